What follows belongs to an exercise in optimizing a design on an open flow for small area; a production flow would make more cautious choices. At most, simulation tests tie the RTL to the original design; equivalence was not proved. The runs stand in the order in which they began. Some may have run side by side, so a run need not build on the results above it, and the first need not be the original design. Some runs may be left out. An edit can pass the tests and still lose a function that they never use. For runs 2 to 7, only the layout was checked, not whether the RTL still works. In runs 13 to 18 the design's own scripts or RTL, not TritonCTS, make the clock network. The flow treats the clock pin as an ideal source. Dropping or thinning the clock tree relies on that and would not hold on a real chip.

## flow/design.v

```verilog
`timescale 1ns / 1ps
module sev_seg(
    input clk,
    input rst,
    input [3:0] binary_input_0,
    input [3:0] binary_input_1,
    input [3:0] binary_input_2,
    input [3:0] binary_input_3,
    output wire [3:0] IO_SSEG_SEL,  
    output wire [6:0] IO_SSEG  
);
    reg [1:0] current_LED;  
    reg [6:0] LED_out [0:3];   
    reg [18:0] counter;  
    parameter max_counter = 5;  
    wire [3:0] four_bit_data [0:3];   
    assign four_bit_data[0] = binary_input_0;
    assign four_bit_data[1] = binary_input_1;
    assign four_bit_data[2] = binary_input_2;
    assign four_bit_data[3] = binary_input_3;
    always @(posedge clk) begin
      if (rst) begin
        counter <= 0;
        current_LED <= 0;
        LED_out[0] <= 7'b0; LED_out[1] <= 7'b0; LED_out[2] <= 7'b0; LED_out[3] <= 7'b0;
      end else begin
        if (counter < max_counter) begin
            counter <= counter + 1;
        end else begin
            counter <= 0;
            current_LED <= current_LED + 1;
        end
        case (four_bit_data[current_LED])
            4'b0000: LED_out[current_LED] <= 7'b1000000;  
            4'b0001: LED_out[current_LED] <= 7'b1111001;  
            4'b0010: LED_out[current_LED] <= 7'b0100100;  
            4'b0011: LED_out[current_LED] <= 7'b0110000;  
            4'b0100: LED_out[current_LED] <= 7'b0011001;  
            4'b0101: LED_out[current_LED] <= 7'b0010010;  
            4'b0110: LED_out[current_LED] <= 7'b0000010;  
            4'b0111: LED_out[current_LED] <= 7'b1111000;  
            4'b1000: LED_out[current_LED] <= 7'b0000000;  
            4'b1001: LED_out[current_LED] <= 7'b0011000;  
        endcase
      end
    end
    assign IO_SSEG_SEL = (current_LED == 2'b00) ? 4'b1110 :
                         (current_LED == 2'b01) ? 4'b1101 :
                         (current_LED == 2'b10) ? 4'b1011 :
                         4'b0111;   
    assign IO_SSEG = LED_out[current_LED];
endmodule
`timescale 1ns / 1ps
module timer(
    input clk,                     
    input rst,                     
    input IO_BTN_C, IO_BTN_L, IO_BTN_R,  
    input [2:0] IO_SWITCH,         
    output wire [6:0] IO_SSEG,      
    output wire [3:0] IO_SSEG_SEL,  
    output reg [15:0] IO_LED       
);
    reg [31:0] counter;
    reg [31:0] blink_counter;  
    parameter max_counter = 1000;  
    parameter blink_rate = 250;    
    reg [5:0] Minutes, Seconds;
    reg [3:0] Digit_0, Digit_1, Digit_2, Digit_3;
    reg [1:0] timer_state;  
    reg blink_enable;       
    sev_seg U00(
        .clk(clk),
        .rst(rst),
        .binary_input_0(Digit_0),
        .binary_input_1(Digit_1),
        .binary_input_2(Digit_2),
        .binary_input_3(Digit_3),
        .IO_SSEG_SEL(IO_SSEG_SEL),  
        .IO_SSEG(IO_SSEG)           
    );
    always @(posedge clk) begin
      if (rst) begin
        counter <= 0;
        blink_counter <= 0;
        Minutes <= 0; Seconds <= 0;
        Digit_0 <= 0; Digit_1 <= 0; Digit_2 <= 0; Digit_3 <= 0;
        timer_state <= 0;
        blink_enable <= 0;
        IO_LED <= 16'b0;
      end else begin
        case (timer_state)
            2'b00: begin
                if (IO_BTN_L) begin
                    timer_state <= 2'b00;  
                end else if (IO_BTN_C) begin
                    timer_state <= 2'b01;  
                end
                if (IO_SWITCH[0]) begin
                    Minutes <= 1; Seconds <= 0;
                end else if (IO_SWITCH[1]) begin
                    Minutes <= 3; Seconds <= 0;
                end else if (IO_SWITCH[2]) begin
                    Minutes <= 5; Seconds <= 0;
                end else begin
                    Minutes <= 0; Seconds <= 0;
                end
                IO_LED <= 16'b0;  
                blink_enable <= 0;  
            end
            2'b01: begin
                if (IO_BTN_R) begin
                    timer_state <= 2'b10;  
                end else if (IO_BTN_L) begin
                    timer_state <= 2'b00;  
                end else if (counter < max_counter) begin
                    counter <= counter + 1;
                end else begin
                    counter <= 0;
                    if (Seconds > 0) begin
                        Seconds <= Seconds - 1;
                    end else if (Minutes > 0) begin
                        Minutes <= Minutes - 1;
                        Seconds <= 59;
                    end else begin
                        timer_state <= 2'b11;  
                    end
                end
            end
            2'b10: begin
                if (IO_BTN_C) begin
                    timer_state <= 2'b01;  
                end else if (IO_BTN_L) begin
                    timer_state <= 2'b00;  
                end
            end
            2'b11: begin
                if (IO_BTN_L) begin
                    timer_state <= 2'b00;  
                    IO_LED <= 16'b0;  
                end else begin
                    if (blink_counter < blink_rate) begin
                        blink_counter <= blink_counter + 1;
                    end else begin
                        blink_counter <= 0;
                        IO_LED <= ~IO_LED;  
                    end
                end
            end
        endcase
        Digit_0 <= Seconds % 10;
        Digit_1 <= Seconds / 10;
        Digit_2 <= Minutes % 10;
        Digit_3 <= Minutes / 10;
      end
    end
endmodule
```

## flow/run.sh

```bash
#!/bin/bash
# synth_recipe.tcl (not shown) runs the flow's synth.tcl, then flattens the netlist and writes it again
# the make line also repeats each setting of config.mk as NAME=value (left out here)
make -C /OpenROAD-flow-scripts/flow DESIGN_CONFIG=/design/flow/config.mk WORK_HOME=/design/flow/orfs CLKGATE_MAP_FILE= SYNTH_SCRIPT=/design/flow/synth_recipe.tcl finish
```

## flow/config.mk

```make
export PLATFORM = sky130hd
export DESIGN_NAME = timer
export DESIGN_NICKNAME = timer
export VERILOG_FILES = /design/flow/design.v
export SDC_FILE = /design/flow/constraint.sdc
export NUM_CORES = 4
export LEC_CHECK = 0
export CAP_MARGIN = 20
export CORE_MARGIN = 2
export CORE_UTILIZATION = 40
export PLACE_DENSITY = 0.6
export SLEW_MARGIN = 20
```

## flow/constraint.sdc

```tcl
create_clock -name core_clock -period 10.0 [get_ports {clk}]
set_input_delay 2.0000 -clock core_clock [delete_from_list [all_inputs] [get_ports {clk}]]
set_output_delay 2.0000 -clock core_clock [all_outputs]
set_load 0.01 [all_outputs]
```

==> results of run 1 <==
sequential cells by signal, indices dropped and copies added (netlist names), named ones only:
| name | cells |
|---|---|
| U00.current_LED | 2 |
| Seconds | 6 |
| Digit_2 | 4 |
| counter | 32 |
| Digit_3 | 3 |
| Digit_0 | 4 |
| U00.LED_out | 28 |
| IO_LED | 16 |
| blink_counter | 32 |
| timer_state | 2 |
| Digit_1 | 3 |
| U00.counter | 19 |
| Minutes | 6 |
metrics by stage:
stage	area (sq um)	setup slack, ns	hold WS [ns]	utilization	std cells
6_report	8090	5.80	0.452	0.471	1021
5_1_grt	8090	5.56	0.478	0.471	1021
4_1_cts	8090	5.47	0.457	0.471	1021
3_5_place_dp	7530	5.00	0.446	0.438	989
3_3_place_gp	7520	5.17	0.421	0.438	989
2_1_floorplan	7040	6.23	0.414	-	762
worst max-delay path: stages:
cell             delay [ns]
clkdlybuf4s50_1        0.54
and3b_2                0.37
nor2b_2                0.61
or2_1                  0.82
nor2_1                 0.12
final cells by class:
cell class              count  area (sq um)  area share
multi-input cells         533          3300       0.408
flip-flops and latches    159          3460       0.428
clock buffers              19           433      0.0535
repair buffers             36           350      0.0433
inverters                  36           135      0.0167
clock inverters            13           130      0.0161
well taps                 225           282      0.0348
logic make-up after synthesis:
group	count (synthesis)	share of synthesized area
compound gates	134	0.125
xor+xnor	32	0.0402
fa+ha+maj	21	0.0376
buf+inv	70	0.0400
flops	159	0.496
mux	18	0.0389
other cells	1	0.000537
simple gates	312	0.222
worst max-delay path by stage:
stage                         to  slack, ns  depth (start not counted)
2_1_floorplan        counter[31]       6.23                          8
3_3_place_gp   blink_counter[24]       5.17                          5
3_5_place_dp    blink_counter[5]       5.00                          5
4_1_cts         blink_counter[5]       5.47                          5
5_1_grt         blink_counter[5]       5.56                          5
6_report       blink_counter[24]       5.80                          5
cells in the final DEF, fill, tap and decap left out, types with 4 or more instances in the layout:
| cell type | n |
|---|---|
| nand3_1 | 19 |
| nand4_1 | 10 |
| edfxtp_1 | 28 |
| ha_1 | 21 |
| o21a_1 | 8 |
| nand2b_1 | 13 |
| dfxtp_1 | 131 |
| a21oi_1 | 36 |
| a31oi_1 | 20 |
| nand2_1 | 24 |
| nor4_1 | 20 |
| inv_6 | 5 |
| clkdlybuf4s50_1 | 33 |
| xnor2_1 | 20 |
| mux4_2 | 7 |
| and2_1 | 6 |
| nor2_1 | 155 |
| or3_1 | 4 |
| clkbuf_16 | 17 |
| nor3_1 | 16 |
| mux2i_1 | 8 |
| and3_1 | 15 |
| o21ai_0 | 17 |
| a211oi_1 | 24 |
| inv_1 | 36 |
| conb_1 | 16 |
| xor2_1 | 12 |
routing by layer:
metal,wire (microns),GRT usage,share of wire,up-vias
li1,-,-,-,2700
met2,6910,0.266,0.48,89
met5,0,0,0,-
met1,6750,0.210,0.47,2579
met3,487,0.0328,0.034,27
met4,292,0.0700,0.020,0
==> results.py, run 1 <==
metrics = {
    "run": {
        "max-cap-violations": 0,
    },
    "detailed_routing": {
        "routedWlPerCell_microns": 14.1,
        "vias": 5395,
        "wirelength_microns": 14400,
        "drc_errors": 0,
        "via_per_inst": 5.28,
        "drt_iter0_markers": 368,
        "drt_pre_antenna_iters": 5,
        "ant_nets": 0,
    },
    "clock_network": {
        "clkTransAtPathRegs_ns": 0.06,
        "cts_buffers": 17,
        "cts_buffer_depth": 2,
        "clk_latency_ns": 0.42,
        "cts_root_buf": "clkbuf_16",
        "hold_buffers": 0,
        "cts_resized": 0,
        "postCtsSetupBuffers": 0,
        "htree_levels": 4,
        "cts_tree": "done",
        "cts.sinks": 159,
    },
    "sta": {
        "final_hold_viol_count": 0,
        "rsz0062_at_grt": "false",
        "post-route-period-util": 0.420,
        "fmax_ghz": 0.238,
        "worst_pin_slew_ns": 0.944,
        "slew_violations": 0,
        "skew_ns": 0.00605,
        "finalSetupViolations": 0,
        "min_period_ns": 4.20,
        "tns_ns": 0,
        "maxSlewHeadroom": 0.370,
    },
    "global_routing": {
        "first_global_vias": 5139,
        "grt_max_degree": 51,
        "gr-total-overflow": 0,
        "grt_pass1_wl_microns": 24300,
        "track_usage": 0.163,
        "antenna_found_initial": 0,
    },
    "finish": {
        "fill_cells": 1655,
        "diodes": 0,
        "drive_gt1_frac": 0.0754,
        "nets": 812,
        "area_delta_synth_final_pct": 16.0,
    },
    "floorplanning": {
        "chipWidth_microns": 136,
        "io_pins": 35,
        "core-area_sq_um": 17200,
        "start_util": 0.406,
        "std_cell_rows": 48,
        "dieHeight_microns": 136,
        "die_area_sq_um": 18500,
    },
    "placed_design": {
        "hpwl_microns": 10200,
        "gp_congestion": 0.765,
        "port_buffers": 34,
    },
    "yosys": {
        "synth_top_area_share": 0.376,
        "ys.flop_type": "dfxtp_1",
        "synth.cell_area_sq_um": 6980,
        "ys_top_cells_by_area": "dfxtp_1, edfxtp_1, nor2_1, ha_1, a21oi_1",
        "yosysMostFrequentCell": "nor2_1",
        "synthCells": 747,
        "ys_warn_count": 2,
        "yosys.area.top_type": "dfxtp_1",
        "ys_ff_latch": 159,
        "synth_common_cells": "nor2_1, dfxtp_1, a21oi_1, inv_1, edfxtp_1",
        "async_reset_ff_frac": 0,
        "yosysUniqueCellTypes": 67,
        "synth.avg_cell_area_sq_um": 9.34,
        "seq_area_frac_synth": 0.496,
        "synth_edf_count": 28,
    },
    "hold_path": {
        "hold_depth": 1,
        "min_from": "U00.counter[0]",
        "worst_hold_path.endpoint": "U00.counter[0]",
        "hold_class": "register to register",
    },
    "setup_path": {
        "r2r-end": "U00.LED_out[1][4]",
        "cp.required_ns": 10.27,
        "crit_type": "input port to register",
        "critPathLaunch": "IO_BTN_L",
        "reg2regPathDepth": 8,
        "timing.rr.start": "U00.current_LED[0]",
        "worstPathArrival_ns": 4.47,
        "r2r_slack_ns": 6.84,
        "end_kind": "register",
        "crit_fanout": 28,
        "setup.worst_path.start_class": "input port",
    },
    "outcome": {
        "outcome": "complete, no violations",
    },
}
Power of run 1 is not shown: the default activity estimate is doubtful for this run.
==> run 2, diff against run 1 <==
==> flow/design.v (replaced) <==
module sev_seg(
    input clk,
    input rst,
    input [2:0] min,
    input [2:0] sec_t,
    input [3:0] sec_u,
    output wire [3:0] IO_SSEG_SEL,
    output reg [6:0] IO_SSEG
);
    reg [1:0] current_LED;
    reg [2:0] counter;        
    reg [3:0] sel;
    reg [3:0] shown;
    reg [3:0] old_0;
    reg [2:0] old_1, old_2;
    reg seen;
    wire step = counter[2] & ~counter[1];   
    wire [1:0] next_LED = current_LED + step;
    always @(posedge clk) begin
      if (rst) begin
        counter <= 0;
        current_LED <= 0;
        sel <= 0;
        shown <= 4'd8;
        seen <= 0;
      end else begin
        counter <= {counter[1:0], ~counter[2]};
        current_LED <= next_LED;
        case (next_LED)
            2'd0: sel <= sec_u;
            2'd1: sel <= {1'b0, sec_t};
            2'd2: sel <= {1'b0, min};
            2'd3: sel <= 4'd0;
        endcase
        if (step) begin
            if (current_LED == 2'd3) seen <= 1'b1;
            case (current_LED)
                2'd3: shown <= old_0;
                2'd0: shown <= seen ? {1'b0, old_1} : 4'd8;
                2'd1: shown <= seen ? {1'b0, old_2} : 4'd8;
                2'd2: shown <= seen ? 4'd0 : 4'd8;
            endcase
        end else begin
            shown <= sel;
        end
      end
    end
    always @(posedge clk) begin
        if (step) begin
            case (current_LED)
                2'd0: old_0 <= sel;
                2'd1: old_1 <= sel[2:0];
                2'd2: old_2 <= sel[2:0];
                default: ;
            endcase
        end
    end
    assign IO_SSEG_SEL = (current_LED == 2'b00) ? 4'b1110 :
                         (current_LED == 2'b01) ? 4'b1101 :
                         (current_LED == 2'b10) ? 4'b1011 :
                         4'b0111;
    wire A = shown[3], B = shown[2], C = shown[1], D = shown[0];
    always @(*) begin
        IO_SSEG[0] = ~(A | C | (B & D) | (~B & ~D));
        IO_SSEG[1] = ~(~B | (~C & ~D) | (C & D));
        IO_SSEG[2] = ~(B | ~C | D);
        IO_SSEG[3] = ~((~B & ~D) | (C & ~D) | (B & ~C & D) | (~B & C));
        IO_SSEG[4] = ~((~B & ~D) | (C & ~D));
        IO_SSEG[5] = ~(A | (~C & ~D) | (B & ~C) | (B & ~D));
        IO_SSEG[6] = ~(A | (B & ~C) | (~B & C) | (C & ~D));
    end
endmodule
module timer(
    input clk,
    input rst,
    input IO_BTN_C, IO_BTN_L, IO_BTN_R,
    input [2:0] IO_SWITCH,
    output wire [6:0] IO_SSEG,
    output wire [3:0] IO_SSEG_SEL,
    output wire [15:0] IO_LED
);
    reg [9:0] counter;        
    reg [7:0] blink_counter;  
    reg [2:0] min;            
    reg [2:0] sec_t;          
    reg [3:0] sec_u;          
    reg [1:0] timer_state;    
    reg led;
    assign IO_LED = {16{led}};
    wire tick  = counter[9] & counter[8] & counter[7] & counter[6] & counter[5] & counter[3];
    wire blink = blink_counter[7] & blink_counter[6] & blink_counter[5] & blink_counter[4] &
                 blink_counter[3] & blink_counter[1];
    wire sec_zero = (sec_u == 4'd0) & (sec_t == 3'd0);
    wire min_zero = (min == 3'd0);
    sev_seg U00(
        .clk(clk),
        .rst(rst),
        .min(min),
        .sec_t(sec_t),
        .sec_u(sec_u),
        .IO_SSEG_SEL(IO_SSEG_SEL),
        .IO_SSEG(IO_SSEG)
    );
    always @(posedge clk) begin
      if (rst) begin
        counter <= 0;
        blink_counter <= 0;
        min <= 0; sec_t <= 0; sec_u <= 0;
        timer_state <= 0;
        led <= 1'b0;
      end else begin
        case (timer_state)
            2'b00: begin
                if (!IO_BTN_L && IO_BTN_C)
                    timer_state <= 2'b01;
                min <= IO_SWITCH[0] ? 3'd1 : IO_SWITCH[1] ? 3'd3 : IO_SWITCH[2] ? 3'd5 : 3'd0;
                sec_t <= 0; sec_u <= 0;
                led <= 1'b0;
            end
            2'b01: begin
                if (IO_BTN_R) begin
                    timer_state <= 2'b10;
                end else if (IO_BTN_L) begin
                    timer_state <= 2'b00;
                end else if (!tick) begin
                    counter <= counter + 1'b1;
                end else begin
                    counter <= 0;
                    if (!sec_zero) begin
                        if (sec_u == 4'd0) begin
                            sec_u <= 4'd9;
                            sec_t <= sec_t - 1'b1;
                        end else begin
                            sec_u <= sec_u - 1'b1;
                        end
                    end else if (!min_zero) begin
                        min <= min - 1'b1;
                        sec_t <= 3'd5; sec_u <= 4'd9;
                    end else begin
                        timer_state <= 2'b11;
                    end
                end
            end
            2'b10: begin
                if (IO_BTN_C)
                    timer_state <= 2'b01;
                else if (IO_BTN_L)
                    timer_state <= 2'b00;
            end
            2'b11: begin
                if (IO_BTN_L) begin
                    timer_state <= 2'b00;
                    led <= 1'b0;
                end else if (!blink) begin
                    blink_counter <= blink_counter + 1'b1;
                end else begin
                    blink_counter <= 0;
                    led <= ~led;
                end
            end
        endcase
      end
    end
endmodule
==> run 2 against run 1 <==
Against the previous run:
- still clean on timing, DRC and antenna
- sequential share of layout area is 6.1 points lower
- critical path depth is 2 lower
- non-clock buffer count stayed put
- first-iteration DRC count is 74% lower
- synthesized cell count is 55% lower
- critical path type is now register to output port
==> results.py, run 2 <==
metrics = {
    "floorplanning": {
        "dieHeight_microns": 89.0,
        "start_util": 0.418,
        "die_area_sq_um": 7910,
        "core-area_sq_um": 6910,
        "io_pins": 35,
        "chipWidth_microns": 89.0,
        "std_cell_rows": 30,
    },
    "finish": {
        "seq_area_sq_um": 1200,
        "top_regs": "counter: 10 flops, blink_counter: 8 flops",
        "area_delta_synth_final_pct": 13.6,
        "diodes": 0,
        "fill_cells": 685,
        "final_util": 0.475,
        "largest_reg_flops": 10,
        "drive_gt1_frac": 0.0688,
        "layout_common_cells": "dfxtp_1, nor2_1, clkdlybuf4s50_1",
        "largest-register": "counter",
        "multi_input_area_sq_um": 1460,
        "layout_commonest_cell": "dfxtp_1",
        "nets": 369,
    },
    "sta": {
        "worst_pin_slew_ns": 0.524,
        "rsz0062_at_grt": "false",
        "skew_ns": 0.00736,
        "tns_ns": 0,
        "finalSetupViolations": 0,
        "whs_ns": 0.435,
        "slew_violations": 0,
        "min_period_ns": 3.70,
        "final_hold_viol_count": 0,
        "maxSlewHeadroom": 0.648,
        "post-route-period-util": 0.370,
        "fmax_ghz": 0.270,
    },
    "setup_path": {
        "reg2regPathDepth": 7,
        "crit_fanout": 8,
        "r2r_slack_ns": 7.66,
        "cpPeakStageDelay_ns": 0.54,
        "cp_top_family": "buffers and inverters",
        "cp.depth": 3,
        "end_kind": "output port",
        "setup.worst_path.start_class": "register",
        "worstPathArrival_ns": 1.70,
        "path_cells": "or2_2 -> a21oi_1 -> clkdlybuf4s50_1",
        "cp.buffers_inverters": 1,
        "cpMaxStageDelayCell": "clkdlybuf4s50_1",
        "cp.required_ns": 8.00,
        "crit_type": "register to output port",
    },
    "yosys": {
        "synth.avg_cell_area_sq_um": 8.64,
        "synthCells": 334,
        "seq_area_frac_synth": 0.416,
        "yosysUniqueCellTypes": 53,
        "synth.cell_area_sq_um": 2890,
        "synth_top_area_share": 0.312,
        "yosysMostFrequentCell": "dfxtp_1",
        "async_reset_ff_frac": 0,
        "ys_ff_latch": 55,
        "synth_common_cells": "dfxtp_1, nor2_1, nand2_1, a21oi_1, o21ai_0",
        "ys_warn_count": 2,
        "yosys.area.top_type": "dfxtp_1",
        "ys.flop_type": "dfxtp_1",
        "ys_top_cells_by_area": "dfxtp_1, edfxtp_1, nor2_1, ha_1, a21oi_1",
        "synth_edf_count": 10,
    },
    "hold_path": {
        "hold_class": "register to register",
        "hold_depth": 1,
    },
    "detailed_routing": {
        "drt_pre_antenna_iters": 4,
        "wirelength_microns": 5470,
        "routedWlPerCell_microns": 12.3,
        "drc_errors": 0,
        "drt_iter0_markers": 94,
        "via_per_inst": 5.13,
        "ant_nets": 0,
        "vias": 2281,
    },
    "clock_network": {
        "cts_resized": 0,
        "cts_root_buf": "clkbuf_8",
        "cts.sinks": 55,
        "clkTransAtPathRegs_ns": 0.10,
        "clk_latency_ns": 0.31,
        "cts_buffers": 5,
        "postCtsSetupBuffers": 0,
        "cts_buffer_depth": 2,
        "cts_tree": "done",
        "htree_levels": 2,
        "hold_buffers": 0,
    },
    "global_routing": {
        "gr-total-overflow": 0,
        "track_usage": 0.147,
        "antenna_found_initial": 0,
        "grt_max_degree": 36,
        "grt_pass1_wl_microns": 9310,
        "first_global_vias": 2069,
    },
    "placed_design": {
        "gp_congestion": 0.791,
        "port_buffers": 34,
        "hpwl_microns": 4020,
    },
    "outcome": {
        "outcome": "complete, no violations",
    },
    "run": {
        "max-cap-violations": 0,
    },
}
[run 2: final cells by class]
| type | instances | share of cell area |
|---|---|---|
| sequential | 55 | 0.366 |
| multi-input combinational | 236 | 0.446 |
| clock buffer | 5 | 0.0210 |
| clock inverter | 3 | 0.00534 |
| timing repair buffer | 36 | 0.108 |
| tap | 96 | 0.0366 |
| inverter | 14 | 0.0160 |
[run 2: path summary, 6_finish.rpt]
path | startpoint | endpoint
hold / removal | U00.counter[2] | U00.counter[0]
setup / recovery | U00.shown[1] | IO_SSEG[6]
setup reg to reg | timer_state[1] | sec_u[2]
hold reg to reg | U00.counter[2] | U00.counter[0]
[run 2: kinds of logic (layout without fill, tap and decap cells)]
logic type	count (synthesis)	after routing	share of synthesized area
adders and majority gates	13	13	0.0564
and+or+nand+nor	142	142	0.257
muxes	6	6	0.0212
xor gates and xnor gates	13	13	0.0394
AOI/OAI and AO/OA	62	62	0.133
buffers and inverters	43	58	0.0772
DFF	55	55	0.416
[run 2: per-layer routing]
| metal | part of all wire | vias to the layer above | track usage |
|---|---|---|---|
| met1 | 0.49 | 1071 | 0.195 |
| met4 | 0.0099 | 0 | 0.0366 |
| met3 | 0.037 | 4 | 0.0305 |
| met5 | 0 | - | 0 |
| li1 | - | 1165 | - |
| met2 | 0.47 | 41 | 0.246 |
[run 2: metrics by stage]
stage          worst slack [ns]  std cells  cell area, sq um
2_1_floorplan              6.71        334              2890
3_3_place_gp               6.12        437              3190
3_5_place_dp               6.08        437              3190
4_1_cts                    6.29        445              3280
5_1_grt                    6.17        445              3280
6_report                   6.30        445              3280
Power of run 2 is not shown: the default activity estimate is doubtful for this run.
==> run 3, diff against run 2 <==
--- a/flow/config.mk
+++ b/flow/config.mk
@@ -6,4 +6,5 @@
 export NUM_CORES = 4
 export LEC_CHECK = 0
+export ABC_AREA = 1
 export CAP_MARGIN = 20
 export CORE_MARGIN = 2
==> run 3 against run 2 <==
Against the previous run:
- sequential share of layout area fell by 1.8 points
- cell area rose by 5.3%
- clock skew rose by 0.0011 ns
- die area rose by 5.0%
- non-clock buffer count fell by 2
- core utilization fell by 0.14 points
- cell count rose by 19%
- count of clock-buffer cells in the layout did not move
==> results.py, run 3 <==
metrics = {
    "clock_network": {
        "clk_latency_ns": 0.31,
        "hold_buffers": 0,
        "htree_levels": 2,
        "cts_buffers": 5,
        "clkTransAtPathRegs_ns": 0.10,
        "cts_root_buf": "clkbuf_8",
        "cts.sinks": 55,
        "cts_buffer_depth": 2,
        "postCtsSetupBuffers": 0,
        "cts_resized": 0,
        "cts_tree": "done",
    },
    "floorplanning": {
        "dieHeight_microns": 91.2,
        "chipWidth_microns": 91.2,
        "std_cell_rows": 31,
        "io_pins": 35,
        "die_area_sq_um": 8310,
        "core-area_sq_um": 7290,
        "start_util": 0.417,
    },
    "detailed_routing": {
        "ant_nets": 0,
        "routedWlPerCell_microns": 10.7,
        "vias": 2489,
        "via_per_inst": 4.71,
        "drt_pre_antenna_iters": 4,
        "drc_errors": 0,
        "wirelength_microns": 5630,
        "drt_iter0_markers": 87,
    },
    "finish": {
        "area_delta_synth_final_pct": 13.6,
        "fill_cells": 761,
        "largest_reg_flops": 10,
        "final_util": 0.473,
        "layout_common_cells": "nand2_1, nor2_1, inv_1",
        "layout_commonest_cell": "nand2_1",
        "fin_cells": 529,
        "nets": 450,
        "drive_gt1_frac": 0.0814,
        "largest-register": "counter",
        "diodes": 0,
        "top_regs": "counter: 10 flops, blink_counter: 8 flops",
    },
    "global_routing": {
        "antenna_found_initial": 0,
        "grt_pass1_wl_microns": 10000,
        "track_usage": 0.145,
        "gr-total-overflow": 0,
        "grt_max_degree": 20,
        "first_global_vias": 2362,
    },
    "setup_path": {
        "worstPathArrival_ns": 3.98,
        "timing.rr.start": "timer_state[1]",
        "cpMaxStageDelayCell": "clkdlybuf4s50_1",
        "crit_type": "input port to register",
        "critPathLaunch": "rst",
        "cpPeakStageDelay_ns": 0.81,
        "reg2regPathDepth": 9,
        "path_cells": "clkdlybuf4s50_1 -> clkinv_1 -> nand2_1 -> nor3_1",
        "cp.required_ns": 10.19,
        "setup.worst_path.start_class": "input port",
        "r2r_slack_ns": 8.08,
        "r2r-end": "sec_u[3]",
        "crit_fanout": 19,
        "end_kind": "register",
        "cp_top_family": "buffers and inverters",
        "worstSetupEndpoint": "counter[8]",
        "cp.depth": 4,
        "cp.buffers_inverters": 2,
    },
    "yosys": {
        "ys.flop_type": "dfxtp_1",
        "synth.cell_area_sq_um": 3040,
        "yosysUniqueCellTypes": 38,
        "synth_edf_count": 10,
        "ys_ff_latch": 55,
        "yosys.area.top_type": "dfxtp_1",
        "seq_area_frac_synth": 0.395,
        "synthCells": 410,
        "yosysMostFrequentCell": "nand2_1",
        "ys_warn_count": 2,
        "ys_top_cells_by_area": "dfxtp_1, nand2_1, edfxtp_1, nor2_1, inv_1",
        "async_reset_ff_frac": 0,
        "synth_top_area_share": 0.297,
        "synth.avg_cell_area_sq_um": 7.41,
        "synth_common_cells": "nand2_1, nor2_1, inv_1, dfxtp_1, nand3_1",
    },
    "sta": {
        "min_period_ns": 3.79,
        "skew_ns": 0.00849,
        "setup_ws_ns": 6.21,
        "fmax_ghz": 0.264,
        "finalSetupViolations": 0,
        "maxSlewHeadroom": 0.629,
        "tns_ns": 0,
        "slew_violations": 0,
        "rsz0062_at_grt": "false",
        "worst_pin_slew_ns": 0.553,
        "post-route-period-util": 0.379,
        "final_hold_viol_count": 0,
    },
    "placed_design": {
        "port_buffers": 34,
        "gp_congestion": 0.797,
        "place_ws_ns": 5.80,
        "hpwl_microns": 4230,
        "dp_cells": 521,
    },
    "run": {
        "max-cap-violations": 0,
    },
    "hold_path": {
        "min_from": "U00.counter[0]",
        "hold_class": "register to register",
    },
    "outcome": {
        "outcome": "complete, no violations",
    },
}
-- run 3: cell types whose count changed after synthesis, sizes merged, moves of 6 or more --
cell and change:
nor2 +25, nand2 +64, nand2b -9, clkbuf -7, inv +36, nand3 +22
nor2b -6, o21ai -12
-- run 3: tightest hold or removal path: stages, from the launching register on --
cell and delay, ns:
dfxtp_1 0.31, inv_1 0.04, nor2_1 0.03
-- run 3: kinds of logic after synthesis --
kind of cell	count (synthesis)	share of synthesized area
xor+xnor	8	0.0255
flops	55	0.395
buf+inv	75	0.121
simple gates	221	0.335
fa+ha+maj	13	0.0535
compound gates	38	0.0700
-- run 3: worst min path at each step --
stage / end / slack [ns] / cells after the start
after floorplan: U00.counter[1] / 0.39 / 2
after detailed placement: U00.counter[1] / 0.40 / 2
after CTS: U00.counter[1] / 0.42 / 2
final: U00.counter[1] / 0.42 / 2
after global placement: U00.counter[1] / 0.40 / 2
after global routing: U00.counter[1] / 0.46 / 2
-- run 3: cell type report --
| class | instances | area (sq um) | share of cell area |
|---|---|---|---|
| Multi-Input combinational cell | 280 | 1470 | 0.426 |
| Clock buffer | 5 | 68.8 | 0.0199 |
| Clock inverter | 3 | 42.5 | 0.0123 |
| Tap cell | 99 | 124 | 0.0359 |
| Sequential cell | 55 | 1200 | 0.348 |
| Inverter | 53 | 204 | 0.0591 |
| Timing Repair Buffer | 34 | 340 | 0.0986 |
-- run 3: through the flow --
stage / hold slack, ns / instance area (sq um)
CTS: 0.418 / 3450
global placement: 0.400 / 3340
global route: 0.456 / 3450
finish: 0.416 / 3450
detailed placement: 0.402 / 3340
floorplan: 0.388 / 3040
-- run 3: per-layer routing --
layer	wire, microns	up-vias	GRT usage
li1	-	1329	-
met1	2730	1120	0.177
met2	2660	38	0.252
met3	199	2	0.0315
met4	42	0	0.0492
met5	0	-	0
Power of run 3 is not shown: the default activity estimate is doubtful for this run.
==> run 4, diff against run 3 <==
==> flow/flow/run.sh (new file) <==
#!/bin/bash
# The standard layout, with two changes to how it is made:
#  - ports are buffered with the smallest buffer (buf_1) instead of the
#    resizer's default choice
#  - clock tree synthesis clusters more sinks per buffer and inserts no
#    dummy loads
# Each tool's output stays in orfs/logs; the make output goes to flow.log.
set -euo pipefail
export BUFFER_PORTS_ARGS="-buffer_cell sky130_fd_sc_hd__buf_1"
export CTS_ARGS="-sink_clustering_enable -repair_clock_nets -dont_use_dummy_load -sink_clustering_size 30 -sink_clustering_max_diameter 100"
bash standard.sh > flow.log 2>&1
==> flow/standard.sh (new file) <==
#!/bin/bash
# synth_recipe.tcl (not shown) runs the flow's synth.tcl, then flattens the netlist and writes it again
# the make line also repeats each setting of config.mk as NAME=value (left out here)
make -C /OpenROAD-flow-scripts/flow DESIGN_CONFIG=/design/flow/config.mk WORK_HOME=/design/flow/orfs CLKGATE_MAP_FILE= SYNTH_SCRIPT=/design/flow/synth_recipe.tcl "${@:-finish}"
removed: flow/run.sh
==> run 4 against run 3 <==
Against the previous run:
- worst setup slack improved by 0.15 ns
- fmax increased by 4.2%
- sequential cell count is the same
- synthesized cell count stayed put
- area after synthesis did not move
- clock skew about the same
- critical endpoint unchanged
==> results.py, run 4 <==
metrics = {
    "outcome": {
        "outcome": "complete, no violations",
    },
    "detailed_routing": {
        "drt_pre_antenna_iters": 4,
        "vias": 2471,
        "via_per_inst": 4.70,
        "ant_nets": 0,
        "drt_iter0_markers": 90,
        "routedWlPerCell_microns": 10.4,
        "wirelength_microns": 5460,
        "drc_errors": 0,
    },
    "sta": {
        "fmax_ghz": 0.275,
        "final_hold_viol_count": 0,
        "rsz0062_at_grt": "false",
        "slew_violations": 0,
        "worst_pin_slew_ns": 0.701,
        "tns_ns": 0,
        "maxSlewHeadroom": 0.533,
        "skew_ns": 0.00887,
        "post-route-period-util": 0.364,
        "min_period_ns": 3.64,
        "finalSetupViolations": 0,
    },
    "setup_path": {
        "cpMaxStageDelayCell": "clkinv_1",
        "r2r-end": "counter[8]",
        "worstPathArrival_ns": 3.82,
        "crit_type": "input port to register",
        "cp.required_ns": 10.18,
        "timing.rr.start": "timer_state[1]",
        "cp_top_family": "buffers and inverters",
        "r2r_slack_ns": 8.09,
        "setup.worst_path.start_class": "input port",
        "crit_fanout": 19,
        "cp.buffers_inverters": 2,
        "cpPeakStageDelay_ns": 0.71,
        "path_cells": "buf_1 -> clkinv_1 -> nand2_1 -> nor3_1",
        "worstSetupEndpoint": "counter[8]",
        "end_kind": "register",
        "cp.depth": 4,
        "critPathLaunch": "rst",
        "reg2regPathDepth": 7,
    },
    "hold_path": {
        "hold_class": "register to register",
    },
    "global_routing": {
        "grt_pass1_wl_microns": 9440,
        "gr-total-overflow": 0,
        "first_global_vias": 2151,
        "track_usage": 0.137,
        "grt_max_degree": 20,
        "antenna_found_initial": 0,
    },
    "finish": {
        "area_delta_synth_final_pct": 5.19,
        "diodes": 0,
        "final_util": 0.438,
        "nets": 450,
        "largest_reg_flops": 10,
        "layout_commonest_cell": "nand2_1",
        "layout_common_cells": "nand2_1, nor2_1, inv_1",
        "largest-register": "counter",
        "top_regs": "counter: 10 flops, blink_counter: 8 flops",
        "drive_gt1_frac": 0.0773,
    },
    "floorplanning": {
        "chipWidth_microns": 91.2,
        "start_util": 0.417,
        "io_pins": 35,
        "dieHeight_microns": 91.2,
        "std_cell_rows": 31,
        "core-area_sq_um": 7290,
        "die_area_sq_um": 8310,
    },
    "placed_design": {
        "hpwl_microns": 4150,
        "port_buffers": 34,
        "gp_congestion": 0.797,
    },
    "yosys": {
        "yosys.area.top_type": "dfxtp_1",
        "async_reset_ff_frac": 0,
        "ys_top_cells_by_area": "dfxtp_1, nand2_1, edfxtp_1, nor2_1, inv_1",
        "synth.avg_cell_area_sq_um": 7.41,
        "synth_common_cells": "nand2_1, nor2_1, inv_1, dfxtp_1, nand3_1",
        "ys.flop_type": "dfxtp_1",
        "ys_ff_latch": 55,
        "synth_top_area_share": 0.297,
        "synth.cell_area_sq_um": 3040,
        "seq_area_frac_synth": 0.395,
        "ys_warn_count": 2,
        "yosysMostFrequentCell": "nand2_1",
        "synth_edf_count": 10,
        "yosysUniqueCellTypes": 38,
        "synthCells": 410,
    },
    "run": {
        "max-cap-violations": 0,
    },
    "clock_network": {
        "cts_buffer_depth": 2,
        "cts_buffers": 5,
        "cts_resized": 0,
        "cts_tree": "done",
        "hold_buffers": 0,
        "clkTransAtPathRegs_ns": 0.08,
        "htree_levels": 2,
        "postCtsSetupBuffers": 0,
        "cts.sinks": 55,
        "clk_latency_ns": 0.30,
        "cts_root_buf": "clkbuf_8",
    },
}
run 4: metrics by stage:
step | cells | setup slack [ns] | hold WS (ns) | instance area (sq um)
final | 526 | 6.36 | 0.412 | 3200
after global routing | 526 | 6.17 | 0.449 | 3200
after CTS | 526 | 6.35 | 0.416 | 3200
after detailed placement | 521 | 6.02 | 0.399 | 3130
after global placement | 521 | 6.04 | 0.397 | 3130
after floorplan | 410 | 7.11 | 0.388 | 3040
run 4: area by class of cell:
cell class / instances / area [sq um]
clock buffer: 5 / 68.8
fill: 793 / 4100
inverter: 53 / 204
multi-input combinational: 280 / 1470
sequential: 55 / 1200
tap: 99 / 124
timing repair buffer: 34 / 128
run 4: how the worst min path moves through the flow:
stage                         startpoint             end  slack, ns  depth (start not counted)
after floorplan           U00.counter[0]  U00.counter[1]       0.39                          2
after global placement    U00.counter[2]  U00.counter[0]       0.40                          1
after detailed placement  U00.counter[0]  U00.counter[1]       0.40                          2
after CTS                 U00.counter[0]  U00.counter[1]       0.42                          2
after global routing      U00.counter[0]  U00.counter[1]       0.45                          2
final                     U00.counter[0]  U00.counter[1]       0.41                          2
run 4: logic make-up after synthesis:
logic type / count (synthesis) / synth area share
DFF: 55 / 0.395
and+or+nand+nor: 221 / 0.335
xor gates and xnor gates: 8 / 0.0255
buffers and inverters: 75 / 0.121
adders and majority gates: 13 / 0.0535
AOI/OAI and AO/OA: 38 / 0.0700
run 4: routing by layer:
metal,track usage,share of wire
met4,0.0417,0.014
met3,0.0282,0.037
met1,0.186,0.50
met5,0,0
met2,0.220,0.45
run 4: worst register-to-register path, stage by stage, from the launching register on:
cell and delay, ns:
dfxtp_1 0.35, inv_1 0.10, ha_1 0.51, nand2_4 0.21
nor3_1 0.32, nand2_1 0.14, nor2_1 0.12, nor3_1 0.05
Power of run 4 is not shown: the default activity estimate is doubtful for this run.
==> run 5, diff against run 4 <==
--- a/flow/flow/run.sh
+++ b/flow/flow/run.sh
@@ -8,4 +8,4 @@
 set -euo pipefail
 export BUFFER_PORTS_ARGS="-buffer_cell sky130_fd_sc_hd__buf_1"
-export CTS_ARGS="-sink_clustering_enable -repair_clock_nets -dont_use_dummy_load -sink_clustering_size 30 -sink_clustering_max_diameter 100"
+export CTS_ARGS="-sink_clustering_enable -repair_clock_nets -dont_use_dummy_load -buf_list sky130_fd_sc_hd__clkbuf_16 -root_buf sky130_fd_sc_hd__clkbuf_16 -sink_clustering_size 60 -sink_clustering_max_diameter 300"
 bash standard.sh > flow.log 2>&1
--- a/flow/config.mk
+++ b/flow/config.mk
@@ -6,5 +6,4 @@
 export NUM_CORES = 4
 export LEC_CHECK = 0
-export ABC_AREA = 1
 export CAP_MARGIN = 20
 export CORE_MARGIN = 2
==> run 5 against run 4 <==
Against the previous run:
- still clean on timing, DRC and antenna
- critical endpoint is now IO_SSEG_SEL[3]
- first-iteration DRC count rose by 16%
- via count fell by 9.3%
- worst hold slack improved by 0.019 ns
==> results.py, run 5 <==
metrics = {
    "sta": {
        "min_period_ns": 3.29,
        "maxSlewHeadroom": 0.631,
        "worst_pin_slew_ns": 0.550,
        "final_hold_viol_count": 0,
        "skew_ns": 0.0114,
        "post-route-period-util": 0.329,
        "slew_violations": 0,
        "rsz0062_at_grt": "false",
        "tns_ns": 0,
        "finalSetupViolations": 0,
        "fmax_ghz": 0.304,
        "setup_ws_ns": 6.71,
    },
    "floorplanning": {
        "std_cell_rows": 30,
        "die_area_sq_um": 7910,
        "chipWidth_microns": 89.0,
        "start_util": 0.418,
        "io_pins": 35,
        "core-area_sq_um": 6910,
        "dieHeight_microns": 89.0,
    },
    "yosys": {
        "ys.flop_type": "dfxtp_1",
        "muxShareOfSynthArea": 0.0212,
        "ys_warn_count": 2,
        "yosys.area.top_type": "dfxtp_1",
        "synthSimpleGateAreaFrac": 0.257,
        "seq_area_frac_synth": 0.416,
        "synthXorXnorAreaFrac": 0.0394,
        "synth_adder_area_share": 0.0564,
        "synth_edf_count": 10,
        "synth.avg_cell_area_sq_um": 8.64,
        "synth_common_cells": "dfxtp_1, nor2_1, nand2_1, a21oi_1, o21ai_0",
        "ys_ff_latch": 55,
        "synthCells": 334,
        "synth-compound-area-share": 0.133,
        "synth_top_area_share": 0.312,
        "yosysMostFrequentCell": "dfxtp_1",
        "synth.cell_area_sq_um": 2890,
        "yosysUniqueCellTypes": 53,
        "synth_top_family_by_area": "simple AND/OR/NAND/NOR gates",
        "async_reset_ff_frac": 0,
        "ys_top_cells_by_area": "dfxtp_1, edfxtp_1, nor2_1, ha_1, a21oi_1",
    },
    "detailed_routing": {
        "ant_nets": 0,
        "drt_iter0_markers": 104,
        "drt_pre_antenna_iters": 4,
        "vias": 2241,
        "wirelength_microns": 5360,
        "via_per_inst": 5.07,
        "routedWlPerCell_microns": 12.1,
        "drc_errors": 0,
    },
    "clock_network": {
        "hold_buffers": 0,
        "cts_resized": 0,
        "clk_latency_ns": 0.29,
        "cts_buffer_depth": 2,
        "htree_levels": 2,
        "cts.sinks": 55,
        "cts_tree": "done",
        "postCtsSetupBuffers": 0,
        "cts_buffers": 5,
        "clkTransAtPathRegs_ns": 0.07,
        "cts_root_buf": "clkbuf_16",
    },
    "finish": {
        "drive_gt1_frac": 0.0636,
        "largest_reg_flops": 10,
        "multi_input_area_sq_um": 1460,
        "seq_area_sq_um": 1200,
        "diodes": 0,
        "area_delta_synth_final_pct": 7.54,
        "largest-register": "counter",
        "fill_cells": 691,
        "top_regs": "counter: 10 flops, blink_counter: 8 flops",
        "layout_common_cells": "dfxtp_1, nor2_1, buf_1",
        "layout_commonest_cell": "dfxtp_1",
        "nets": 369,
    },
    "hold_path": {
        "hold_depth": 1,
        "hold_class": "register to register",
        "min_from": "U00.counter[2]",
        "worst_hold_path.endpoint": "U00.counter[0]",
    },
    "global_routing": {
        "gr-total-overflow": 0,
        "antenna_found_initial": 0,
        "first_global_vias": 2027,
        "grt_max_degree": 36,
        "track_usage": 0.141,
        "grt_pass1_wl_microns": 8970,
    },
    "setup_path": {
        "cp.buffers_inverters": 1,
        "crit_type": "register to output port",
        "cpPeakStageDelay_ns": 0.65,
        "cp_top_family": "flip-flops",
        "cpMaxStageDelayCell": "dfxtp_1",
        "crit_fanout": 14,
        "path_cells": "nand2_1 -> buf_1",
        "reg2regPathDepth": 7,
        "end_kind": "output port",
        "cp.required_ns": 8.00,
        "setup.worst_path.start_class": "register",
        "r2r-end": "sec_u[2]",
        "timing.rr.start": "timer_state[1]",
        "r2r_slack_ns": 7.64,
        "worstPathArrival_ns": 1.29,
    },
    "run": {
        "max-cap-violations": 0,
    },
    "placed_design": {
        "port_buffers": 34,
        "place_ws_ns": 6.45,
        "hpwl_microns": 3940,
        "gp_congestion": 0.799,
    },
    "outcome": {
        "outcome": "complete, no violations",
    },
}
==> run 5: per-layer routing <==
layer,part of all wire,GRT usage
met1,0.49,0.184
met2,0.46,0.244
met3,0.040,0.0277
met4,0.0099,0.0326
met5,0,0
==> run 5: kinds of logic after synthesis <==
group	count (synthesis)
DFF	55
muxes	6
and+or+nand+nor	142
buffers and inverters	43
xor gates and xnor gates	13
adders and majority gates	13
AOI/OAI and AO/OA	62
==> run 5: cell type report <==
type	count	share of cell area
clock buffer	5	0.0403
inverter	14	0.0169
multi-input combinational	236	0.471
sequential	55	0.387
tap	96	0.0387
timing repair buffer	36	0.0459
==> run 5: through the flow <==
stage / instances / util / area [sq um] / hold slack [ns]
final: 442 / 0.449 / 3100 / 0.431
after global routing: 442 / 0.449 / 3100 / 0.453
after CTS: 442 / 0.449 / 3100 / 0.429
after detailed placement: 437 / 0.431 / 2980 / 0.420
after global placement: 437 / 0.431 / 2980 / 0.411
after floorplan: 334 / - / 2890 / 0.394
==> run 5: worst reg2reg max path: stages, from the launching register on <==
cell	delay, ns
dfxtp_1	0.34
inv_1	0.10
ha_1	0.49
or3b_4	0.49
nor3_4	0.20
and2_4	0.21
nand3b_2	0.10
a2111oi_4	0.33
==> run 5: how the worst max path moves through the flow <==
stage | start | end | slack, ns | cells past startpoint
after floorplan | IO_BTN_L | sec_u[2] | 6.71 | 5
after global placement | IO_BTN_L | sec_u[2] | 6.50 | 6
after detailed placement | IO_BTN_L | sec_u[2] | 6.45 | 6
after CTS | U00.current_LED[0] | IO_SSEG_SEL[3] | 6.66 | 2
after global routing | IO_BTN_L | min[0] | 6.50 | 7
final | U00.current_LED[0] | IO_SSEG_SEL[3] | 6.71 | 2
Power of run 5 is not shown: the default activity estimate is doubtful for this run.
==> run 6, diff against run 5 <==
--- a/flow/flow/run.sh
+++ b/flow/flow/run.sh
@@ -8,4 +8,4 @@
 set -euo pipefail
 export BUFFER_PORTS_ARGS="-buffer_cell sky130_fd_sc_hd__buf_1"
-export CTS_ARGS="-sink_clustering_enable -repair_clock_nets -dont_use_dummy_load -buf_list sky130_fd_sc_hd__clkbuf_16 -root_buf sky130_fd_sc_hd__clkbuf_16 -sink_clustering_size 60 -sink_clustering_max_diameter 300"
+export CTS_ARGS="-sink_clustering_enable -repair_clock_nets -dont_use_dummy_load -buf_list sky130_fd_sc_hd__clkbuf_4 -root_buf sky130_fd_sc_hd__clkbuf_8 -sink_clustering_size 10 -sink_clustering_max_diameter 50"
 bash standard.sh > flow.log 2>&1
==> run 6 against run 5 <==
Against the previous run:
- still clean on timing, DRC and antenna
- register-to-register slack about the same
- core utilization down 0.82 points
- non-clock buffer count unchanged
- die area unchanged
- count of clock-buffer cells in the layout unchanged
==> results.py, run 6 <==
metrics = {
    "outcome": {
        "outcome": "complete, no violations",
    },
    "yosys": {
        "synth.avg_cell_area_sq_um": 8.64,
        "async_reset_ff_frac": 0,
        "synth_top_area_share": 0.312,
        "seq_area_frac_synth": 0.416,
        "ys_top_cells_by_area": "dfxtp_1, edfxtp_1, nor2_1, ha_1, a21oi_1",
        "ys_warn_count": 2,
        "synth_edf_count": 10,
        "yosys.area.top_type": "dfxtp_1",
        "ys_ff_latch": 55,
        "yosysMostFrequentCell": "dfxtp_1",
        "synth.cell_area_sq_um": 2890,
        "synth_common_cells": "dfxtp_1, nor2_1, nand2_1, a21oi_1, o21ai_0",
        "ys.flop_type": "dfxtp_1",
        "yosysUniqueCellTypes": 53,
        "synthCells": 334,
    },
    "clock_network": {
        "cts.sinks": 55,
        "clk_latency_ns": 0.30,
        "clkTransAtPathRegs_ns": 0.10,
        "cts_root_buf": "clkbuf_8",
        "cts_buffers": 5,
        "htree_levels": 2,
        "postCtsSetupBuffers": 0,
        "cts_buffer_depth": 2,
        "cts_tree": "done",
        "hold_buffers": 0,
        "cts_resized": 0,
    },
    "finish": {
        "area_delta_synth_final_pct": 5.59,
        "layout_commonest_cell": "dfxtp_1",
        "nets": 369,
        "diodes": 0,
        "drive_gt1_frac": 0.0636,
        "layout_common_cells": "dfxtp_1, nor2_1, buf_1",
        "top_regs": "counter: 10 flops, blink_counter: 8 flops",
        "largest-register": "counter",
        "largest_reg_flops": 10,
    },
    "sta": {
        "fmax_ghz": 0.302,
        "maxSlewHeadroom": 0.631,
        "worst_pin_slew_ns": 0.549,
        "slew_violations": 0,
        "finalSetupViolations": 0,
        "rsz0062_at_grt": "false",
        "min_period_ns": 3.31,
        "final_hold_viol_count": 0,
        "skew_ns": 0.0216,
        "tns_ns": 0,
        "post-route-period-util": 0.331,
    },
    "detailed_routing": {
        "drc_errors": 0,
        "wirelength_microns": 5330,
        "via_per_inst": 5.02,
        "vias": 2219,
        "drt_pre_antenna_iters": 4,
        "ant_nets": 0,
        "routedWlPerCell_microns": 12.0,
        "drt_iter0_markers": 92,
    },
    "global_routing": {
        "gr-total-overflow": 0,
        "grt_pass1_wl_microns": 8930,
        "first_global_vias": 2012,
        "grt_max_degree": 36,
        "track_usage": 0.139,
        "antenna_found_initial": 0,
    },
    "hold_path": {
        "hold_depth": 1,
        "worst_hold_path.endpoint": "U00.counter[0]",
        "hold_class": "register to register",
        "min_from": "U00.counter[2]",
    },
    "setup_path": {
        "setup.worst_path.start_class": "register",
        "crit_fanout": 14,
        "reg2regPathDepth": 7,
        "worstPathArrival_ns": 1.31,
        "r2r-end": "sec_u[2]",
        "cp.required_ns": 8.00,
        "r2r_slack_ns": 7.65,
        "timing.rr.start": "timer_state[1]",
        "end_kind": "output port",
        "crit_type": "register to output port",
    },
    "floorplanning": {
        "std_cell_rows": 30,
        "die_area_sq_um": 7910,
        "dieHeight_microns": 89.0,
        "core-area_sq_um": 6910,
        "io_pins": 35,
        "chipWidth_microns": 89.0,
        "start_util": 0.418,
    },
    "placed_design": {
        "gp_congestion": 0.799,
        "hpwl_microns": 3940,
        "port_buffers": 34,
    },
    "run": {
        "max-cap-violations": 0,
    },
}
==> run 6: cell families (layout without fill, tap and decap cells) <==
group	Yosys count	count (layout)	share of synthesized area
AND/OR/NAND/NOR	142	142	0.257
AO/OA/AOI/OAI	62	62	0.133
flip-flops	55	55	0.416
buffers and inverters	43	55	0.0772
adder cells (fa/ha/maj)	13	13	0.0564
XOR/XNOR	13	13	0.0394
multiplexers	6	6	0.0212
==> run 6: per-layer routing <==
layer,vias to the layer above,track usage,routed length [microns]
met5,-,0,0
met4,0,0.0204,13
met3,2,0.0277,200
met2,38,0.240,2430
met1,1013,0.186,2680
li1,1166,-,-
==> run 6: worst max-delay path: stages (launching register included) <==
cell,delay (ns)
dfxtp_1,0.66
nand2_1,0.18
buf_1,0.17
==> run 6: worst max-delay path by stage <==
stage	startpoint	to	slack [ns]	depth (start not counted)
final	U00.current_LED[0]	IO_SSEG_SEL[3]	6.69	2
after global routing	IO_BTN_L	min[0]	6.51	7
after CTS	U00.current_LED[0]	IO_SSEG_SEL[3]	6.63	2
after detailed placement	IO_BTN_L	sec_u[2]	6.45	6
after global placement	IO_BTN_L	sec_u[2]	6.50	6
after floorplan	IO_BTN_L	sec_u[2]	6.71	5
==> run 6: area by class of cell <==
class,instances,area [sq um]
Clock buffer,5,68.8
Fill cell,696,3860
Inverter,14,52.6
Multi-Input combinational cell,236,1460
Sequential cell,55,1200
Tap cell,96,120
Timing Repair Buffer,36,143
==> run 6: through the flow <==
step           instances  setup WS (ns)  hold slack, ns  instance area (sq um)  utilization
2_1_floorplan        334           6.71           0.394                   2890            -
3_3_place_gp         437           6.50           0.411                   2980        0.431
3_5_place_dp         437           6.45           0.420                   2980        0.431
4_1_cts              442           6.63           0.432                   3050        0.441
5_1_grt              442           6.51           0.458                   3050        0.441
6_report             442           6.69           0.436                   3050        0.441
Power of run 6 is not shown: the default activity estimate is doubtful for this run.
==> run 7, diff against run 6 <==
--- a/flow/flow/run.sh
+++ b/flow/flow/run.sh
@@ -8,4 +8,4 @@
 set -euo pipefail
 export BUFFER_PORTS_ARGS="-buffer_cell sky130_fd_sc_hd__buf_1"
-export CTS_ARGS="-sink_clustering_enable -repair_clock_nets -dont_use_dummy_load -buf_list sky130_fd_sc_hd__clkbuf_4 -root_buf sky130_fd_sc_hd__clkbuf_8 -sink_clustering_size 10 -sink_clustering_max_diameter 50"
+export CTS_ARGS="-sink_clustering_enable -repair_clock_nets -dont_use_dummy_load -buf_list sky130_fd_sc_hd__clkbuf_4 -root_buf sky130_fd_sc_hd__clkbuf_8 -tree_buf sky130_fd_sc_hd__clkbuf_4"
 bash standard.sh > flow.log 2>&1
==> run 7 against run 6 <==
Against the previous run:
- area after synthesis unchanged
- worst hold slack unchanged
- sequential share of layout area unchanged
- first-iteration DRC count stayed put
- fmax did not move
- global-route usage unchanged
- worst setup slack did not move
- count of clock-buffer cells in the layout unchanged
- sequential cell count unchanged
- largest cell class unchanged
- routed wire length unchanged
- synthesized cell count stayed put
- still clean on timing, DRC and antenna
==> results.py, run 7 <==
metrics = {
    "hold_path": {
        "hold_class": "register to register",
        "worst_hold_path.endpoint": "U00.counter[0]",
        "hold_depth": 1,
        "min_from": "U00.counter[2]",
    },
    "floorplanning": {
        "start_util": 0.418,
        "core-area_sq_um": 6910,
        "std_cell_rows": 30,
        "chipWidth_microns": 89.0,
        "io_pins": 35,
        "die_area_sq_um": 7910,
        "dieHeight_microns": 89.0,
    },
    "sta": {
        "min_period_ns": 3.31,
        "rsz0062_at_grt": "false",
        "post-route-period-util": 0.331,
        "final_hold_viol_count": 0,
        "slew_violations": 0,
        "finalSetupViolations": 0,
        "fmax_ghz": 0.302,
        "worst_pin_slew_ns": 0.549,
        "tns_ns": 0,
        "maxSlewHeadroom": 0.631,
        "skew_ns": 0.0216,
    },
    "setup_path": {
        "critPathLaunch": "U00.current_LED[0]",
        "cp.required_ns": 8.00,
        "worstPathArrival_ns": 1.31,
        "cpMaxStageDelayCell": "dfxtp_1",
        "cp.buffers_inverters": 1,
        "path_cells": "nand2_1 -> buf_1",
        "cpPeakStageDelay_ns": 0.66,
        "r2r-end": "sec_u[2]",
        "timing.rr.start": "timer_state[1]",
        "crit_type": "register to output port",
        "crit_fanout": 14,
        "reg2regPathDepth": 7,
        "cp.depth": 2,
        "r2r_slack_ns": 7.65,
        "end_kind": "output port",
        "setup.worst_path.start_class": "register",
        "cp_top_family": "flip-flops",
    },
    "yosys": {
        "ys_warn_count": 2,
        "seq_area_frac_synth": 0.416,
        "async_reset_ff_frac": 0,
        "synthCells": 334,
        "synth_edf_count": 10,
        "ys_ff_latch": 55,
        "synth.cell_area_sq_um": 2890,
        "synth_top_area_share": 0.312,
        "ys_top_cells_by_area": "dfxtp_1, edfxtp_1, nor2_1, ha_1, a21oi_1",
        "yosysMostFrequentCell": "dfxtp_1",
        "ys.flop_type": "dfxtp_1",
        "yosys.area.top_type": "dfxtp_1",
        "yosysUniqueCellTypes": 53,
        "synth.avg_cell_area_sq_um": 8.64,
        "synth_common_cells": "dfxtp_1, nor2_1, nand2_1, a21oi_1, o21ai_0",
    },
    "finish": {
        "diodes": 0,
        "top_regs": "counter: 10 flops, blink_counter: 8 flops",
        "fill_cells": 696,
        "largest-register": "counter",
        "area_delta_synth_final_pct": 5.59,
        "nets": 369,
        "layout_commonest_cell": "dfxtp_1",
        "largest_reg_flops": 10,
        "drive_gt1_frac": 0.0636,
        "layout_common_cells": "dfxtp_1, nor2_1, buf_1",
    },
    "detailed_routing": {
        "wl_met3_microns": 200,
        "routedWlPerCell_microns": 12.0,
        "wl_met1_microns": 2680,
        "dr_wl_met2_microns": 2430,
        "via_per_inst": 5.02,
        "drt_pre_antenna_iters": 4,
        "drc_errors": 0,
        "wirelength_microns": 5330,
        "ant_nets": 0,
        "drt_iter0_markers": 92,
        "maxUsedRoutingLayer": "met4",
        "vias": 2219,
    },
    "run": {
        "max-cap-violations": 0,
    },
    "global_routing": {
        "grt_max_degree": 36,
        "antenna_found_initial": 0,
        "grt_pass1_wl_microns": 8930,
        "first_global_vias": 2012,
        "track_usage": 0.139,
        "gr-total-overflow": 0,
    },
    "clock_network": {
        "hold_buffers": 0,
        "cts_root_buf": "clkbuf_8",
        "postCtsSetupBuffers": 0,
        "htree_levels": 2,
        "cts_buffers": 5,
        "clk_latency_ns": 0.30,
        "clkTransAtPathRegs_ns": 0.10,
        "cts_resized": 0,
        "cts_buffer_depth": 2,
        "cts.sinks": 55,
        "cts_tree": "done",
    },
    "placed_design": {
        "hpwl_microns": 3940,
        "gp_congestion": 0.799,
        "port_buffers": 34,
    },
    "outcome": {
        "outcome": "complete, no violations",
    },
}
## run 7: cell counts after synthesis
No cell type changed its count.
## run 7: worst max-delay path by stage
stage / slack (ns) / endpoint
floorplan: 6.71 / sec_u[2]
global placement: 6.50 / sec_u[2]
detailed placement: 6.45 / sec_u[2]
CTS: 6.63 / IO_SSEG_SEL[3]
global route: 6.51 / min[0]
finish: 6.69 / IO_SSEG_SEL[3]
## run 7: cell families after synthesis
logic type / Yosys count / synth area share
muxes: 6 / 0.0212
AOI/OAI and AO/OA: 62 / 0.133
DFF: 55 / 0.416
xor gates and xnor gates: 13 / 0.0394
adders and majority gates: 13 / 0.0564
buffers and inverters: 43 / 0.0772
and+or+nand+nor: 142 / 0.257
## run 7: cell type report
cell class | count | area (sq um) | area share
multi-input combinational | 236 | 1460 | 0.480
clock buffer | 5 | 68.8 | 0.0226
sequential | 55 | 1200 | 0.394
inverter | 14 | 52.6 | 0.0172
timing repair buffer | 36 | 143 | 0.0468
tap | 96 | 120 | 0.0394
## run 7: routing by layer
layer | global-route usage | vias up
li1 | - | 1166
met1 | 0.186 | 1013
met2 | 0.240 | 38
met3 | 0.0277 | 2
met4 | 0.0204 | 0
met5 | 0 | -
## run 7: stage by stage
stage / std cells / utilization / hold slack, ns / setup WS (ns) / cell area (sq um)
2_1_floorplan: 334 / - / 0.394 / 6.71 / 2890
3_3_place_gp: 437 / 0.431 / 0.411 / 6.50 / 2980
6_report: 442 / 0.441 / 0.436 / 6.69 / 3050
5_1_grt: 442 / 0.441 / 0.458 / 6.51 / 3050
4_1_cts: 442 / 0.441 / 0.432 / 6.63 / 3050
3_5_place_dp: 437 / 0.431 / 0.420 / 6.45 / 2980
## run 7: worst reg2reg max path, delay by kind of cell, from the launching register on
| family | cells | cell delay, ns |
|---|---|---|
| adder cells (fa/ha/maj) | 1 | 0.49 |
| AND/OR/NAND/NOR | 4 | 1.00 |
| AO/OA/AOI/OAI | 1 | 0.33 |
| buffers and inverters | 1 | 0.10 |
| flip-flops | 1 | 0.34 |
Power of run 7 is not shown: the default activity estimate is doubtful for this run.
==> run 8, diff against run 7 <==
--- a/flow/design.v
+++ b/flow/design.v
@@ -88,9 +88,4 @@
     reg led;
     assign IO_LED = {16{led}};
-    wire tick  = counter[9] & counter[8] & counter[7] & counter[6] & counter[5] & counter[3];
-    wire blink = blink_counter[7] & blink_counter[6] & blink_counter[5] & blink_counter[4] &
-                 blink_counter[3] & blink_counter[1];
-    wire sec_zero = (sec_u == 4'd0) & (sec_t == 3'd0);
-    wire min_zero = (min == 3'd0);
     sev_seg U00(
         .clk(clk),
@@ -102,63 +97,76 @@
         .IO_SSEG(IO_SSEG)
     );
+    wire st_clear = (timer_state == 2'b00);
+    wire st_run   = (timer_state == 2'b01);
+    wire st_pause = (timer_state == 2'b10);
+    wire st_done  = (timer_state == 2'b11);
+    wire tick  = counter[9] & counter[8] & counter[7] & counter[6] & counter[5] & counter[3];
+    wire blink = blink_counter[7] & blink_counter[6] & blink_counter[5] & blink_counter[4] &
+                 blink_counter[3] & blink_counter[1];
+    wire u_zero = ~(sec_u[3] | sec_u[2] | sec_u[1] | sec_u[0]);
+    wire t_zero = ~(sec_t[2] | sec_t[1] | sec_t[0]);
+    wire m_zero = ~(min[2] | min[1] | min[0]);
+    wire counting = st_run & ~IO_BTN_R & ~IO_BTN_L;   
+    wire second   = counting & tick;                  
+    wire finished = second & u_zero & t_zero & m_zero;
+    wire dec_u    = second & ~(u_zero & t_zero & m_zero);
+    wire dec_t    = dec_u & u_zero;
+    wire dec_m    = dec_t & t_zero;
+    wire blinking = st_done & ~IO_BTN_L;              
+    wire [3:0] u_dn = {u_zero | (sec_u[3] & sec_u[0]),
+                       (sec_u[2] & (sec_u[1] | sec_u[0])) | (sec_u[3] & ~sec_u[0]),
+                       sec_u[1] ? sec_u[0] : (~sec_u[0] & (sec_u[2] | sec_u[3])),
+                       ~sec_u[0]};
+    wire [2:0] t_dn = {t_zero | (sec_t[2] & sec_t[0]),
+                       (sec_t[1] & sec_t[0]) | (sec_t[2] & ~sec_t[0]),
+                       ~sec_t[0]};
+    wire [2:0] m_dn = {min[2] & min[0],
+                       (min[1] & min[0]) | (min[2] & ~min[0]),
+                       ~min[0]};
+    wire [2:0] preset = {~IO_SWITCH[0] & ~IO_SWITCH[1] & IO_SWITCH[2],
+                         ~IO_SWITCH[0] & IO_SWITCH[1],
+                         IO_SWITCH[0] | IO_SWITCH[1] | IO_SWITCH[2]};
+    wire [9:0] c_tgl;
+    wire [7:0] b_tgl;
+    assign c_tgl[0] = counting;
+    assign b_tgl[0] = blinking;
+    genvar i;
+    generate
+        for (i = 1; i < 10; i = i + 1) begin : cg
+            assign c_tgl[i] = c_tgl[i-1] & counter[i-1];
+        end
+        for (i = 1; i < 8; i = i + 1) begin : bg
+            assign b_tgl[i] = b_tgl[i-1] & blink_counter[i-1];
+        end
+    endgenerate
+    reg [1:0] next_state;
+    always @(*) begin
+        case (timer_state)
+            2'b00: next_state = (~IO_BTN_L & IO_BTN_C) ? 2'b01 : 2'b00;
+            2'b01: next_state = IO_BTN_R ? 2'b10 : IO_BTN_L ? 2'b00 : finished ? 2'b11 : 2'b01;
+            2'b10: next_state = IO_BTN_C ? 2'b01 : IO_BTN_L ? 2'b00 : 2'b10;
+            default: next_state = IO_BTN_L ? 2'b00 : 2'b11;
+        endcase
+    end
     always @(posedge clk) begin
-      if (rst) begin
-        counter <= 0;
-        blink_counter <= 0;
-        min <= 0; sec_t <= 0; sec_u <= 0;
-        timer_state <= 0;
-        led <= 1'b0;
-      end else begin
-        case (timer_state)
-            2'b00: begin
-                if (!IO_BTN_L && IO_BTN_C)
-                    timer_state <= 2'b01;
-                min <= IO_SWITCH[0] ? 3'd1 : IO_SWITCH[1] ? 3'd3 : IO_SWITCH[2] ? 3'd5 : 3'd0;
-                sec_t <= 0; sec_u <= 0;
-                led <= 1'b0;
+        if (rst) begin
+            timer_state <= 2'b00;
+            counter <= 0;
+            blink_counter <= 0;
+            min <= 0; sec_t <= 0; sec_u <= 0;
+        end else begin
+            timer_state <= next_state;
+            counter <= (counting & tick) ? 10'd0 : counter ^ c_tgl;
+            blink_counter <= (blinking & blink) ? 8'd0 : blink_counter ^ b_tgl;
+            if (st_clear) begin
+                min <= preset; sec_t <= 0; sec_u <= 0;
+            end else begin
+                if (dec_u) sec_u <= u_dn;
+                if (dec_t) sec_t <= t_dn;
+                if (dec_m) min <= m_dn;
             end
-            2'b01: begin
-                if (IO_BTN_R) begin
-                    timer_state <= 2'b10;
-                end else if (IO_BTN_L) begin
-                    timer_state <= 2'b00;
-                end else if (!tick) begin
-                    counter <= counter + 1'b1;
-                end else begin
-                    counter <= 0;
-                    if (!sec_zero) begin
-                        if (sec_u == 4'd0) begin
-                            sec_u <= 4'd9;
-                            sec_t <= sec_t - 1'b1;
-                        end else begin
-                            sec_u <= sec_u - 1'b1;
-                        end
-                    end else if (!min_zero) begin
-                        min <= min - 1'b1;
-                        sec_t <= 3'd5; sec_u <= 4'd9;
-                    end else begin
-                        timer_state <= 2'b11;
-                    end
-                end
-            end
-            2'b10: begin
-                if (IO_BTN_C)
-                    timer_state <= 2'b01;
-                else if (IO_BTN_L)
-                    timer_state <= 2'b00;
-            end
-            2'b11: begin
-                if (IO_BTN_L) begin
-                    timer_state <= 2'b00;
-                    led <= 1'b0;
-                end else if (!blink) begin
-                    blink_counter <= blink_counter + 1'b1;
-                end else begin
-                    blink_counter <= 0;
-                    led <= ~led;
-                end
-            end
-        endcase
-      end
+        end
     end
+    always @(posedge clk)
+        led <= ~rst & blinking & (led ^ blink);
 endmodule
==> flow/run.sh (new file) <==
#!/bin/bash
# synth_recipe.tcl (not shown) runs the flow's synth.tcl, then flattens the netlist and writes it again
# the make line also repeats each setting of config.mk as NAME=value (left out here)
make -C /OpenROAD-flow-scripts/flow DESIGN_CONFIG=/design/flow/config.mk WORK_HOME=/design/flow/orfs CLKGATE_MAP_FILE= SYNTH_SCRIPT=/design/flow/synth_recipe.tcl finish
removed: flow/flow/run.sh
removed: flow/standard.sh
==> run 8 against run 7 <==
Against the previous run:
- die area is 12% lower
- register-to-register slack worse by 0.29 ns
- still clean
- critical path depth is 12 higher
- first-iteration DRC count is 58% lower
- core utilization is 3.8 points higher
- count of clock-buffer cells in the layout is 1 higher
- via count is 21% lower
- sequential cell count stayed put
- worst hold slack worse by 0.017 ns
- largest cell class is now flip-flops and latches
==> results.py, run 8 <==
metrics = {
    "clock_network": {
        "htree_levels": 2,
        "hold_buffers": 0,
        "clk_latency_ns": 0.30,
        "cts_root_buf": "clkbuf_8",
        "cts_tree": "done",
        "cts_resized": 0,
        "postCtsSetupBuffers": 0,
        "cts_buffers": 5,
        "cts.sinks": 55,
        "cts_buffer_depth": 2,
        "clkTransAtPathRegs_ns": 0.09,
    },
    "sta": {
        "maxSlewHeadroom": 0.337,
        "worst_pin_slew_ns": 0.991,
        "slew_violations": 0,
        "min_period_ns": 4.44,
        "rsz0062_at_grt": "false",
        "final_hold_viol_count": 0,
        "fmax_ghz": 0.225,
        "setup_ws_ns": 5.56,
        "post-route-period-util": 0.444,
        "finalSetupViolations": 0,
        "skew_ns": 0.00660,
        "tns_ns": 0,
    },
    "yosys": {
        "synthXorXnorAreaFrac": 0.0208,
        "synth_common_cells": "dfxtp_1, nor2_1, and2_1, ha_1, buf_4",
        "async_reset_ff_frac": 0,
        "synth_adder_area_share": 0.0842,
        "yosysUniqueCellTypes": 47,
        "synth_top_family_by_area": "simple AND/OR/NAND/NOR gates",
        "seq_area_frac_synth": 0.475,
        "ys.flop_type": "dfxtp_1",
        "yosys.area.top_type": "dfxtp_1",
        "synthSimpleGateAreaFrac": 0.216,
        "yosysMostFrequentCell": "dfxtp_1",
        "ys_warn_count": 2,
        "synth.avg_cell_area_sq_um": 10.1,
        "muxShareOfSynthArea": 0.0357,
        "synth_edf_count": 10,
        "synth-compound-area-share": 0.0991,
        "synth.cell_area_sq_um": 2530,
        "synthCells": 250,
        "synth_top_area_share": 0.357,
        "ys_top_cells_by_area": "dfxtp_1, edfxtp_1, ha_1, buf_4, and2_1",
        "ys_ff_latch": 55,
    },
    "finish": {
        "fill_cells": 556,
        "diodes": 0,
        "drive_gt1_frac": 0.0485,
        "layout_commonest_cell": "dfxtp_1",
        "area_delta_synth_final_pct": 14.4,
        "largest-register": "counter",
        "largest_reg_flops": 10,
        "layout_common_cells": "dfxtp_1, clkdlybuf4s50_1, nor2_1",
        "top_regs": "counter: 10 flops, blink_counter: 8 flops",
        "nets": 292,
        "final_util": 0.480,
        "finish.instance_area_sq_um": 2890,
    },
    "outcome": {
        "outcome": "complete, no violations",
    },
    "placed_design": {
        "gp_congestion": 0.761,
        "port_buffers": 34,
        "place_ws_ns": 5.27,
        "dpl-instance-area_sq_um": 2810,
        "hpwl_microns": 3140,
    },
    "floorplanning": {
        "die_area_sq_um": 6970,
        "start_util": 0.419,
        "dieHeight_microns": 83.5,
        "std_cell_rows": 28,
        "chipWidth_microns": 83.5,
        "io_pins": 35,
        "core-area_sq_um": 6030,
    },
    "setup_path": {
        "path_cells": "clkdlybuf4s50_1 -> or4b_4 -> inv_1 -> ha_1 -> ha_1 -> ha_1 -> ha_1 -> ha_1 -> ha_1 -> ha_1 -> ha_1 -> ha_1 -> xnor2_1 -> nor3_1",
        "end_kind": "register",
        "cpPeakStageDelay_ns": 0.59,
        "worstPathArrival_ns": 4.59,
        "setup.worst_path.start_class": "input port",
        "critPathMostFrequentCell": "ha_1",
        "crit_fanout": 5,
        "cp.required_ns": 10.15,
        "crit_type": "input port to register",
        "cpMaxStageDelayCell": "or4b_4",
    },
    "global_routing": {
        "track_usage": 0.132,
        "grt_pass1_wl_microns": 7610,
        "first_global_vias": 1717,
        "gr-total-overflow": 0,
        "grt_max_degree": 28,
        "antenna_found_initial": 0,
    },
    "detailed_routing": {
        "drc_errors": 0,
        "drt_pre_antenna_iters": 4,
        "routedWlPerCell_microns": 12.6,
        "ant_nets": 0,
        "drt_iter0_markers": 39,
        "wirelength_microns": 4310,
        "vias": 1759,
        "via_per_inst": 5.13,
    },
    "run": {
        "max-cap-violations": 0,
    },
    "hold_path": {
        "hold_class": "register to register",
    },
}
==> run 8: kinds of logic after synthesis <==
family | count (synthesis)
mux | 9
xor+xnor | 6
fa+ha+maj | 17
compound gates | 37
buf+inv | 30
flops | 55
simple gates | 96
==> run 8: critical path: cells and delay by family <==
family / cells / cell delay (ns)
fa+ha+maj: 9 / 1.28
simple gates: 2 / 0.65
buf+inv: 2 / 0.55
xor+xnor: 1 / 0.12
==> run 8: path summary, 6_finish.rpt <==
path                  startpoint             end  slack [ns]  depth (start not counted)
setup / recovery        IO_BTN_L      counter[9]        5.56                         14
hold / removal    U00.counter[2]  U00.counter[0]        0.42                          1
setup reg to reg  timer_state[0]      counter[9]        7.36                         13
hold reg to reg   U00.counter[2]  U00.counter[0]        0.42                          1
==> run 8: area by class of cell <==
class / instances / area, sq um / share of cell area
flip-flops and latches: 55 / 1200 / 0.416
multi-input cells: 165 / 1150 / 0.399
clock buffers: 6 / 72.6 / 0.0251
repair buffers: 34 / 340 / 0.118
clock inverters: 2 / 7.51 / 0.00260
inverters: 6 / 22.5 / 0.00779
well taps: 75 / 93.8 / 0.0325
==> run 8: routing by layer <==
metal / wire (microns) / part of all wire / global-route usage
met1: 2090 / 0.49 / 0.164
met2: 1930 / 0.45 / 0.216
met3: 210 / 0.049 / 0.0386
met4: 75 / 0.017 / 0.0484
met5: 0 / 0 / 0
==> run 8: through the flow <==
stage	hold WS (ns)	cells
floorplan	0.394	250
global placement	0.414	335
detailed placement	0.410	335
CTS	0.423	343
global route	0.435	343
finish	0.419	343
Power of run 8 is not shown: the default activity estimate is doubtful for this run.
==> run 9, diff against run 8 <==
==> flow/flow/run.sh (new file) <==
#!/bin/bash
# The standard layout, with two changes to how it is made:
#  - ports are buffered with the smallest buffer (buf_1) instead of the
#    resizer's default choice
#  - clock tree synthesis inserts no dummy loads
# Each tool's output stays in orfs/logs; the make output goes to flow.log.
set -euo pipefail
export BUFFER_PORTS_ARGS="-buffer_cell sky130_fd_sc_hd__buf_1"
export CTS_ARGS="-sink_clustering_enable -repair_clock_nets -dont_use_dummy_load"
bash standard.sh > flow.log 2>&1
==> flow/standard.sh (new file) <==
#!/bin/bash
# synth_recipe.tcl (not shown) runs the flow's synth.tcl, then flattens the netlist and writes it again
# the make line also repeats each setting of config.mk as NAME=value (left out here)
make -C /OpenROAD-flow-scripts/flow DESIGN_CONFIG=/design/flow/config.mk WORK_HOME=/design/flow/orfs CLKGATE_MAP_FILE= SYNTH_SCRIPT=/design/flow/synth_recipe.tcl "${@:-finish}"
removed: flow/run.sh
==> run 9 against run 8 <==
Against the previous run:
- via count decreased by 0.85%
- non-clock buffer count grew 1
- still clean on timing, DRC and antenna
- sequential cell count did not move
- first-iteration DRC count rose by 67%
- fmax rose by 10%
- count of clock-buffer cells in the layout is 1 lower
- register-to-register slack improved by 0.02 ns
- largest cell class unchanged
- die area is the same
- critical path type unchanged
- worst setup slack improved by 0.41 ns
- routed wire length is 3.1% lower
==> results.py, run 9 <==
metrics = {
    "outcome": {
        "outcome": "complete, no violations",
    },
    "sta": {
        "fmax_ghz": 0.248,
        "slew_violations": 0,
        "finalSetupViolations": 0,
        "worst_pin_slew_ns": 0.734,
        "skew_ns": 0.0190,
        "post-route-period-util": 0.403,
        "rsz0062_at_grt": "false",
        "min_period_ns": 4.03,
        "final_hold_viol_count": 0,
        "tns_ns": 0,
        "maxSlewHeadroom": 0.507,
    },
    "finish": {
        "layout_commonest_cell": "dfxtp_1",
        "top_regs": "counter: 10 flops, blink_counter: 8 flops",
        "area_delta_synth_final_pct": 5.84,
        "largest_reg_flops": 10,
        "drive_gt1_frac": 0.0526,
        "nets": 293,
        "final_util": 0.444,
        "diodes": 0,
        "layout_common_cells": "dfxtp_1, buf_1, nor2_1",
        "largest-register": "counter",
    },
    "clock_network": {
        "cts_buffers": 5,
        "hold_buffers": 0,
        "cts_tree": "done",
        "htree_levels": 2,
        "cts.sinks": 55,
        "cts_root_buf": "clkbuf_8",
        "clk_latency_ns": 0.31,
        "cts_buffer_depth": 2,
        "cts_resized": 0,
        "postCtsSetupBuffers": 0,
        "clkTransAtPathRegs_ns": 0.09,
    },
    "setup_path": {
        "critPathMostFrequentCell": "ha_1",
        "crit_fanout": 5,
        "setup.worst_path.start_class": "input port",
        "end_kind": "register",
        "r2r_slack_ns": 7.38,
        "worstPathArrival_ns": 4.24,
        "cpMaxStageDelayCell": "or4b_4",
        "cp.required_ns": 10.21,
        "cpPeakStageDelay_ns": 0.57,
        "crit_type": "input port to register",
        "path_cells": "buf_1 -> or4b_4 -> inv_1 -> ha_1 -> ha_1 -> ha_1 -> ha_1 -> ha_1 -> ha_1 -> ha_1 -> ha_1 -> ha_1 -> and2_1",
    },
    "yosys": {
        "synth_top_area_share": 0.357,
        "yosysUniqueCellTypes": 47,
        "synth.avg_cell_area_sq_um": 10.1,
        "ys_ff_latch": 55,
        "ys_warn_count": 2,
        "seq_area_frac_synth": 0.475,
        "synth.cell_area_sq_um": 2530,
        "async_reset_ff_frac": 0,
        "ys.flop_type": "dfxtp_1",
        "yosysMostFrequentCell": "dfxtp_1",
        "yosys.area.top_type": "dfxtp_1",
        "ys_top_cells_by_area": "dfxtp_1, edfxtp_1, ha_1, buf_4, and2_1",
        "synth_edf_count": 10,
        "synth_common_cells": "dfxtp_1, nor2_1, and2_1, ha_1, buf_4",
        "synthCells": 250,
    },
    "hold_path": {
        "hold_class": "register to register",
    },
    "detailed_routing": {
        "drt_pre_antenna_iters": 4,
        "wirelength_microns": 4180,
        "ant_nets": 0,
        "drc_errors": 0,
        "via_per_inst": 5.11,
        "drt_iter0_markers": 65,
        "routedWlPerCell_microns": 12.2,
        "vias": 1744,
    },
    "global_routing": {
        "first_global_vias": 1650,
        "grt_pass1_wl_microns": 7610,
        "gr-total-overflow": 0,
        "antenna_found_initial": 0,
        "grt_max_degree": 28,
        "track_usage": 0.133,
    },
    "floorplanning": {
        "dieHeight_microns": 83.5,
        "std_cell_rows": 28,
        "start_util": 0.419,
        "die_area_sq_um": 6970,
        "chipWidth_microns": 83.5,
        "io_pins": 35,
        "core-area_sq_um": 6030,
    },
    "placed_design": {
        "gp_congestion": 0.745,
        "port_buffers": 34,
        "hpwl_microns": 3040,
    },
    "run": {
        "max-cap-violations": 0,
    },
}
[run 9: cell counts after synthesis]
No cell type changed its count.
[run 9: worst paths after layout]
kind / from / endpoint / cells past startpoint
setup / recovery: IO_BTN_L / counter[8] / 13
hold / removal: U00.counter[2] / U00.counter[0] / 1
setup reg to reg: timer_state[0] / counter[8] / 12
hold reg to reg: U00.counter[2] / U00.counter[0] / 1
[run 9: cell families after synthesis]
logic type	Yosys count	synth area share
simple gates	96	0.216
buf+inv	30	0.0684
mux	9	0.0357
fa+ha+maj	17	0.0842
flops	55	0.475
compound gates	37	0.0991
xor+xnor	6	0.0208
[run 9: per-layer routing]
layer  vias to the layer above  GRT usage  wire, microns
met5                         -          0              0
met4                         0     0.0484             63
met3                         5     0.0336            160
met2                        36      0.217           1960
met1                       802      0.170           1990
li1                        901          -              -
[run 9: area by class of cell]
| cell class | instances | area (sq um) |
|---|---|---|
| inverters | 6 | 22.5 |
| well taps | 75 | 93.8 |
| fillers | 590 | 3350 |
| repair buffers | 35 | 135 |
| clock buffers | 5 | 68.8 |
| multi-input cells | 165 | 1150 |
| flip-flops and latches | 55 | 1200 |
[run 9: critical path: cells and delay by family]
kind / cells / cell delay, ns
buffers and inverters: 2 / 0.18
adders and majority gates: 9 / 1.37
and+or+nand+nor: 2 / 0.70
[run 9: stage by stage]
step / hold WS, ns / std cells / setup WS [ns] / cell area, sq um
after floorplan: 0.394 / 250 / 5.91 / 2530
after global placement: 0.416 / 336 / 5.68 / 2610
after detailed placement: 0.425 / 336 / 5.64 / 2610
after CTS: 0.436 / 341 / 5.97 / 2670
after global routing: 0.474 / 341 / 5.79 / 2670
final: 0.433 / 341 / 5.97 / 2670
Power of run 9 is not shown: the default activity estimate is doubtful for this run.
==> run 10, diff against run 9 <==
==> flow/flow/run.sh (replaced) <==
#!/bin/bash
# The standard layout, with these changes to how it is made:
#  - ports are buffered with the smallest buffer (buf_1) instead of the
#    resizer's default choice
#  - clock tree synthesis inserts no dummy loads
#  - after global routing, cells off the critical paths are downsized
# Each tool's output stays in orfs/logs; the make output goes to flow.log.
set -euo pipefail
export BUFFER_PORTS_ARGS="-buffer_cell sky130_fd_sc_hd__buf_1"
export CTS_ARGS="-sink_clustering_enable -repair_clock_nets -dont_use_dummy_load"
export RECOVER_POWER=100
bash standard.sh > flow.log 2>&1
==> run 10 against run 9 <==
Against the previous run:
- area after synthesis unchanged
- sequential share of layout area rose by 0.27 points
- sequential cell count unchanged
- critical path depth is 1 higher
- largest cell class unchanged
==> results.py, run 10 <==
metrics = {
    "clock_network": {
        "cts_resized": 0,
        "hold_buffers": 0,
        "clkTransAtPathRegs_ns": 0.09,
        "clk_latency_ns": 0.30,
        "htree_levels": 2,
        "cts_root_buf": "clkbuf_8",
        "cts_buffers": 5,
        "cts_buffer_depth": 2,
        "cts.sinks": 55,
        "postCtsSetupBuffers": 0,
        "cts_tree": "done",
    },
    "yosys": {
        "synth.cell_area_sq_um": 2530,
        "yosys.area.top_type": "dfxtp_1",
        "yosysMostFrequentCell": "dfxtp_1",
        "yosysUniqueCellTypes": 47,
        "synth_top_area_share": 0.357,
        "ys_ff_latch": 55,
        "synthCells": 250,
        "seq_area_frac_synth": 0.475,
        "synth.avg_cell_area_sq_um": 10.1,
        "ys_warn_count": 2,
        "async_reset_ff_frac": 0,
        "ys_top_cells_by_area": "dfxtp_1, edfxtp_1, ha_1, buf_4, and2_1",
        "synth_edf_count": 10,
        "ys.flop_type": "dfxtp_1",
        "synth_common_cells": "dfxtp_1, nor2_1, and2_1, ha_1, buf_4",
    },
    "sta": {
        "worst_pin_slew_ns": 1.17,
        "skew_ns": 0.0191,
        "tns_ns": 0,
        "slew_violations": 0,
        "finalSetupViolations": 0,
        "post-route-period-util": 0.410,
        "setup_ws_ns": 5.90,
        "fmax_ghz": 0.244,
        "rsz0062_at_grt": "false",
        "min_period_ns": 4.10,
        "maxSlewHeadroom": 0.219,
        "final_hold_viol_count": 0,
    },
    "detailed_routing": {
        "drt_iter0_markers": 62,
        "ant_nets": 0,
        "wirelength_microns": 4190,
        "routedWlPerCell_microns": 12.3,
        "via_per_inst": 5.11,
        "drt_pre_antenna_iters": 4,
        "vias": 1744,
        "drc_errors": 0,
    },
    "floorplanning": {
        "die_area_sq_um": 6970,
        "start_util": 0.419,
        "io_pins": 35,
        "chipWidth_microns": 83.5,
        "core-area_sq_um": 6030,
        "dieHeight_microns": 83.5,
        "std_cell_rows": 28,
    },
    "setup_path": {
        "cp.buffers_inverters": 2,
        "worstPathArrival_ns": 4.25,
        "crit_type": "input port to register",
        "timing.rr.start": "timer_state[0]",
        "crit_fanout": 5,
        "cpMaxStageDelayCell": "or4b_1",
        "critPathLaunch": "IO_BTN_L",
        "cpPeakStageDelay_ns": 0.60,
        "end_kind": "register",
        "cp_top_family": "adder cells",
        "r2r_slack_ns": 7.32,
        "path_cells": "buf_1 -> or4b_1 -> inv_1 -> ha_1 -> ha_1 -> ha_1 -> ha_1 -> ha_1 -> ha_1 -> ha_1 -> ha_1 -> ha_1 -> xnor2_1 -> nor3_1",
        "cp.required_ns": 10.15,
        "setup.worst_path.start_class": "input port",
        "critPathMostFrequentCell": "ha_1",
    },
    "global_routing": {
        "track_usage": 0.133,
        "first_global_vias": 1650,
        "antenna_found_initial": 0,
        "busiest_layer": "met2",
        "gr-total-overflow": 0,
        "grt_pass1_wl_microns": 7610,
        "grt.met1_usage": 0.170,
        "met2_usage": 0.217,
        "use_met3": 0.0336,
        "grt_max_degree": 28,
    },
    "finish": {
        "fill_cells": 593,
        "largest_reg_flops": 10,
        "drive_gt1_frac": 0.0376,
        "diodes": 0,
        "top_regs": "counter: 10 flops, blink_counter: 8 flops",
        "largest-register": "counter",
        "finish.instance_area_sq_um": 2660,
        "nets": 293,
        "seq_area_sq_um": 1200,
        "multi_input_area_sq_um": 1140,
        "layout_common_cells": "dfxtp_1, buf_1, nor2_1",
        "layout_commonest_cell": "dfxtp_1",
        "area_delta_synth_final_pct": 5.20,
    },
    "run": {
        "max-cap-violations": 0,
    },
    "placed_design": {
        "gp_congestion": 0.745,
        "dpl-instance-area_sq_um": 2610,
        "place_ws_ns": 5.64,
        "port_buffers": 34,
        "hpwl_microns": 3040,
    },
    "outcome": {
        "outcome": "complete, no violations",
    },
    "hold_path": {
        "hold_class": "register to register",
        "min_from": "U00.counter[2]",
    },
}
[run 10: through the flow]
step / util / hold WS, ns / cells
4_1_cts: 0.444 / 0.436 / 341
2_1_floorplan: - / 0.394 / 250
3_5_place_dp: 0.432 / 0.425 / 336
6_report: 0.441 / 0.433 / 341
5_1_grt: 0.441 / 0.474 / 341
3_3_place_gp: 0.432 / 0.416 / 336
[run 10: cell families (layout without fill, tap and decap cells)]
family                     count (synthesis)  after routing  share of synthesized area
AOI/OAI and AO/OA                         37             37                     0.0991
xor gates and xnor gates                   6              6                     0.0208
adders and majority gates                 17             17                     0.0842
buffers and inverters                     30             46                     0.0684
DFF                                       55             55                      0.475
muxes                                      9              9                     0.0357
and+or+nand+nor                           96             96                      0.216
[run 10: final timing paths]
| path | end | cells past startpoint |
|---|---|---|
| setup / recovery | counter[9] | 14 |
| hold / removal | U00.counter[0] | 1 |
| setup reg to reg | counter[9] | 13 |
| hold reg to reg | U00.counter[0] | 1 |
[run 10: layout make-up]
type	count	share of cell area
Sequential cell	55	0.452
Inverter	6	0.00847
Clock buffer	5	0.0259
Multi-Input combinational cell	165	0.429
Timing Repair Buffer	35	0.0494
Tap cell	75	0.0353
[run 10: layer usage]
| metal | vias to the layer above | routed length (microns) |
|---|---|---|
| li1 | 902 | - |
| met1 | 801 | 2000 |
| met2 | 36 | 1960 |
| met3 | 5 | 163 |
| met4 | 0 | 60 |
| met5 | - | 0 |
Power of run 10 is not shown: the default activity estimate is doubtful for this run.
==> run 11, diff against run 10 <==
==> flow/flow/run.sh (replaced) <==
#!/bin/bash
# The standard layout, with these changes to how it is made:
#  - after the standard synthesis, its combinational logic is mapped again
#    for area (ABC: deepsyn, choices, area-recovering mapping); the
#    registers, their names and cell types stay as the synthesis made them
#  - ports are buffered with the smallest buffer (buf_1)
#  - clock tree synthesis inserts no dummy loads
#  - after global routing, cells off the critical paths are downsized
# Logs: synth.log, reopt.log (Yosys/ABC), flow.log (make); ORFS's own logs
# stay in orfs/logs.
set -euo pipefail
export BUFFER_PORTS_ARGS="-buffer_cell sky130_fd_sc_hd__buf_1"
export CTS_ARGS="-sink_clustering_enable -repair_clock_nets -dont_use_dummy_load"
export RECOVER_POWER=100

PLAT=$FLOW_HOME/platforms/$FLOW_PLATFORM
LIB=$PLAT/lib/sky130_fd_sc_hd__tt_025C_1v80.lib
RES=$PWD/orfs/results/$FLOW_PLATFORM/timer/base
YOSYS=yosys
[[ -x $FLOW_HOME/../tools/install/yosys/bin/yosys ]] && YOSYS=$FLOW_HOME/../tools/install/yosys/bin/yosys

# 1. standard synthesis only
bash standard.sh "$RES/1_2_yosys.v" > synth.log 2>&1
cp "$RES/1_2_yosys.v" standard_synth.v

# 2. map the combinational logic again; registers are kept as instances
python3 flow/mkcells.py "$LIB" > comb_cells.v
DONT_USE=$(make -s -C "$FLOW_HOME" DESIGN_CONFIG="$PWD/config.mk" WORK_HOME="$PWD/orfs" print-DONT_USE_CELLS 2>/dev/null | sed -n 's/^DONT_USE_CELLS: //p')
DU=""
for c in $DONT_USE; do DU="$DU -dont_use $c"; done
$YOSYS -l reopt.log -p "
read_verilog comb_cells.v
read_liberty -lib -ignore_redef $LIB
read_verilog standard_synth.v
hierarchy -top $FLOW_TOP
flatten
hierarchy -top $FLOW_TOP
techmap
opt -purge
abc -liberty $LIB $DU -script $PWD/flow/reopt.abc
opt_clean -purge
insbuf -buf sky130_fd_sc_hd__buf_1 A X
stat -liberty $LIB
write_verilog -noattr -nohex -nodec reopt.v
" > /dev/null
cp reopt.v "$RES/1_2_yosys.v"

# 3. the rest of the standard layout
bash standard.sh > flow.log 2>&1
==> flow/flow/mkcells.py (new file) <==
# Writes a Verilog model of every combinational cell of a liberty file (its
# output functions as assigns), so that Yosys can take mapped logic apart.
import re, sys
lib = open(sys.argv[1]).read()
for c in re.split(r'\n\s*cell\s*\(', lib)[1:]:
    name = c.split(')')[0].strip().strip('"')
    if re.search(r'\bff\s*\(|\blatch\s*\(|statetable', c):
        continue
    ins, outs = [], []
    for pin, body in re.findall(r'pin\s*\(\s*"?(\w+)"?\s*\)\s*\{(.*?)\n\s{8}\}', c, re.S):
        d = re.search(r'direction\s*:\s*"?(\w+)"?', body)
        if not d:
            continue
        if d.group(1) == 'input':
            ins.append(pin)
        elif d.group(1) == 'output':
            f = re.search(r'function\s*:\s*"([^"]*)"', body)
            if f:
                outs.append((pin, f.group(1)))
    if not outs:
        continue
    print(f"module {name}({', '.join(ins + [o for o, _ in outs])});")
    for i in ins:
        print(f"  input {i};")
    for o, f in outs:
        e = re.sub(r'\)\s+\(', ') & (', f.replace('!', '~'))
        print(f"  output {o};\n  assign {o} = {e};")
    print("endmodule")
==> flow/flow/reopt.abc (new file) <==
strash
&get -n
&st
&deepsyn -T 20
&dch
&nf -R 1000
&put
==> run 11 against run 10 <==
Against the previous run:
- still clean on timing, DRC and antenna
- via count shrank 4.4%
- area after synthesis decreased by 15%
- critical path depth stayed put
- cell area shrank 11%
- die area fell by 14%
- count of clock-buffer cells in the layout stayed put
- fmax is 10% lower
- sequential share of layout area increased by 5.4 points
==> results.py, run 11 <==
metrics = {
    "outcome": {
        "outcome": "complete, no violations",
    },
    "global_routing": {
        "first_global_vias": 1522,
        "track_usage": 0.138,
        "grt_pass1_wl_microns": 6530,
        "gr-total-overflow": 0,
        "grt_max_degree": 19,
        "antenna_found_initial": 0,
    },
    "floorplanning": {
        "io_pins": 35,
        "start_util": 0.419,
        "die_area_sq_um": 5980,
        "core-area_sq_um": 5140,
        "chipWidth_microns": 77.4,
        "dieHeight_microns": 77.4,
        "std_cell_rows": 26,
    },
    "clock_network": {
        "hold_buffers": 0,
        "htree_levels": 2,
        "cts_tree": "done",
        "cts_resized": 0,
        "clk_latency_ns": 0.30,
        "cts.sinks": 55,
        "cts_root_buf": "clkbuf_8",
        "postCtsSetupBuffers": 0,
        "clkTransAtPathRegs_ns": 0.09,
        "cts_buffers": 5,
        "cts_buffer_depth": 2,
    },
    "finish": {
        "drive_gt1_frac": 0.0190,
        "top_regs": "counter: 10 flops, blink_counter: 8 flops",
        "diodes": 0,
        "area_delta_synth_final_pct": 10.4,
        "largest_reg_flops": 10,
        "layout_common_cells": "dfxtp_1, nor2_1, buf_1",
        "fin_cells": 333,
        "layout_commonest_cell": "dfxtp_1",
        "nets": 273,
        "largest-register": "counter",
    },
    "setup_path": {
        "crit_type": "input port to register",
        "crit_fanout": 4,
        "setup.worst_path.start_class": "input port",
        "end_kind": "register",
        "reg2regPathDepth": 13,
        "timing.rr.start": "timer_state[1]",
        "worstPathArrival_ns": 4.74,
        "cp.required_ns": 10.17,
        "r2r_slack_ns": 6.67,
    },
    "detailed_routing": {
        "ant_nets": 0,
        "drt_iter0_markers": 89,
        "drt_pre_antenna_iters": 4,
        "drc_errors": 0,
        "vias": 1667,
        "routedWlPerCell_microns": 11.7,
        "via_per_inst": 5.01,
        "wirelength_microns": 3890,
    },
    "hold_path": {
        "hold_depth": 2,
        "min_from": "U00.old_1[1]",
        "hold_class": "register to register",
        "worst_hold_path.endpoint": "U00.shown[1]",
    },
    "yosys": {
        "synth.avg_cell_area_sq_um": 8.97,
        "ys_warn_count": 2,
        "synth.cell_area_sq_um": 2150,
        "synthCells": 240,
    },
    "sta": {
        "slew_violations": 0,
        "tns_ns": 0,
        "final_hold_viol_count": 0,
        "worst_pin_slew_ns": 0.766,
        "maxSlewHeadroom": 0.489,
        "fmax_ghz": 0.219,
        "post-route-period-util": 0.457,
        "rsz0062_at_grt": "false",
        "skew_ns": 0.0143,
        "finalSetupViolations": 0,
        "min_period_ns": 4.57,
    },
    "placed_design": {
        "gp_congestion": 0.779,
        "dp_cells": 328,
        "hpwl_microns": 2890,
        "port_buffers": 34,
    },
    "run": {
        "max-cap-violations": 0,
    },
}
-- run 11: how the worst max path moves through the flow --
| stage | from | end | cells after the start |
|---|---|---|---|
| 5_1_grt | IO_BTN_R | register | 14 |
| 4_1_cts | IO_BTN_L | register | 14 |
| 6_report | IO_BTN_R | register | 14 |
| 3_5_place_dp | IO_BTN_R | register | 14 |
| 2_1_floorplan | IO_BTN_R | register | 13 |
| 3_3_place_gp | IO_BTN_R | register | 14 |
-- run 11: cell type report --
| class | instances | area [sq um] |
|---|---|---|
| clock buffers | 5 | 68.8 |
| fillers | 529 | 2760 |
| inverters | 11 | 41.3 |
| well taps | 70 | 87.6 |
| repair buffers | 34 | 128 |
| multi-input cells | 158 | 850 |
| flip-flops and latches | 55 | 1200 |
-- run 11: critical path, cell delays in order --
cell	delay [ns]
buf_1	0.07
nand2b_1	0.08
nand3_1	0.12
nor4_1	0.49
nor2b_1	0.28
nand2b_1	0.13
or4_1	0.47
or3_1	0.39
nor2_1	0.15
nand2_1	0.12
a21oi_1	0.21
nor2_1	0.06
a21oi_1	0.13
nor2_1	0.05
-- run 11: per-layer routing --
metal	up-vias	global-route usage	share of wire
met5	-	0	0
met4	0	0.0554	0.0069
met3	2	0.0419	0.049
met2	39	0.221	0.44
met1	756	0.174	0.50
li1	870	-	-
-- run 11: stage by stage --
step           worst slack (ns)  hold WS, ns  cell area [sq um]  utilization
2_1_floorplan              5.52        0.400               2150            -
3_3_place_gp               5.23        0.418               2310        0.449
3_5_place_dp               5.13        0.419               2310        0.449
4_1_cts                    5.44        0.442               2380        0.462
5_1_grt                    5.04        0.464               2380        0.462
6_report                   5.43        0.439               2380        0.462
Power of run 11 is not shown: the default activity estimate is doubtful for this run.
==> run 12, diff against run 11 <==
--- a/flow/design.v
+++ b/flow/design.v
@@ -14,5 +14,4 @@
     reg [3:0] old_0;
     reg [2:0] old_1, old_2;
-    reg seen;
     wire step = counter[2] & ~counter[1];   
     wire [1:0] next_LED = current_LED + step;
@@ -23,5 +22,4 @@
         sel <= 0;
         shown <= 4'd8;
-        seen <= 0;
       end else begin
         counter <= {counter[1:0], ~counter[2]};
@@ -34,10 +32,9 @@
         endcase
         if (step) begin
-            if (current_LED == 2'd3) seen <= 1'b1;
             case (current_LED)
                 2'd3: shown <= old_0;
-                2'd0: shown <= seen ? {1'b0, old_1} : 4'd8;
-                2'd1: shown <= seen ? {1'b0, old_2} : 4'd8;
-                2'd2: shown <= seen ? 4'd0 : 4'd8;
+                2'd0: shown <= (old_1 == 3'd7) ? 4'd8 : {1'b0, old_1};
+                2'd1: shown <= (old_2 == 3'd7) ? 4'd8 : {1'b0, old_2};
+                2'd2: shown <= (old_2 == 3'd7) ? 4'd8 : 4'd0;
             endcase
         end else begin
@@ -47,5 +44,7 @@
     end
     always @(posedge clk) begin
-        if (step) begin
+        if (rst) begin
+            old_1 <= 3'd7; old_2 <= 3'd7;
+        end else if (step) begin
             case (current_LED)
                 2'd0: old_0 <= sel;
@@ -101,7 +100,6 @@
     wire st_pause = (timer_state == 2'b10);
     wire st_done  = (timer_state == 2'b11);
-    wire tick  = counter[9] & counter[8] & counter[7] & counter[6] & counter[5] & counter[3];
-    wire blink = blink_counter[7] & blink_counter[6] & blink_counter[5] & blink_counter[4] &
-                 blink_counter[3] & blink_counter[1];
+    wire tick  = (counter == 10'd356);
+    wire blink = (blink_counter == 8'd216);
     wire u_zero = ~(sec_u[3] | sec_u[2] | sec_u[1] | sec_u[0]);
     wire t_zero = ~(sec_t[2] | sec_t[1] | sec_t[0]);
@@ -127,17 +125,4 @@
                          ~IO_SWITCH[0] & IO_SWITCH[1],
                          IO_SWITCH[0] | IO_SWITCH[1] | IO_SWITCH[2]};
-    wire [9:0] c_tgl;
-    wire [7:0] b_tgl;
-    assign c_tgl[0] = counting;
-    assign b_tgl[0] = blinking;
-    genvar i;
-    generate
-        for (i = 1; i < 10; i = i + 1) begin : cg
-            assign c_tgl[i] = c_tgl[i-1] & counter[i-1];
-        end
-        for (i = 1; i < 8; i = i + 1) begin : bg
-            assign b_tgl[i] = b_tgl[i-1] & blink_counter[i-1];
-        end
-    endgenerate
     reg [1:0] next_state;
     always @(*) begin
@@ -157,6 +142,9 @@
         end else begin
             timer_state <= next_state;
-            counter <= (counting & tick) ? 10'd0 : counter ^ c_tgl;
-            blink_counter <= (blinking & blink) ? 8'd0 : blink_counter ^ b_tgl;
+            if (counting)
+                counter <= tick ? 10'd0 : {counter[8:0], ~(counter[9] ^ counter[6])};
+            if (blinking)
+                blink_counter <= blink ? 8'd0 :
+                    {blink_counter[6:0], ~(blink_counter[7] ^ blink_counter[5] ^ blink_counter[4] ^ blink_counter[3])};
             if (st_clear) begin
                 min <= preset; sec_t <= 0; sec_u <= 0;
==> run 12 against run 11 <==
Against the previous run:
- area after synthesis is 1.6% lower
- register-to-register slack better by 0.39 ns
- still clean
- synthesized cell count shrank 6.7%
- global-route usage is 0.48 points higher
- largest cell class unchanged
- die area is 1.5% lower
- worst setup slack gained 0.43 ns
- fmax increased by 10%
- count of clock-buffer cells in the layout did not move
- non-clock buffer count is 1 higher
- worst hold slack worse by 0.0019 ns
==> results.py, run 12 <==
metrics = {
    "detailed_routing": {
        "routedWlPerCell_microns": 12.8,
        "vias": 1648,
        "drt_pre_antenna_iters": 5,
        "drc_errors": 0,
        "drt_iter0_markers": 136,
        "via_per_inst": 5.18,
        "wirelength_microns": 4070,
        "ant_nets": 0,
    },
    "setup_path": {
        "path_cells": "buf_1 -> clkinv_1 -> mux2i_1 -> nand3b_1 -> or2_0 -> nor2_1 -> nand2_1 -> or2_0 -> nor4_1 -> nand2b_1 -> o21ai_0 -> and3_1",
        "cpMaxStageDelayCell": "nor4_1",
        "r2r_slack_ns": 7.06,
        "cp.depth": 12,
        "cp.buffers_inverters": 2,
        "setup.worst_path.start_class": "input port",
        "critPathMostFrequentCell": "or2_0",
        "worstPathArrival_ns": 4.38,
        "cpPeakStageDelay_ns": 0.49,
        "cp.required_ns": 10.23,
        "crit_type": "input port to register",
        "crit_fanout": 6,
        "cp_top_family": "simple AND/OR/NAND/NOR gates",
        "end_kind": "register",
        "reg2regPathDepth": 11,
    },
    "clock_network": {
        "cts_tree": "done",
        "cts.sinks": 54,
        "clk_latency_ns": 0.31,
        "cts_resized": 0,
        "cts_buffers": 5,
        "clkTransAtPathRegs_ns": 0.08,
        "cts_root_buf": "clkbuf_8",
        "htree_levels": 2,
        "cts_buffer_depth": 2,
        "hold_buffers": 0,
        "postCtsSetupBuffers": 0,
    },
    "placed_design": {
        "port_buffers": 34,
        "dp_cells": 313,
        "gp_congestion": 0.827,
        "hpwl_microns": 3020,
        "dpl-instance-area_sq_um": 2280,
    },
    "global_routing": {
        "antenna_found_initial": 0,
        "grt_pass1_wl_microns": 6820,
        "first_global_vias": 1466,
        "track_usage": 0.143,
        "grt_max_degree": 19,
        "gr-total-overflow": 0,
    },
    "finish": {
        "top_regs": "counter: 10 flops, blink_counter: 8 flops",
        "drive_gt1_frac": 0.0202,
        "area_delta_synth_final_pct": 10.8,
        "finish.instance_area_sq_um": 2350,
        "layout_common_cells": "dfxtp_1, buf_1, nand2_1",
        "diodes": 0,
        "largest_reg_flops": 10,
        "layout_commonest_cell": "dfxtp_1",
        "seq_area_sq_um": 1120,
        "multi_input_area_sq_um": 903,
        "fin_cells": 318,
        "largest-register": "counter",
        "nets": 258,
        "fill_cells": 503,
    },
    "sta": {
        "whs_ns": 0.437,
        "tns_ns": 0,
        "slew_violations": 0,
        "fmax_ghz": 0.241,
        "skew_ns": 0.0281,
        "maxSlewHeadroom": 0.413,
        "finalSetupViolations": 0,
        "rsz0062_at_grt": "false",
        "post-route-period-util": 0.414,
        "final_hold_viol_count": 0,
        "min_period_ns": 4.14,
        "worst_pin_slew_ns": 0.870,
    },
    "outcome": {
        "outcome": "complete, no violations",
    },
    "hold_path": {
        "hold_class": "register to register",
        "hold_depth": 0,
    },
    "floorplanning": {
        "io_pins": 35,
        "dieHeight_microns": 76.8,
        "chipWidth_microns": 76.8,
        "die_area_sq_um": 5890,
        "core-area_sq_um": 5110,
        "start_util": 0.415,
        "std_cell_rows": 26,
    },
    "run": {
        "max-cap-violations": 0,
    },
    "yosys": {
        "synth.avg_cell_area_sq_um": 9.46,
        "ys_warn_count": 2,
        "synthCells": 224,
        "synth.cell_area_sq_um": 2120,
    },
}
[run 12: per-stage QoR]
stage,utilization,setup slack (ns)
6_report,0.459,5.86
5_1_grt,0.459,5.54
4_1_cts,0.460,5.90
3_5_place_dp,0.447,5.61
3_3_place_gp,0.447,5.68
2_1_floorplan,-,6.09
[run 12: per-layer routing]
metal  track usage  routed length (microns)  vias to the layer above
li1              -                        -                      859
met1         0.199                     1930                      743
met2         0.212                     1850                       40
met3        0.0365                      232                        6
met4        0.0527                       57                        0
met5             0                        0                        -
[run 12: worst paths after layout]
kind,from,end
worst min-delay path,U00.sel[3],U00.old_0[3]
worst max-delay path,IO_BTN_L,timer_state[1]
worst min register to register,U00.sel[3],U00.old_0[3]
worst max register to register,counter[2],timer_state[1]
[run 12: worst register-to-register path: cells and delay by family, from the launching register on]
kind               cells  cell delay [ns]
DFF                    1             0.37
AOI/OAI and AO/OA      1             0.17
and+or+nand+nor       10             2.36
[run 12: cell type report]
type | instances | share of cell area
multi-input cells | 145 | 0.385
well taps | 70 | 0.0373
inverters | 9 | 0.0144
repair buffers | 35 | 0.0560
flip-flops and latches | 54 | 0.478
clock buffers | 5 | 0.0293
Power of run 12 is not shown: the default activity estimate is doubtful for this run.
==> run 13, diff against run 12 <==
--- a/flow/flow/run.sh
+++ b/flow/flow/run.sh
@@ -5,5 +5,7 @@
 #    registers, their names and cell types stay as the synthesis made them
 #  - ports are buffered with the smallest buffer (buf_1)
-#  - clock tree synthesis inserts no dummy loads
+#  - clock tree synthesis inserts no dummy loads, and its tree is then
+#    replaced by two clkbuf_16, each driven by the clock port and driving
+#    the half of the flip-flops nearest to it (flow/clock_tree.tcl)
 #  - after global routing, cells off the critical paths are downsized
 # Logs: synth.log, reopt.log (Yosys/ABC), flow.log (make); ORFS's own logs
@@ -13,4 +15,5 @@
 export CTS_ARGS="-sink_clustering_enable -repair_clock_nets -dont_use_dummy_load"
 export RECOVER_POWER=100
+export POST_CTS_TCL=$PWD/flow/clock_tree.tcl
 
 PLAT=$FLOW_HOME/platforms/$FLOW_PLATFORM
==> flow/flow/clock_tree.tcl (new file) <==
# Run as ORFS's POST_CTS_TCL hook (the clock buffer type and count are set
# at the end). Replace the clock tree that CTS built with NB buffers of type BUFCELL, all
# driven straight from the clock port, each driving one cluster of nearby
# flip-flops (k-means on the flip-flop positions, started from x-sorted
# groups), placed at its cluster's centre. Every flip-flop sees one buffer.
proc rebuild_clock_tree {bufcell nb} {
  set block [ord::get_db_block]
  set clk_net [$block findNet clk]
  set sinks {}
  set old {}
  foreach inst [$block getInsts] {
    if {[string match clkbuf_* [$inst getName]] || [string match clkload* [$inst getName]]} {
      lappend old $inst
      continue
    }
    foreach it [$inst getITerms] {
      if {[$it getNet] ne "NULL" && [[$it getNet] getSigType] eq "CLOCK" && [$it isInputSignal]} {
        lappend sinks $it
      }
    }
  }
  set oldnets {}
  foreach inst $old {
    foreach it [$inst getITerms] {
      set n [$it getNet]
      if {$n ne "NULL" && $n ne $clk_net && [lsearch $oldnets $n] < 0} { lappend oldnets $n }
      $it disconnect
    }
    odb::dbInst_destroy $inst
  }
  foreach n $oldnets {
    foreach it [$n getITerms] { $it disconnect }
    odb::dbNet_destroy $n
  }
  set pts {}
  foreach it $sinks {
    set b [[$it getInst] getBBox]
    lappend pts [list [expr {([$b xMin]+[$b xMax])/2.0}] [expr {([$b yMin]+[$b yMax])/2.0}] $it]
  }
  set pts [lsort -real -index 0 $pts]
  set n [llength $pts]
  set cs {}
  for {set g 0} {$g < $nb} {incr g} {
    set part [lrange $pts [expr {$g*$n/$nb}] [expr {($g+1)*$n/$nb - 1}]]
    set sx 0; set sy 0
    foreach p $part { set sx [expr {$sx + [lindex $p 0]}]; set sy [expr {$sy + [lindex $p 1]}] }
    lappend cs [list [expr {$sx/[llength $part]}] [expr {$sy/[llength $part]}]]
  }
  for {set iter 0} {$iter < 20} {incr iter} {
    set groups [lrepeat $nb {}]
    foreach p $pts {
      set best 0; set bd 1e30
      for {set g 0} {$g < $nb} {incr g} {
        set c [lindex $cs $g]
        set d [expr {abs([lindex $p 0]-[lindex $c 0]) + abs([lindex $p 1]-[lindex $c 1])}]
        if {$d < $bd} { set bd $d; set best $g }
      }
      lset groups $best [concat [lindex $groups $best] [list $p]]
    }
    set cs {}
    foreach part $groups {
      set sx 0; set sy 0
      foreach p $part { set sx [expr {$sx + [lindex $p 0]}]; set sy [expr {$sy + [lindex $p 1]}] }
      set k [expr {max(1, [llength $part])}]
      lappend cs [list [expr {$sx/$k}] [expr {$sy/$k}]]
    }
  }
  set master [[ord::get_db] findMaster $bufcell]
  for {set g 0} {$g < $nb} {incr g} {
    set part [lindex $groups $g]
    if {[llength $part] == 0} continue
    set buf [odb::dbInst_create $block $master clkbuf_root_$g]
    set net [odb::dbNet_create $block clknet_root_$g]
    $net setSigType CLOCK
    [$buf findITerm A] connect $clk_net
    [$buf findITerm X] connect $net
    foreach p $part { [lindex $p 2] connect $net }
    set c [lindex $cs $g]
    $buf setLocation [expr {int([lindex $c 0])}] [expr {int([lindex $c 1])}]
    $buf setPlacementStatus PLACED
  }
}

rebuild_clock_tree sky130_fd_sc_hd__clkbuf_16 2
detailed_placement
estimate_parasitics -placement
report_clock_skew
==> run 13 against run 12 <==
Against the previous run:
- still clean on timing, DRC and antenna
- core utilization fell by 0.37 points
- global-route usage fell by 0.38 points
- clock skew shrank 0.024 ns
- area after synthesis unchanged
- sequential share of layout area grew 0.39 points
- sequential cell count unchanged
- cell count fell by 0.94%
- fmax decreased by 3.2%
- die area stayed put
- critical path depth unchanged
- synthesized cell count is the same
- highest routed layer unchanged
==> results.py, run 13 <==
metrics = {
    "detailed_routing": {
        "drc_errors": 0,
        "routedWlPerCell_microns": 12.8,
        "wirelength_microns": 4050,
        "drt_iter0_markers": 99,
        "via_per_inst": 5.15,
        "vias": 1623,
        "ant_nets": 0,
        "drt_pre_antenna_iters": 5,
    },
    "floorplanning": {
        "std_cell_rows": 26,
        "core-area_sq_um": 5110,
        "dieHeight_microns": 76.8,
        "die_area_sq_um": 5890,
        "io_pins": 35,
        "start_util": 0.415,
        "chipWidth_microns": 76.8,
    },
    "outcome": {
        "outcome": "complete, no violations",
    },
    "setup_path": {
        "end_kind": "register",
        "reg2regPathDepth": 11,
        "cpPeakStageDelay_ns": 0.50,
        "timing.rr.start": "counter[2]",
        "r2r_slack_ns": 7.04,
        "cp.buffers_inverters": 2,
        "crit_fanout": 6,
        "critPathMostFrequentCell": "or2_0",
        "cpMaxStageDelayCell": "nor4_1",
        "setup.worst_path.start_class": "input port",
        "worstPathArrival_ns": 4.39,
        "path_cells": "buf_1 -> clkinv_1 -> mux2i_1 -> nand3b_1 -> or2_0 -> nor2_1 -> nand2_1 -> or2_0 -> nor4_1 -> nand2b_1 -> o21ai_0 -> and3_1",
        "r2r-end": "timer_state[1]",
        "crit_type": "input port to register",
        "cp_top_family": "simple AND/OR/NAND/NOR gates",
        "critPathLaunch": "IO_BTN_L",
        "cp.required_ns": 10.11,
    },
    "sta": {
        "rsz0062_at_grt": "false",
        "final_hold_viol_count": 0,
        "tns_ns": 0,
        "maxSlewHeadroom": 0.408,
        "worst_pin_slew_ns": 0.876,
        "min_period_ns": 4.28,
        "fmax_ghz": 0.234,
        "finalSetupViolations": 0,
        "slew_violations": 0,
        "post-route-period-util": 0.428,
        "skew_ns": 0.00363,
    },
    "hold_path": {
        "worst_hold_path.endpoint": "U00.old_0[3]",
        "hold_depth": 0,
        "hold_class": "register to register",
        "min_from": "U00.sel[3]",
    },
    "finish": {
        "seq_area_sq_um": 1120,
        "largest-register": "counter",
        "largest_reg_flops": 10,
        "layout_commonest_cell": "dfxtp_1",
        "multi_input_area_sq_um": 903,
        "diodes": 0,
        "nets": 255,
        "drive_gt1_frac": 0.00816,
        "area_delta_synth_final_pct": 9.86,
        "top_regs": "counter: 10 flops, blink_counter: 8 flops",
        "fill_cells": 504,
        "layout_common_cells": "dfxtp_1, buf_1, nand2_1",
    },
    "global_routing": {
        "first_global_vias": 1456,
        "grt_pass1_wl_microns": 6760,
        "grt_max_degree": 29,
        "track_usage": 0.139,
        "gr-total-overflow": 0,
        "antenna_found_initial": 0,
    },
    "yosys": {
        "ys_warn_count": 2,
        "synthCells": 224,
        "synth.cell_area_sq_um": 2120,
        "synth.avg_cell_area_sq_um": 9.46,
    },
    "placed_design": {
        "gp_congestion": 0.827,
        "port_buffers": 34,
        "hpwl_microns": 3020,
    },
    "run": {
        "max-cap-violations": 0,
    },
    "clock_network": {
        "clkTransAtPathRegs_ns": 0.10,
        "cts.sinks": 54,
        "clk_latency_ns": 0.16,
    },
}
-- run 13: layout make-up --
type	count	area share
flip-flops and latches	54	0.482
multi-input cells	145	0.388
repair buffers	35	0.0565
well taps	70	0.0376
plain buffers	2	0.0215
inverters	9	0.0145
-- run 13: through the flow --
step                      hold slack, ns  setup slack [ns]  std cells  area (sq um)   util
after floorplan                    0.409              6.09        224          2120      -
after global routing               0.449              5.41        315          2330  0.456
after global placement             0.415              5.68        313          2280  0.447
after detailed placement           0.429              5.61        313          2280  0.447
final                              0.440              5.72        315          2330  0.456
-- run 13: worst max path at each step --
| stage | to | slack, ns | cells after the start |
|---|---|---|---|
| 3_5_place_dp | timer_state[1] | 5.61 | 12 |
| 2_1_floorplan | timer_state[1] | 6.09 | 11 |
| 6_report | timer_state[1] | 5.72 | 12 |
| 5_1_grt | timer_state[1] | 5.41 | 12 |
| 3_3_place_gp | timer_state[1] | 5.68 | 12 |
-- run 13: routing by layer --
| metal | global-route usage | routed length [microns] |
|---|---|---|
| met3 | 0.0282 | 146 |
| met1 | 0.197 | 2010 |
| met4 | 0.0382 | 28 |
| met2 | 0.215 | 1860 |
| met5 | 0 | 0 |
Power of run 13 is not shown: the default activity estimate is doubtful for this run.
==> run 14, diff against run 13 <==
--- a/flow/design.v
+++ b/flow/design.v
@@ -100,6 +100,6 @@
     wire st_pause = (timer_state == 2'b10);
     wire st_done  = (timer_state == 2'b11);
-    wire tick  = (counter == 10'd356);
-    wire blink = (blink_counter == 8'd216);
+    wire tick  = &{counter[9:6], counter[4:3], counter[1:0]};
+    wire blink = &{blink_counter[7:5], ~blink_counter[3:0]};
     wire u_zero = ~(sec_u[3] | sec_u[2] | sec_u[1] | sec_u[0]);
     wire t_zero = ~(sec_t[2] | sec_t[1] | sec_t[0]);
@@ -137,5 +137,5 @@
         if (rst) begin
             timer_state <= 2'b00;
-            counter <= 0;
+            counter <= 10'd178;
             blink_counter <= 0;
             min <= 0; sec_t <= 0; sec_u <= 0;
@@ -143,8 +143,8 @@
             timer_state <= next_state;
             if (counting)
-                counter <= tick ? 10'd0 : {counter[8:0], ~(counter[9] ^ counter[6])};
+                counter <= tick ? 10'd178 : {counter[8:0], ~(counter[9] ^ counter[2])};
             if (blinking)
                 blink_counter <= blink ? 8'd0 :
-                    {blink_counter[6:0], ~(blink_counter[7] ^ blink_counter[5] ^ blink_counter[4] ^ blink_counter[3])};
+                    {blink_counter[6:0], ~(blink_counter[7] ^ blink_counter[1] ^ blink_counter[0])};
             if (st_clear) begin
                 min <= preset; sec_t <= 0; sec_u <= 0;
==> run 14 against run 13 <==
Against the previous run:
- core utilization shrank 0.078 points
- global-route usage down 0.72 points
- sequential share of layout area increased by 0.39 points
- worst setup slack gained 0.49 ns
- synthesized cell count is 0.89% higher
- fmax increased by 13%
- cell area down 0.81%
- via count decreased by 0.49%
- worst hold slack worse by 0.0016 ns
- area after synthesis is 0.71% lower
- clock skew grew 0.026 ns
- die area fell by 0.66%
- critical path type unchanged
- largest cell class unchanged
- highest routed layer unchanged
==> results.py, run 14 <==
metrics = {
    "clock_network": {
        "cts.sinks": 54,
        "clk_latency_ns": 0.17,
        "clkTransAtPathRegs_ns": 0.11,
    },
    "finish": {
        "multi_input_area_sq_um": 896,
        "layout_common_cells": "dfxtp_1, buf_1, nor2_1, nand2_1, a22o_1",
        "top_regs": "counter: 10 flops, blink_counter: 8 flops",
        "fill_cells": 496,
        "area_delta_synth_final_pct": 9.76,
        "largest_reg_flops": 10,
        "layout_commonest_cell": "dfxtp_1",
        "diodes": 0,
        "drive_gt1_frac": 0.00813,
        "seq_area_sq_um": 1120,
        "largest-register": "counter",
        "nets": 256,
    },
    "global_routing": {
        "met2_usage": 0.203,
        "first_global_vias": 1392,
        "antenna_found_initial": 0,
        "gr-total-overflow": 0,
        "grt_max_degree": 34,
        "grt.met1_usage": 0.188,
        "busiest_layer": "met2",
        "track_usage": 0.132,
        "use_met3": 0.0320,
        "grt_pass1_wl_microns": 6430,
    },
    "sta": {
        "tns_ns": 0,
        "finalSetupViolations": 0,
        "worst_pin_slew_ns": 0.692,
        "min_period_ns": 3.79,
        "rsz0062_at_grt": "false",
        "fmax_ghz": 0.264,
        "maxSlewHeadroom": 0.534,
        "final_hold_viol_count": 0,
        "slew_violations": 0,
        "post-route-period-util": 0.379,
        "skew_ns": 0.0300,
    },
    "setup_path": {
        "end_kind": "register",
        "cpPeakStageDelay_ns": 0.48,
        "crit_type": "input port to register",
        "path_cells": "clkbuf_1 -> or3b_1 -> or2_0 -> o21ai_0 -> a222oi_1 -> clkinv_1",
        "crit_fanout": 17,
        "setup.worst_path.start_class": "input port",
        "worstPathArrival_ns": 3.86,
        "cpMaxStageDelayCell": "clkbuf_1",
        "cp.required_ns": 10.07,
    },
    "detailed_routing": {
        "drt_iter0_markers": 90,
        "drc_errors": 0,
        "via_per_inst": 5.11,
        "ant_nets": 0,
        "wirelength_microns": 3760,
        "routedWlPerCell_microns": 11.9,
        "vias": 1615,
        "drt_pre_antenna_iters": 5,
    },
    "floorplanning": {
        "std_cell_rows": 26,
        "core-area_sq_um": 5070,
        "chipWidth_microns": 76.5,
        "die_area_sq_um": 5850,
        "start_util": 0.414,
        "io_pins": 35,
        "dieHeight_microns": 76.5,
    },
    "placed_design": {
        "port_buffers": 34,
        "gp_congestion": 0.739,
        "hpwl_microns": 2800,
    },
    "yosys": {
        "synth.avg_cell_area_sq_um": 9.31,
        "ys_warn_count": 2,
        "synth.cell_area_sq_um": 2100,
        "synthCells": 226,
    },
    "outcome": {
        "outcome": "complete, no violations",
    },
    "hold_path": {
        "hold_class": "register to register",
    },
    "run": {
        "max-cap-violations": 0,
    },
}
## run 14: final timing paths
path | end | cells past startpoint | slack (ns) | startpoint
setup / recovery | U00.sel[1] | 6 | 6.21 | rst
hold / removal | U00.counter[0] | 1 | 0.44 | U00.counter[2]
hold reg to reg | U00.counter[0] | 1 | 0.44 | U00.counter[2]
setup reg to reg | min[0] | 8 | 7.87 | timer_state[1]
## run 14: metal layers
metal  vias up  share of wire  wire (microns)
met1       729           0.51            1930
met2        43           0.42            1590
met4         0         0.0099              37
met5         -              0               0
met3         3          0.053             199
li1        840              -               -
## run 14: cell type report
cell class | count | area share
buffer | 2 | 0.0217
inverter | 7 | 0.0114
multi-input combinational | 149 | 0.388
sequential | 54 | 0.486
tap | 70 | 0.0379
timing repair buffer | 34 | 0.0553
## run 14: worst max-delay path, delay by kind of cell
kind,cells,cell delay [ns]
AO/OA/AOI/OAI,2,0.62
buffers and inverters,2,0.58
AND/OR/NAND/NOR,2,0.66
## run 14: per-stage QoR
stage	utilization	instances	hold slack [ns]	setup slack, ns	area, sq um
after floorplan	-	226	0.396	6.55	2100
after global placement	0.445	314	0.406	6.05	2260
after detailed placement	0.445	314	0.422	6.00	2260
after global routing	0.455	316	0.458	5.98	2310
final	0.455	316	0.438	6.21	2310
Power of run 14 is not shown: the default activity estimate is doubtful for this run.
==> run 15, diff against run 14 <==
--- a/flow/config.mk
+++ b/flow/config.mk
@@ -8,5 +8,5 @@
 export CAP_MARGIN = 20
 export CORE_MARGIN = 2
-export CORE_UTILIZATION = 40
-export PLACE_DENSITY = 0.6
+export CORE_UTILIZATION = 70
+export PLACE_DENSITY = 0.85
 export SLEW_MARGIN = 20
==> run 15 against run 14 <==
Against the previous run:
- synthesized cell count stayed put
- cell count is 12% lower
- fmax is 2.3% lower
- register-to-register slack worse by 0.05 ns
- worst setup slack worse by 0.089 ns
- global-route usage is 15 points higher
- critical path type unchanged
- clock skew is 0.028 ns lower
- cell area is 2.1% lower
- core utilization is 35 points higher
==> results.py, run 15 <==
metrics = {
    "placed_design": {
        "dpl-instance-area_sq_um": 2210,
        "hpwl_microns": 3340,
        "port_buffers": 34,
        "place_ws_ns": 6.03,
        "gp_congestion": 0.903,
    },
    "detailed_routing": {
        "ant_nets": 0,
        "drt_pre_antenna_iters": 17,
        "drt_iter0_markers": 141,
        "vias": 1713,
        "drc_errors": 0,
        "via_per_inst": 6.18,
        "routedWlPerCell_microns": 15.9,
        "wirelength_microns": 4390,
    },
    "finish": {
        "largest-register": "counter",
        "layout_commonest_cell": "dfxtp_1",
        "area_delta_synth_final_pct": 7.44,
        "drive_gt1_frac": 0.00813,
        "top_regs": "counter: 10 flops, blink_counter: 8 flops",
        "nets": 256,
        "layout_common_cells": "dfxtp_1, buf_1, nor2_1, nand2_1, a22o_1",
        "diodes": 0,
        "finish.instance_area_sq_um": 2260,
        "largest_reg_flops": 10,
    },
    "clock_network": {
        "clk_latency_ns": 0.16,
        "clkTransAtPathRegs_ns": 0.10,
        "cts.sinks": 54,
    },
    "global_routing": {
        "first_global_vias": 1639,
        "gr-total-overflow": 0,
        "grt_pass1_wl_microns": 7420,
        "grt_max_degree": 30,
        "antenna_found_initial": 0,
        "track_usage": 0.277,
    },
    "sta": {
        "worst_pin_slew_ns": 0.757,
        "skew_ns": 0.00244,
        "min_period_ns": 3.88,
        "finalSetupViolations": 0,
        "slew_violations": 0,
        "tns_ns": 0,
        "setup_ws_ns": 6.12,
        "maxSlewHeadroom": 0.490,
        "post-route-period-util": 0.388,
        "final_hold_viol_count": 0,
        "rsz0062_at_grt": "false",
        "fmax_ghz": 0.258,
    },
    "yosys": {
        "ys_warn_count": 2,
        "synthCells": 226,
        "synth.avg_cell_area_sq_um": 9.31,
        "synth.cell_area_sq_um": 2100,
    },
    "setup_path": {
        "path_cells": "clkbuf_1 -> nor2_1 -> or2_0 -> a21o_1 -> nor2b_1 -> a222oi_1 -> clkinv_1",
        "cp.required_ns": 10.04,
        "crit_type": "input port to register",
        "setup.worst_path.start_class": "input port",
        "crit_fanout": 17,
        "cpMaxStageDelayCell": "clkbuf_1",
        "worstPathArrival_ns": 3.92,
        "end_kind": "register",
        "r2r-end": "min[0]",
        "r2r_slack_ns": 7.82,
        "reg2regPathDepth": 8,
        "cpPeakStageDelay_ns": 0.47,
        "timing.rr.start": "timer_state[1]",
    },
    "floorplanning": {
        "core-area_sq_um": 2810,
        "std_cell_rows": 19,
        "io_pins": 35,
        "dieHeight_microns": 58.8,
        "start_util": 0.750,
        "die_area_sq_um": 3460,
        "chipWidth_microns": 58.8,
    },
    "hold_path": {
        "hold_class": "register to register",
        "min_from": "U00.counter[2]",
        "worst_hold_path.endpoint": "U00.counter[0]",
        "hold_depth": 1,
    },
    "outcome": {
        "outcome": "complete, no violations",
    },
    "run": {
        "max-cap-violations": 0,
    },
}
## run 15: through the flow
step	hold WS, ns	cells	utilization
5_1_grt	0.457	277	0.806
6_report	0.453	277	0.806
3_5_place_dp	0.428	275	0.788
2_1_floorplan	0.396	226	-
3_3_place_gp	0.418	275	0.788
## run 15: final cells by class
cell class | instances | area (sq um)
inverter | 7 | 26.3
tap | 31 | 38.8
timing repair buffer | 34 | 128
sequential | 54 | 1120
buffer | 2 | 50.0
multi-input combinational | 149 | 896
fill | 183 | 546
## run 15: worst max-delay path by stage
stage                       to  cells after the start  slack (ns)      from
floorplan               min[0]                      9        6.55  IO_BTN_R
global route          register                      9        5.84  IO_BTN_L
global placement    U00.sel[0]                      7        6.07       rst
detailed placement  U00.sel[0]                      7        6.03       rst
finish              U00.sel[0]                      7        6.12       rst
## run 15: critical path: cells and delay by family
family | cells | cell delay [ns]
AOI/OAI and AO/OA | 2 | 0.63
and+or+nand+nor | 3 | 0.69
buffers and inverters | 2 | 0.59
## run 15: layer usage
metal / routed length (microns) / up-vias / track usage
met5: 0 / - / 0
met4: 51 / 0 / 0.0617
met3: 214 / 7 / 0.0440
met2: 2310 / 52 / 0.492
met1: 1820 / 807 / 0.355
li1: - / 847 / -
Power of run 15 is not shown: the default activity estimate is doubtful for this run.
==> run 16, diff against run 15 <==
--- a/flow/flow/clock_tree.tcl
+++ b/flow/flow/clock_tree.tcl
@@ -82,5 +82,5 @@
 }
 
-rebuild_clock_tree sky130_fd_sc_hd__clkbuf_16 2
+rebuild_clock_tree sky130_fd_sc_hd__clkbuf_8 3
 detailed_placement
 estimate_parasitics -placement
--- a/flow/config.mk
+++ b/flow/config.mk
@@ -8,5 +8,5 @@
 export CAP_MARGIN = 20
 export CORE_MARGIN = 2
-export CORE_UTILIZATION = 70
-export PLACE_DENSITY = 0.85
+export CORE_UTILIZATION = 40
+export PLACE_DENSITY = 0.6
 export SLEW_MARGIN = 20
==> run 16 against run 15 <==
Against the previous run:
- worst hold slack got worse by 0.017 ns
- core utilization fell by 35 points
- critical path type unchanged
- critical endpoint is now U00.sel[1]
- routed wire length fell by 15%
- synthesized cell count did not move
- area after synthesis did not move
- fmax rose by 2.8%
- via count fell by 5.4%
- cell area rose by 1.8%
- still clean on timing, DRC and antenna
==> results.py, run 16 <==
metrics = {
    "outcome": {
        "outcome": "complete, no violations",
    },
    "global_routing": {
        "first_global_vias": 1393,
        "grt_max_degree": 22,
        "track_usage": 0.134,
        "gr-total-overflow": 0,
        "grt_pass1_wl_microns": 6430,
        "antenna_found_initial": 0,
    },
    "detailed_routing": {
        "wirelength_microns": 3750,
        "vias": 1620,
        "ant_nets": 0,
        "drt_iter0_markers": 96,
        "via_per_inst": 5.11,
        "drt_pre_antenna_iters": 4,
        "drc_errors": 0,
        "routedWlPerCell_microns": 11.8,
    },
    "hold_path": {
        "hold_depth": 1,
        "hold_class": "register to register",
        "min_from": "U00.counter[2]",
    },
    "sta": {
        "rsz0062_at_grt": "false",
        "fmax_ghz": 0.265,
        "whs_ns": 0.435,
        "slew_violations": 0,
        "maxSlewHeadroom": 0.510,
        "post-route-period-util": 0.378,
        "final_hold_viol_count": 0,
        "tns_ns": 0,
        "finalSetupViolations": 0,
        "skew_ns": 0.0174,
        "min_period_ns": 3.78,
        "worst_pin_slew_ns": 0.727,
    },
    "floorplanning": {
        "std_cell_rows": 26,
        "io_pins": 35,
        "chipWidth_microns": 76.5,
        "dieHeight_microns": 76.5,
        "die_area_sq_um": 5850,
        "core-area_sq_um": 5070,
        "start_util": 0.414,
    },
    "finish": {
        "layout_commonest_cell": "dfxtp_1",
        "diodes": 0,
        "nets": 257,
        "largest-register": "counter",
        "top_regs": "counter: 10 flops, blink_counter: 8 flops",
        "fill_cells": 497,
        "layout_common_cells": "dfxtp_1, buf_1, nor2_1, nand2_1, a22o_1",
        "area_delta_synth_final_pct": 9.34,
        "drive_gt1_frac": 0.0121,
        "finish.instance_area_sq_um": 2300,
        "largest_reg_flops": 10,
    },
    "placed_design": {
        "port_buffers": 34,
        "gp_congestion": 0.739,
        "hpwl_microns": 2800,
        "dpl-instance-area_sq_um": 2260,
    },
    "setup_path": {
        "reg2regPathDepth": 8,
        "crit_type": "input port to register",
        "end_kind": "register",
        "path_cells": "clkbuf_1 -> or3b_1 -> or2_0 -> o21ai_0 -> a222oi_1 -> clkinv_1",
        "cp.buffers_inverters": 2,
        "critPathLaunch": "rst",
        "cp_top_family": "simple AND/OR/NAND/NOR gates",
        "cp.required_ns": 10.06,
        "cp.depth": 6,
        "cpMaxStageDelayCell": "clkbuf_1",
        "cpPeakStageDelay_ns": 0.48,
        "timing.rr.start": "timer_state[1]",
        "setup.worst_path.start_class": "input port",
        "worstPathArrival_ns": 3.84,
        "crit_fanout": 17,
    },
    "yosys": {
        "ys_warn_count": 2,
        "synth.avg_cell_area_sq_um": 9.31,
        "synthCells": 226,
        "synth.cell_area_sq_um": 2100,
    },
    "run": {
        "max-cap-violations": 0,
    },
    "clock_network": {
        "cts.sinks": 54,
        "clkTransAtPathRegs_ns": 0.12,
        "clk_latency_ns": 0.17,
    },
}
-- run 16: cell types whose count changed in the layout (fill, tap and decap cells not counted), sizes merged --
cell,change
clkbuf,+1
-- run 16: per-layer routing --
| layer | GRT usage | part of all wire |
|---|---|---|
| met3 | 0.0427 | 0.051 |
| met2 | 0.200 | 0.42 |
| met4 | 0.0345 | 0.011 |
| met1 | 0.186 | 0.52 |
| met5 | 0 | 0 |
-- run 16: metrics by stage --
stage | std cells | setup slack [ns] | utilization
final | 317 | 6.22 | 0.453
after global routing | 317 | 5.99 | 0.453
after detailed placement | 314 | 6.00 | 0.445
after global placement | 314 | 6.05 | 0.445
after floorplan | 226 | 6.55 | -
-- run 16: path summary, 6_finish.rpt --
kind                                       end  slack (ns)
worst max-delay path                U00.sel[1]        6.22
worst max register to register          min[0]        7.86
worst min-delay path            U00.counter[0]        0.44
worst min register to register  U00.counter[0]        0.44
-- run 16: layout make-up --
class	instances	area, sq um	share of cell area
flip-flops and latches	54	1120	0.487
multi-input cells	149	896	0.390
repair buffers	34	128	0.0555
well taps	70	87.6	0.0381
plain buffers	3	41.3	0.0180
inverters	7	26.3	0.0114
Power of run 16 is not shown: the default activity estimate is doubtful for this run.
==> run 17, diff against run 16 <==
--- a/flow/flow/run.sh
+++ b/flow/flow/run.sh
@@ -6,6 +6,6 @@
 #  - ports are buffered with the smallest buffer (buf_1)
 #  - clock tree synthesis inserts no dummy loads, and its tree is then
-#    replaced by two clkbuf_16, each driven by the clock port and driving
-#    the half of the flip-flops nearest to it (flow/clock_tree.tcl)
+#    replaced by three clkbuf_8, each driven by the clock port and driving
+#    one cluster of nearby flip-flops (flow/clock_tree.tcl)
 #  - after global routing, cells off the critical paths are downsized
 # Logs: synth.log, reopt.log (Yosys/ABC), flow.log (make); ORFS's own logs
==> run 17 against run 16 <==
Against the previous run:
- still clean on timing, DRC and antenna
- sequential cell count unchanged
- critical endpoint unchanged
- core utilization unchanged
- register-to-register slack about the same
- critical path depth unchanged
- routed wire length unchanged
==> results.py, run 17 <==
metrics = {
    "outcome": {
        "outcome": "complete, no violations",
    },
    "finish": {
        "nets": 257,
        "drive_gt1_frac": 0.0121,
        "multi_input_area_sq_um": 896,
        "layout_commonest_cell": "dfxtp_1",
        "largest-register": "counter",
        "largest_reg_flops": 10,
        "layout_common_cells": "dfxtp_1, buf_1, nor2_1, nand2_1, a22o_1",
        "area_delta_synth_final_pct": 9.34,
        "top_regs": "counter: 10 flops, blink_counter: 8 flops",
        "diodes": 0,
        "seq_area_sq_um": 1120,
        "fill_cells": 497,
    },
    "sta": {
        "maxSlewHeadroom": 0.510,
        "worst_pin_slew_ns": 0.727,
        "tns_ns": 0,
        "final_hold_viol_count": 0,
        "rsz0062_at_grt": "false",
        "finalSetupViolations": 0,
        "setup_ws_ns": 6.22,
        "fmax_ghz": 0.265,
        "whs_ns": 0.435,
        "post-route-period-util": 0.378,
        "min_period_ns": 3.78,
        "skew_ns": 0.0174,
        "slew_violations": 0,
    },
    "floorplanning": {
        "start_util": 0.414,
        "core-area_sq_um": 5070,
        "io_pins": 35,
        "die_area_sq_um": 5850,
        "dieHeight_microns": 76.5,
        "chipWidth_microns": 76.5,
        "std_cell_rows": 26,
    },
    "setup_path": {
        "path_cells": "clkbuf_1 -> or3b_1 -> or2_0 -> o21ai_0 -> a222oi_1 -> clkinv_1",
        "setup.worst_path.start_class": "input port",
        "r2r_slack_ns": 7.86,
        "worstPathArrival_ns": 3.84,
        "cp.required_ns": 10.06,
        "cpMaxStageDelayCell": "clkbuf_1",
        "end_kind": "register",
        "crit_type": "input port to register",
        "cpPeakStageDelay_ns": 0.48,
        "crit_fanout": 17,
    },
    "detailed_routing": {
        "wirelength_microns": 3750,
        "ant_nets": 0,
        "drt_iter0_markers": 96,
        "vias": 1620,
        "drc_errors": 0,
        "drt_pre_antenna_iters": 4,
        "via_per_inst": 5.11,
        "routedWlPerCell_microns": 11.8,
    },
    "clock_network": {
        "clkTransAtPathRegs_ns": 0.12,
        "clk_latency_ns": 0.17,
        "cts.sinks": 54,
    },
    "global_routing": {
        "grt_pass1_wl_microns": 6430,
        "antenna_found_initial": 0,
        "gr-total-overflow": 0,
        "track_usage": 0.134,
        "grt_max_degree": 22,
        "first_global_vias": 1393,
    },
    "hold_path": {
        "hold_class": "register to register",
    },
    "run": {
        "max-cap-violations": 0,
    },
    "placed_design": {
        "hpwl_microns": 2800,
        "gp_congestion": 0.739,
        "place_ws_ns": 6.00,
        "port_buffers": 34,
    },
    "yosys": {
        "synthCells": 226,
        "ys_warn_count": 2,
        "synth.cell_area_sq_um": 2100,
        "synth.avg_cell_area_sq_um": 9.31,
    },
}
[run 17: critical path: cells and delay by family]
kind / cells / cell delay [ns]
AO/OA/AOI/OAI: 2 / 0.61
buffers and inverters: 2 / 0.58
AND/OR/NAND/NOR: 2 / 0.64
[run 17: per-stage QoR]
| step | utilization | std cells | area [sq um] |
|---|---|---|---|
| 6_report | 0.453 | 317 | 2300 |
| 2_1_floorplan | - | 226 | 2100 |
| 3_5_place_dp | 0.445 | 314 | 2260 |
| 3_3_place_gp | 0.445 | 314 | 2260 |
| 5_1_grt | 0.453 | 317 | 2300 |
[run 17: worst paths after layout]
path                                startpoint        endpoint  depth (start not counted)
worst max-delay path                       rst      U00.sel[1]                          6
worst min register to register  U00.counter[2]  U00.counter[0]                          1
worst min-delay path            U00.counter[2]  U00.counter[0]                          1
worst max register to register  timer_state[1]          min[0]                          8
[run 17: cell type report]
| cell class | instances | share of cell area |
|---|---|---|
| flip-flops and latches | 54 | 0.487 |
| multi-input cells | 149 | 0.390 |
| repair buffers | 34 | 0.0555 |
| well taps | 70 | 0.0381 |
| plain buffers | 3 | 0.0180 |
| inverters | 7 | 0.0114 |
[run 17: per-layer routing]
metal,up-vias,wire length (microns),global-route usage
li1,842,-,-
met4,0,42,0.0345
met1,730,1950,0.186
met5,-,0,0
met3,3,192,0.0427
met2,45,1570,0.200
Power of run 17 is not shown: the default activity estimate is doubtful for this run.
==> run 18, diff against run 17 <==
--- a/flow/config.mk
+++ b/flow/config.mk
@@ -8,5 +8,5 @@
 export CAP_MARGIN = 20
 export CORE_MARGIN = 2
-export CORE_UTILIZATION = 40
-export PLACE_DENSITY = 0.6
+export CORE_UTILIZATION = 60
+export PLACE_DENSITY = 0.75
 export SLEW_MARGIN = 20
==> run 18 against run 17 <==
Against the previous run:
- still clean on timing, DRC and antenna
- via count grew 2.0%
- cell count shrank 7.6%
- routed wire length grew 3.4%
- core utilization grew 22 points
- synthesized cell count is the same
- fmax grew 0.23%
- die area shrank 32%
- register-to-register slack is essentially flat
- global-route usage grew 7.0 points
- sequential cell count is the same
==> results.py, run 18 <==
metrics = {
    "outcome": {
        "outcome": "complete, no violations",
    },
    "floorplanning": {
        "std_cell_rows": 21,
        "start_util": 0.625,
        "dieHeight_microns": 63.2,
        "core-area_sq_um": 3360,
        "chipWidth_microns": 63.2,
        "io_pins": 35,
        "die_area_sq_um": 3990,
    },
    "global_routing": {
        "first_global_vias": 1485,
        "gr-total-overflow": 0,
        "track_usage": 0.204,
        "grt_max_degree": 20,
        "antenna_found_initial": 0,
        "grt_pass1_wl_microns": 6610,
    },
    "finish": {
        "area_delta_synth_final_pct": 7.91,
        "nets": 257,
        "fill_cells": 297,
        "largest-register": "counter",
        "drive_gt1_frac": 0.0121,
        "layout_commonest_cell": "dfxtp_1",
        "largest_reg_flops": 10,
        "layout_common_cells": "dfxtp_1, buf_1, nor2_1, nand2_1, a22o_1",
        "diodes": 0,
        "top_regs": "counter: 10 flops, blink_counter: 8 flops",
        "final_util": 0.675,
    },
    "sta": {
        "slew_violations": 0,
        "final_hold_viol_count": 0,
        "min_period_ns": 3.77,
        "worst_pin_slew_ns": 0.681,
        "maxSlewHeadroom": 0.541,
        "rsz0062_at_grt": "false",
        "finalSetupViolations": 0,
        "tns_ns": 0,
        "skew_ns": 0.00689,
        "fmax_ghz": 0.265,
        "post-route-period-util": 0.377,
    },
    "setup_path": {
        "path_cells": "clkbuf_1 -> nor2_1 -> or2_0 -> a21o_1 -> nor2b_1 -> a222oi_1 -> clkinv_1",
        "critPathLaunch": "rst",
        "cpPeakStageDelay_ns": 0.46,
        "r2r-end": "min[0]",
        "worstPathArrival_ns": 3.82,
        "crit_fanout": 17,
        "crit_type": "input port to register",
        "end_kind": "register",
        "reg2regPathDepth": 8,
        "cpMaxStageDelayCell": "clkbuf_1",
        "r2r_slack_ns": 7.85,
        "cp.required_ns": 10.05,
        "worstSetupEndpoint": "U00.sel[1]",
        "setup.worst_path.start_class": "input port",
        "timing.rr.start": "timer_state[1]",
    },
    "yosys": {
        "synthCells": 226,
        "synth.avg_cell_area_sq_um": 9.31,
        "synth.cell_area_sq_um": 2100,
        "ys_warn_count": 2,
    },
    "clock_network": {
        "clkTransAtPathRegs_ns": 0.10,
        "clk_latency_ns": 0.16,
        "cts.sinks": 54,
    },
    "detailed_routing": {
        "drc_errors": 0,
        "drt_iter0_markers": 113,
        "wirelength_microns": 3880,
        "via_per_inst": 5.64,
        "vias": 1652,
        "routedWlPerCell_microns": 13.2,
        "drt_pre_antenna_iters": 4,
        "ant_nets": 0,
    },
    "run": {
        "max-cap-violations": 0,
    },
    "placed_design": {
        "gp_congestion": 0.824,
        "port_buffers": 34,
        "hpwl_microns": 2900,
    },
    "hold_path": {
        "hold_class": "register to register",
    },
}
run 18: critical path, delay by kind of cell:
kind,cells,cell delay [ns]
AO/OA/AOI/OAI,2,0.58
buffers and inverters,2,0.57
AND/OR/NAND/NOR,3,0.67
run 18: routing by layer:
layer  up-vias  global-route usage  wire [microns]
li1        848                   -               -
met1       769               0.263            1850
met2        31               0.336            1850
met3         4              0.0464             143
met4         0              0.0734              32
met5         -                   0               0
run 18: layout make-up:
cell class	instances	area, sq um	share of cell area
multi-input cells	149	896	0.395
inverters	7	26.3	0.0116
plain buffers	3	41.3	0.0182
repair buffers	34	128	0.0562
well taps	46	57.6	0.0254
flip-flops and latches	54	1120	0.494
run 18: worst min-delay path by stage:
| stage | from | endpoint | cells after the start |
|---|---|---|---|
| after floorplan | U00.counter[2] | U00.counter[0] | 1 |
| after global placement | U00.counter[2] | U00.counter[0] | 1 |
| after detailed placement | U00.counter[2] | U00.counter[0] | 1 |
| after global routing | U00.counter[0] | U00.counter[1] | 1 |
| final | U00.counter[2] | U00.counter[0] | 1 |
run 18: per-stage QoR:
step,hold WS (ns),setup slack (ns),instances,cell area (sq um)
3_5_place_dp,0.429,6.04,290,2230
2_1_floorplan,0.396,6.55,226,2100
3_3_place_gp,0.413,6.07,290,2230
6_report,0.442,6.23,293,2270
5_1_grt,0.475,5.99,293,2270
Power of run 18 is not shown: the default activity estimate is doubtful for this run.

## afterwards: timing with drivers on the ports
Ports are ideal in the flow. The routed layouts listed here were re-timed in OpenROAD.
Step 1: set_driving_cell puts a clkbuf_16 on clk and a buf_2 on each other input, an assumption about the parent block.
Step 2 times the ports against the registers' clock, not the clock port: input delays grow and output delays shrink by t, the midpoint of the rising clock arrivals with the driver on.
a / b / c = no drivers / after step 1 / after step 2; a / b = the first two.
run | t, ns | setup slack, ns | latest minus earliest clock arrival (ns) | cell pins on the clock port's net
run 1 | 0.458 | 5.797 / 5.803 / 5.345 | 0.006 / 0.007 | 1
run 2 | 0.334 | 6.303 / 6.272 / 6.082 | 0.007 / 0.007 | 1
run 3 | 0.332 | 6.209 / 6.210 / 5.878 | 0.009 / 0.009 | 1
run 4 | 0.327 | 6.360 / 6.364 / 6.038 | 0.009 / 0.009 | 1
run 5 | 0.313 | 6.707 / 6.677 / 6.438 | 0.011 / 0.012 | 1
run 6 | 0.313 | 6.688 / 6.662 / 6.446 | 0.022 / 0.022 | 1
run 7 | 0.313 | 6.688 / 6.662 / 6.446 | 0.022 / 0.022 | 1
run 8 | 0.327 | 5.560 / 5.566 / 5.239 | 0.008 / 0.008 | 1
run 9 | 0.324 | 5.969 / 5.976 / 5.652 | 0.019 / 0.019 | 1
run 10 | 0.321 | 5.901 / 5.907 / 5.587 | 0.019 / 0.019 | 1
run 11 | 0.323 | 5.430 / 5.435 / 5.113 | 0.014 / 0.015 | 1
run 12 | 0.319 | 5.857 / 5.860 / 5.541 | 0.028 / 0.028 | 1
run 13 | 0.205 | 5.719 / 5.742 / 5.537 | 0.003 / 0.004 | 2
run 14 | 0.207 | 6.207 / 6.231 / 6.024 | 0.032 / 0.031 | 2
run 15 | 0.205 | 6.118 / 6.140 / 5.934 | 0.002 / 0.003 | 2
run 16 | 0.208 | 6.224 / 6.249 / 6.041 | 0.017 / 0.018 | 3
run 17 | 0.208 | 6.224 / 6.249 / 6.041 | 0.017 / 0.018 | 3
run 18 | 0.201 | 6.232 / 6.254 / 6.053 | 0.007 / 0.007 | 3
After both steps every run listed still meets setup and hold. The setup slack of run 1, which loses most, moves by +0.006 ns with the drivers and by -0.452 ns with both steps.
